From an optimization exercise on the open Yosys and OpenROAD flow, aimed at a short achievable clock period and few clock cycles; shortcuts taken in it are not production practice. RTL that was checked went through simulation tests only; none was proved equivalent to the original. Runs are listed by start time; runs that overlapped did not see each other's results, and the first one shown may already differ from the original design. Some runs may be left out. An edit can pass the tests and still lose a function that they never use. The RTL of run 1 was laid out without a check of its function. Power is estimated from default activity; no workload was simulated.

--- config.mk ---
export PLATFORM = sky130hd
export DESIGN_NAME = y86_pipe
export DESIGN_NICKNAME = y86_pipe
export VERILOG_FILES = /design/flow/design.v
export SDC_FILE = /design/flow/constraint.sdc
export NUM_CORES = 4
export LEC_CHECK = 0
export CAP_MARGIN = 20
export CORE_MARGIN = 2
export CORE_UTILIZATION = 25
export GPL_ROUTABILITY_DRIVEN = 1
export PLACE_DENSITY = 0.35
export SLEW_MARGIN = 20
--- constraint.sdc ---
create_clock -name core_clock -period 33.0 [get_ports {clk}]
set_input_delay 6.6000 -clock core_clock [delete_from_list [all_inputs] [get_ports {clk}]]
set_output_delay 6.6000 -clock core_clock [all_outputs]
set_load 0.01 [all_outputs]
--- design.v ---
module mux (
    input S0, 
    input S1, 
    output D0, D1, D2, D3
);
    wire S0comp, S1comp;
    not n1(S0comp, S0);
    not n2(S1comp, S1);
    and a1(D0, S0comp, S1comp);
    and a2(D1, S0, S1comp);
    and a3(D2, S0comp, S1);
    and a4(D3, S0, S1);
endmodule
module adder (
    input [63:0] A, 
    input [63:0] B, 
    input M, 
    output [63:0] sum
);
    genvar i;
    wire [64:0] C;
    wire [63:0] AXORB, BXORM;
    wire [63:0] AND1, AND2;
    assign C[0] = M;
    generate
        for (i = 0; i <= 63; i = i + 1) 
        begin 
            xor x1(BXORM[i], C[0], B[i]);
            xor x2(AXORB[i], A[i], BXORM[i]);
            xor x3(sum[i], AXORB[i], C[i]);
            and a1(AND1[i], A[i], BXORM[i]);
            and a2(AND2[i], AXORB[i], C[i]);
            or o1(C[i+1], AND1[i], AND2[i]);
        end
    endgenerate
endmodule
module subtractor (
    input [63:0] A, 
    input [63:0] B, 
    input M, 
    output [63:0] diff
);
    genvar i;
    wire [64:0] C;
    wire [63:0] AXORB, BXORM;
    wire [63:0] AND1, AND2;
    assign C[0] = M;
    generate    
        for (i = 0; i <= 63; i = i + 1) 
        begin 
            xor x1(BXORM[i], C[0], B[i]);
            xor x2(AXORB[i], A[i], BXORM[i]);
            xor x3(diff[i], AXORB[i], C[i]);
            and a1(AND1[i], A[i], BXORM[i]);
            and a2(AND2[i], AXORB[i], C[i]);
            or o1(C[i+1], AND1[i], AND2[i]);
        end
    endgenerate
endmodule
module andder (
    input [63:0] A, 
    input [63:0] B, 
    output [63:0] and_out
);
    genvar i;
    generate
        for (i = 0; i <= 63; i = i + 1) 
        begin 
            and a1(and_out[i], A[i], B[i]);
        end
    endgenerate
endmodule
module xor_calc (
    input [63:0] A, 
    input [63:0] B, 
    output [63:0] xor_out
);
    genvar i;
    generate
        for (i = 0; i <= 63; i = i + 1) 
        begin 
            xor x1(xor_out[i], A[i], B[i]);
        end
    endgenerate
endmodule
module alu_final (
    input S0, 
    input S1, 
    input [63:0] A, 
    input [63:0] B, 
    output [63:0] sum, 
    output [63:0] diff, 
    output [63:0] and_out, 
    output [63:0] xor_out, 
    output reg overflow
);
    wire D0, D1, D2, D3;
    mux d1(S0, S1, D0, D1, D2, D3);
    wire [63:0] Aadd, Badd, Asub, Bsub, Aand, Band, Axor, Bxor;
    genvar i;
    generate
        for (i = 0; i <= 63; i = i + 1) 
        begin 
            and a1(Aadd[i], A[i], D0);
            and a2(Badd[i], B[i], D0);
            and a3(Asub[i], A[i], D1);
            and a4(Bsub[i], B[i], D1);
            and a5(Aand[i], A[i], D2);
            and a6(Band[i], B[i], D2);
            and a7(Axor[i], A[i], D3);
            and a8(Bxor[i], B[i], D3);
        end
    endgenerate
    adder add1(.A(Aadd), .B(Badd), .M(D1), .sum(sum));
    subtractor sub1(.A(Asub), .B(Bsub), .M(D1), .diff(diff));
    andder and1(.A(Aand), .B(Band), .and_out(and_out));  
    xor_calc xor1(.A(Axor), .B(Bxor), .xor_out(xor_out));
    always @* begin 
        if ((S0 == 0) && (S1 == 0))
            overflow = (A[63] == B[63]) && (sum[63] != A[63]);
        else if ((S0 == 1) && (S1 == 0))
            overflow = (A[63] != B[63]) && (diff[63] != A[63]);
        else
            overflow = 1'b0;
    end
endmodule
module select_PC(
    input [63:0] F_predPC,
    input [63:0] W_valM,
    input [63:0] M_valA,
    input [3:0] M_icode,
    input [3:0] W_icode,
    input M_cnd,
    output reg [63:0] PC_new
);
always @(*)
    begin
        if(M_icode == 4'd7 && M_cnd == 1'b0)
            PC_new = M_valA;
        else if(W_icode == 4'd9)
            PC_new = W_valM;
        else
            PC_new = F_predPC;
    end
endmodule
module f_reg(
    input clk,
    input rst,
    input F_stall,
    input [63:0] predPC,
    output reg [63:0] F_predPC
);
always @(posedge clk)
begin
    if(rst)
        F_predPC <= 64'd0;
    else if(F_stall == 1'b0)
        F_predPC <= predPC;
end
endmodule
module fetch(
    input clk,
    input rst,
    input [63:0] F_pc,
    input [79:0] instr_bytes,      
    input D_stall,
    input D_bubble,
    output reg [63:0] predPC,
    output reg [3:0] D_icode, D_ifun,
    output reg [1:0] D_stat,
    output reg [3:0] D_rA, D_rB,
    output reg [63:0] D_valC, D_valP
);
reg [63:0] f_valC, f_valP;
reg [3:0]  f_rA, f_rB, f_icode, f_ifun;
reg [1:0]  f_stat;
reg        instr_valid, need_regids, need_valC;
always @(*)
begin
    f_icode = instr_bytes[7:4];
    f_ifun  = instr_bytes[3:0];
    instr_valid = (f_icode <= 4'hB);
    if((f_icode == 4'd2 || f_icode == 4'd7) && (f_ifun > 4'd6))
        instr_valid = 1'b0;
    if((f_icode == 4'd6) && (f_ifun > 4'd3))
        instr_valid = 1'b0;
    if(!instr_valid)
        f_stat = 2'd2;             
    else if(f_icode == 4'd0)
        f_stat = 2'd1;             
    else
        f_stat = 2'd0;             
    need_regids = (f_icode == 4'd2) || (f_icode == 4'd3) || (f_icode == 4'd4) ||
                  (f_icode == 4'd5) || (f_icode == 4'd6) || (f_icode == 4'hA) ||
                  (f_icode == 4'hB);
    need_valC   = (f_icode == 4'd3) || (f_icode == 4'd4) || (f_icode == 4'd5) ||
                  (f_icode == 4'd7) || (f_icode == 4'd8);
    if(need_regids)
    begin
        f_rA = instr_bytes[15:12];
        f_rB = instr_bytes[11:8];
        f_valC = instr_bytes[79:16];
    end
    else
    begin
        f_rA = 4'hF;
        f_rB = 4'hF;
        f_valC = instr_bytes[71:8];
    end
    f_valP = F_pc + 64'd1 + {63'd0, need_regids} + {60'd0, need_valC, 3'd0};
    if(f_icode == 4'd7 || f_icode == 4'd8)
        predPC = f_valC;
    else
        predPC = f_valP;
end
always @(posedge clk)
begin
   if(rst || (D_stall == 1'b0 && D_bubble == 1'b1))
   begin
      D_icode <= 4'd1;
      D_ifun  <= 4'd0;
      D_stat  <= 2'd0;
      D_rA    <= 4'hF;
      D_rB    <= 4'hF;
   end
   else if(D_stall == 1'b0)
   begin
      D_rA    <= f_rA;
      D_rB    <= f_rB;
      D_icode <= f_icode;
      D_ifun  <= f_ifun;
      D_valC  <= f_valC;
      D_valP  <= f_valP;
      D_stat  <= f_stat;
   end
end
endmodule
module decoder(
    input [3:0] D_rA,
    input [3:0] D_rB,
    input [3:0] D_icode,
    input [63:0] D_valP,
    input [63:0] W_valM,
    input [63:0] m_valM,
    input [63:0] e_valE,
    input [63:0] M_valE,
    input [63:0] W_valE,
    input [3:0] W_destE, W_destM, M_destM, e_destE, M_destE,
    input [63:0] rdataA, rdataB,
    output reg [63:0] d_valA, d_valB,
    output reg [3:0] d_destE, d_destM, d_srcA, d_srcB
);
    always @(*)
    begin
        d_srcA = 4'hF;
        d_srcB = 4'hF;
        d_destE = 4'hF;
        d_destM = 4'hF;
        case (D_icode)
        4'd2: begin d_srcA = D_rA; d_destE = D_rB; end                    
        4'd3: begin d_destE = D_rB; end                                   
        4'd4: begin d_srcA = D_rA; d_srcB = D_rB; end                     
        4'd5: begin d_srcB = D_rB; d_destM = D_rA; end                    
        4'd6: begin d_srcA = D_rA; d_srcB = D_rB; d_destE = D_rB; end     
        4'd8: begin d_srcB = 4'd4; d_destE = 4'd4; end                    
        4'd9: begin d_srcA = 4'd4; d_srcB = 4'd4; d_destE = 4'd4; end     
        4'hA: begin d_srcA = D_rA; d_srcB = 4'd4; d_destE = 4'd4; end     
        4'hB: begin d_srcA = 4'd4; d_srcB = 4'd4; d_destE = 4'd4; d_destM = D_rA; end  
        default: ;
        endcase
    end
    always @(*)
    begin
        if (D_icode == 4'd7 || D_icode == 4'd8)
            d_valA = D_valP;
        else if(d_srcA != 4'hF && d_srcA == e_destE)
            d_valA = e_valE;
        else if(d_srcA != 4'hF && d_srcA == M_destM)
            d_valA = m_valM;
        else if(d_srcA != 4'hF && d_srcA == M_destE)
            d_valA = M_valE;
        else if(d_srcA != 4'hF && d_srcA == W_destM)
            d_valA = W_valM;
        else if(d_srcA != 4'hF && d_srcA == W_destE)
            d_valA = W_valE;
        else
            d_valA = rdataA;
    end
    always @(*)
    begin
        if(d_srcB != 4'hF && d_srcB == e_destE)
            d_valB = e_valE;
        else if(d_srcB != 4'hF && d_srcB == M_destM)
            d_valB = m_valM;
        else if(d_srcB != 4'hF && d_srcB == M_destE)
            d_valB = M_valE;
        else if(d_srcB != 4'hF && d_srcB == W_destM)
            d_valB = W_valM;
        else if(d_srcB != 4'hF && d_srcB == W_destE)
            d_valB = W_valE;
        else
            d_valB = rdataB;
    end
endmodule
module e_reg(
input clk,
input rst,
input E_bubble,
input [63:0] d_valA ,d_valB, d_valC,
input [3:0] d_destE ,d_destM, d_icode ,d_ifun,
input [1:0] d_stat,
output reg [63:0] E_valA, E_valB, E_valC,
output reg [3:0] E_destE, E_destM, E_icode, E_ifun,
output reg [1:0] E_stat
);
always @(posedge clk)
begin
   if(rst || E_bubble)
   begin
      E_icode <= 4'd1;
      E_ifun  <= 4'd0;
      E_destE <= 4'hF;
      E_destM <= 4'hF;
      E_stat  <= 2'd0;
   end
   else
   begin
      E_destE <= d_destE;
      E_destM <= d_destM;
      E_icode <= d_icode;
      E_ifun  <= d_ifun;
      E_stat  <= d_stat;
   end
   E_valA <= d_valA;
   E_valB <= d_valB;
   E_valC <= d_valC;
end
endmodule
module execute (
    input clk,
    input rst,
    input set_cc,
    input [63:0] E_valA, E_valB, E_valC,
    input [3:0] E_icode, E_ifun,
    input [3:0] E_destE,
    output reg [63:0] e_valE,
    output reg [3:0] e_destE,
    output reg e_cnd
);
    reg [63:0] aluA, aluB;
    reg [3:0]  alufun;
    wire [63:0] sum, diff, and_out, xor_out;
    wire overflow;
    reg ZF, SF, OF;
    reg cond;
    always @(*) begin
        case(E_icode)
            4'd2, 4'd6:             aluA = E_valA;       
            4'd3, 4'd4, 4'd5:       aluA = E_valC;       
            4'd8, 4'hA:             aluA = -64'd8;       
            4'd9, 4'hB:             aluA = 64'd8;        
            default:                aluA = 64'd0;
        endcase
        case(E_icode)
            4'd4, 4'd5, 4'd6, 4'd8, 4'd9, 4'hA, 4'hB: aluB = E_valB;
            default:                aluB = 64'd0;
        endcase
        alufun = (E_icode == 4'd6) ? E_ifun : 4'd0;
    end
    alu_final alu(alufun[0], alufun[1], aluB, aluA, sum, diff, and_out, xor_out, overflow);
    always @(*) begin
        case(alufun[1:0])
            2'd0: e_valE = sum;
            2'd1: e_valE = diff;
            2'd2: e_valE = and_out;
            default: e_valE = xor_out;
        endcase
    end
    always @(posedge clk) begin
        if(rst) begin
            ZF <= 1'b1;
            SF <= 1'b0;
            OF <= 1'b0;
        end
        else if(set_cc) begin
            ZF <= (e_valE == 64'd0);
            SF <= e_valE[63];
            OF <= overflow;
        end
    end
    always @(*) begin
        case(E_ifun)
            4'd0: cond = 1'b1;
            4'd1: cond = (SF ^ OF) | ZF;       
            4'd2: cond = SF ^ OF;              
            4'd3: cond = ZF;                   
            4'd4: cond = ~ZF;                  
            4'd5: cond = ~(SF ^ OF);           
            4'd6: cond = ~(SF ^ OF) & ~ZF;     
            default: cond = 1'b0;
        endcase
        e_cnd = (E_icode == 4'd2 || E_icode == 4'd7) ? cond : 1'b0;
        e_destE = (E_icode == 4'd2 && !e_cnd) ? 4'hF : E_destE;
    end
endmodule
module m_reg(
    input clk,
    input rst,
    input M_bubble,
    input e_cnd,
    input [1:0] e_stat,
    input [3:0] e_icode, e_destE, e_destM,
    input [63:0] e_valA, e_valE,
    output reg M_cnd,
    output reg [63:0] M_valA, M_valE,
    output reg [1:0] M_stat,
    output reg [3:0] M_icode, M_destE, M_destM
);
always@(posedge clk)
    begin
        if(rst || M_bubble)
        begin
            M_icode <= 4'd1;
            M_destE <= 4'hF;
            M_destM <= 4'hF;
            M_stat  <= 2'd0;
            M_cnd   <= 1'b1;
        end
        else
        begin
            M_icode <= e_icode;
            M_destE <= e_destE;
            M_destM <= e_destM;
            M_stat  <= e_stat;
            M_cnd   <= e_cnd;
        end
        M_valA <= e_valA;
        M_valE <= e_valE;
    end
endmodule
module memory(
    input [63:0] M_valA, M_valE,
    input [3:0] M_icode,
    output reg [63:0] mem_addr,
    output reg mem_write
);
always @(*)
    begin
        case(M_icode)
            4'd4, 4'd5, 4'd8, 4'hA: mem_addr = M_valE;    
            4'd9, 4'hB:             mem_addr = M_valA;    
            default:                mem_addr = M_valE;
        endcase
        mem_write = (M_icode == 4'd4) || (M_icode == 4'hA) || (M_icode == 4'd8);
    end
endmodule
module w_reg(
input clk, rst, W_stall,
input [1:0] m_stat,
input [3:0] m_icode, m_destE, m_destM,
input [63:0] m_valE, m_valM,
output reg [1:0] W_stat,
output reg [3:0] W_icode, W_destE, W_destM,
output reg [63:0] W_valE, W_valM
);
always @(posedge clk)
    begin
        if(rst)
        begin
            W_stat  <= 2'd0;
            W_icode <= 4'd1;
            W_destE <= 4'hF;
            W_destM <= 4'hF;
        end
        else if(W_stall == 1'b0)
        begin
            W_stat  <= m_stat;
            W_icode <= m_icode;
            W_valE  <= m_valE;
            W_valM  <= m_valM;
            W_destE <= m_destE;
            W_destM <= m_destM;
        end
    end
endmodule
module writeback(
    input clk,
    input rst,
    input [3:0] W_destE, W_destM,
    input [63:0] W_valM, W_valE,
    input [3:0] srcA, srcB,
    output [63:0] rdataA, rdataB
);
    reg  [64*15-1:0] registers;
    wire [64*16-1:0] rf = {64'd0, registers};    
    genvar i;
    generate
        for(i = 0; i <= 14; i = i + 1)
        begin : regs
            always @(posedge clk)
            begin
                if(rst)
                    registers[64*i +: 64] <= 64'd0;
                else if(W_destM == i)
                    registers[64*i +: 64] <= W_valM;
                else if(W_destE == i)
                    registers[64*i +: 64] <= W_valE;
            end
        end
    endgenerate
    assign rdataA = rf[64*srcA +: 64];
    assign rdataB = rf[64*srcB +: 64];
endmodule
module controllogic(
    input e_cnd,
    input [1:0] m_stat, W_stat,
    input [3:0] d_srcA, d_srcB, E_destM,
    input [3:0] D_icode, E_icode, M_icode,
    output reg set_cc,
    output reg D_bubble, E_bubble, M_bubble,
    output reg F_stall, D_stall, W_stall
);
reg load_use, ret_busy, mispred;
always @(*)
begin
    load_use = (E_icode == 4'd5 || E_icode == 4'd11) && (E_destM != 4'hF) &&
               (E_destM == d_srcA || E_destM == d_srcB);
    ret_busy = (D_icode == 4'd9 || E_icode == 4'd9 || M_icode == 4'd9);
    mispred  = (E_icode == 4'd7) && (!e_cnd);
    F_stall  = load_use || ret_busy;
    D_stall  = load_use;
    D_bubble = mispred || (!load_use && ret_busy);
    E_bubble = mispred || load_use;
    M_bubble = (m_stat != 2'd0) || (W_stat != 2'd0);
    W_stall  = (W_stat != 2'd0);
    set_cc   = (E_icode == 4'd6) && (m_stat == 2'd0) && (W_stat == 2'd0);
end
endmodule
module y86_pipe(
    input         clk,
    input         rst,             
    output [63:0] imem_addr,       
    input  [79:0] imem_data,       
    output [63:0] dmem_addr,
    output        dmem_we,
    output [63:0] dmem_wdata,
    input  [63:0] dmem_rdata,      
    output [1:0]  stat             
);
wire [63:0] F_predPC, predPC, PC_new;
wire F_stall, D_stall, D_bubble, E_bubble, M_bubble, W_stall, set_cc;
wire [3:0]  D_icode, D_ifun, D_rA, D_rB;
wire [1:0]  D_stat;
wire [63:0] D_valC, D_valP;
wire [63:0] d_valA, d_valB;
wire [3:0]  d_destE, d_destM, d_srcA, d_srcB;
wire [63:0] rdataA, rdataB;
wire [63:0] E_valA, E_valB, E_valC;
wire [3:0]  E_destE, E_destM, E_icode, E_ifun;
wire [1:0]  E_stat;
wire [63:0] e_valE;
wire [3:0]  e_destE;
wire        e_cnd;
wire        M_cnd;
wire [63:0] M_valA, M_valE;
wire [1:0]  M_stat;
wire [3:0]  M_icode, M_destE, M_destM;
wire [63:0] m_valM = dmem_rdata;
wire [1:0]  W_stat;
wire [3:0]  W_icode, W_destE, W_destM;
wire [63:0] W_valE, W_valM;
select_PC sel(F_predPC, W_valM, M_valA, M_icode, W_icode, M_cnd, PC_new);
assign imem_addr = PC_new;
f_reg freg(clk, rst, F_stall, predPC, F_predPC);
fetch fet(clk, rst, PC_new, imem_data, D_stall, D_bubble, predPC,
          D_icode, D_ifun, D_stat, D_rA, D_rB, D_valC, D_valP);
decoder dec(D_rA, D_rB, D_icode, D_valP, W_valM, m_valM, e_valE, M_valE, W_valE,
            W_destE, W_destM, M_destM, e_destE, M_destE, rdataA, rdataB,
            d_valA, d_valB, d_destE, d_destM, d_srcA, d_srcB);
e_reg ereg(clk, rst, E_bubble, d_valA, d_valB, D_valC, d_destE, d_destM, D_icode, D_ifun, D_stat,
           E_valA, E_valB, E_valC, E_destE, E_destM, E_icode, E_ifun, E_stat);
execute exe(clk, rst, set_cc, E_valA, E_valB, E_valC, E_icode, E_ifun, E_destE,
            e_valE, e_destE, e_cnd);
m_reg mreg(clk, rst, M_bubble, e_cnd, E_stat, E_icode, e_destE, E_destM, E_valA, e_valE,
           M_cnd, M_valA, M_valE, M_stat, M_icode, M_destE, M_destM);
memory mem(M_valA, M_valE, M_icode, dmem_addr, dmem_we);
assign dmem_wdata = M_valA;
w_reg wreg(clk, rst, W_stall, M_stat, M_icode, M_destE, M_destM, M_valE, m_valM,
           W_stat, W_icode, W_destE, W_destM, W_valE, W_valM);
writeback wb(clk, rst, W_destE, W_destM, W_valM, W_valE, d_srcA, d_srcB, rdataA, rdataB);
controllogic ctl(e_cnd, M_stat, W_stat, d_srcA, d_srcB, E_destM, D_icode, E_icode, M_icode,
                 set_cc, D_bubble, E_bubble, M_bubble, F_stall, D_stall, W_stall);
assign stat = W_stat;
endmodule
--- run.sh ---
#!/bin/bash
# synth_recipe.tcl (not shown) runs the flow's synth.tcl, then flattens the netlist and writes it again
# the make line also repeats each setting of config.mk as NAME=value (left out here)
make -C /OpenROAD-flow-scripts/flow DESIGN_CONFIG=/design/flow/config.mk WORK_HOME=/design/flow/orfs CLKGATE_MAP_FILE= SYNTH_SCRIPT=/design/flow/synth_recipe.tcl finish
==> flow_summary.json, run 1 <==
{
  "synth.distinct_cells": 96,
  "crit_required_ns": 33.79,
  "avgViaCountPerCell": 5.86,
  "drt-pass1-iter-count": 8,
  "async_flop_share_pct": 0,
  "syn_avg_cell_area_um2": 8.31,
  "fin_area_um2": 113000,
  "worst-r2r-cell-count": 73,
  "core_um2": 389000,
  "reg2reg_to": "exe.ZF",
  "cp_max_fo": 10,
  "r2r-start": "ereg.E_icode[2]",
  "final_nets": 11562,
  "yosysWarningCount": 12,
  "netlist_top_cells_count": "nand2_1, dfxtp_1, nor2_1, a211oi_1, mux2i_1",
  "setup_viol": 0,
  "p_leak_nw": 35.6,
  "period_share_pct": 97.4,
  "antenna_left": 0,
  "syn_nets": 12016,
  "dieHeight_um": 629,
  "track_usage_pct": 29.4,
  "num_io_pins": 341,
  "rows": 229,
  "place_area_um2": 106000,
  "cts_inserted_buffers": 213,
  "synth_edf_count": 256,
  "yosysMostFrequentCell": "nand2_1",
  "hold_depth": 0,
  "die-area_um2": 395000,
  "slew_headroom_pct": 12.2,
  "clkTransAtPathRegs_ns": 0.07,
  "layout-drive-gt1-share_pct": 9.36,
  "ys_ff_latch": 1668,
  "end_kind": "flip-flop",
  "slew_violations": 0,
  "antenna_found_initial": 58,
  "vdd_drop_max_uv": 41.3,
  "synth_cells": 11743,
  "ff2ff_setup_slack_ns": 0.85,
  "fmaxAchievable_mhz": 31.1,
  "start_util_pct": 25.1,
  "crit_type": "reg -> reg",
  "endpoint": "exe.ZF",
  "postCtsHoldBufs": 0,
  "wl_mm": 607,
  "port_buffers": 340,
  "cts-root-buf": "clkbuf_16",
  "drt_iter0_drc": 11964,
  "routabilityCongestion": 0.935,
  "cts.sinks": 1668,
  "route.detailed.drc": 0,
  "clockBufferDepth": 4,
  "min_period_ns": 32.15,
  "clk_latency_ns": 0.95,
  "status": "complete, no violations",
  "syn_area_um2": 97600,
  "finalPower_w": 0.00617,
  "synth_area_leader_cell": "dfxtp_1",
  "cts-htree-levels": 4,
  "grt_pass1_vias": 92333,
  "cp.arrival_ns": 32.95,
  "grt_start_max_net_pins": 147,
  "worst_pin_slew_ns": 1.30,
  "cp-startpoint": "ereg.E_icode[2]",
  "finalClockSkew_ns": 0.0503,
  "vias": 97753,
  "synth_top_area_share_pct": 29.0,
  "finalHoldViolations": 0,
  "crit_slowest_cell": "fa_1",
  "final_core_util_pct": 29.2,
  "cts_tree": "yes",
  "worst_path_most_repeated_cell": "fa_1",
  "seq_area_frac_synth_pct": 36.8,
  "power_density_nw_per_um2": 54.4,
  "hp-class": "reg -> reg",
  "critPathLaunchType": "flip-flop",
  "grt_first_pass_wirelength_mm": 821,
  "syn2layout_area_growth_pct": 16.2,
  "yosys-top-cells-area": "dfxtp_1, mux2i_1, a211oi_1, edfxtp_1, nand2_1",
  "grt.overflow.total": 0,
  "setup_ws_ns": 0.846,
  "synth-main-ff-cell": "dfxtp_1",
  "fin_hold_ws_ns": 0.318,
  "dpl.hpwl_mm": 390,
  "die_x_um": 629,
  "wl_per_cell_um": 36.4,
  "maxCapViolations": 0,
  "slowest_delay_ns": 0.55,
  "dp_worst_setup_slack_ns": 0.194
}
-- worst max-delay path, delay by kind of cell, from the launching register on --
kind,cells,cell delay [ns]
fa+ha+maj,62,29.50
compound gates,5,0.96
simple gates,4,0.79
flops,1,0.42
buf+inv,2,0.36
-- per-layer routing --
layer,vias up,part of all wire (%),GRT usage (%)
met5,-,0.014,0
met4,14,5.2,13.6
met3,1188,8.1,5.66
met2,5245,44,45.2
met1,49248,43,39.5
li1,42058,-,-
-- sequential cells by signal, indices dropped and copies added (netlist names), 64 cells and up --
name,cells
fet.D_valC,64
wreg.W_valM,64
wb.registers,960
freg.F_predPC,64
mreg.M_valA,64
wreg.W_valE,64
fet.D_valP,64
ereg.E_valB,64
mreg.M_valE,64
ereg.E_valA,64
ereg.E_valC,64
-- layout by cell type (no fill, tap or decap), types with 29 or more instances in the layout --
cell	count
a221oi_1	70
buf_4	340
o221ai_1	240
fa_1	118
clkbuf_1	55
a21oi_1	477
nand4_1	35
a221o_1	55
xnor2_1	62
xor2_1	29
mux2_2	174
a222oi_1	39
a31oi_1	243
clkbuf_16	220
edfxtp_1	256
inv_1	99
nand2b_1	38
o211ai_1	44
mux2i_1	1126
clkdlybuf4s50_1	339
a311oi_1	124
a22oi_1	42
nand3_1	239
a2111oi_0	67
a211oi_1	1145
clkinv_2	34
nand2_1	1606
or3_1	109
nor4_1	31
dfxtp_1	1407
nor2_1	1383
clkbuf_8	46
o21ai_1	64
o22ai_1	36
and2_1	30
nor3_1	156
buf_12	31
o21ai_0	282
and3_1	107
-- cell type report --
type,instances,area (µm²)
fillers,40933,275000
repair buffers,717,6650
multi-input cells,8587,56800
inverters,102,383
well taps,5197,6500
clock buffers,321,6340
flip-flops and latches,1668,36000
diodes,23,57.6
clock inverters,63,702
-- worst min path at each step --
stage                 endpoint  slack [ns]           start
2_1_floorplan   ereg.E_valC[0]        0.32   fet.D_valC[0]
3_3_place_gp   ereg.E_valC[35]        0.33  fet.D_valC[35]
3_5_place_dp   ereg.E_valC[35]        0.33  fet.D_valC[35]
4_1_cts         ereg.E_valC[4]        0.33   fet.D_valC[4]
5_1_grt        ereg.E_valC[46]        0.33  fet.D_valC[46]
6_report        ereg.E_valC[4]        0.32   fet.D_valC[4]
-- logic make-up (layout without fill, tap and decap cells) --
kind of cell	Yosys count	count (layout)	synth area share, %
muxes	1325	1325	14.1
other	0	23	0
xor gates and xnor gates	91	91	0.817
buffers and inverters	1488	1203	5.90
adders and majority gates	127	127	2.58
DFF	1668	1668	36.8
AOI/OAI and AO/OA	3142	3142	22.8
and+or+nand+nor	3902	3902	17.0
-- through the flow --
step	setup TNS (ns)	std cells
after floorplan	0	11743
after global placement	0	16257
after detailed placement	0	16258
after CTS	0	16642
after global routing	-0.0128	16663
final	0	16678
-- report_power, final --
part | internal (W) | switching, W
Combinational | 0.000390 | 0.000820
Clock | 0.00142 | 0.00104
Sequential | 0.00222 | 0.000279
Total | 0.00404 | 0.00214
-- repair_timing --
item                       CTS  global route
gates resized for setup      0            23
setup endpoints to repair    0            10
buffers inserted             0             8
==> inputs of run 2 (changes only) <==
==> design.v (replaced) <==
module y86_pipe(
    input         clk,
    input         rst,             
    output [63:0] imem_addr,       
    input  [79:0] imem_data,       
    output [63:0] dmem_addr,
    output        dmem_we,
    output [63:0] dmem_wdata,
    input  [63:0] dmem_rdata,      
    output [1:0]  stat             
);
localparam [3:0] RNONE = 4'hF, RSP = 4'd4;
reg  [63:0] pc;
reg         f_stop;                
reg         x_valid;
reg  [3:0]  x_icode, x_ifun;
reg  [3:0]  x_srcA, x_srcB, x_dstE, x_dstM;
reg  [63:0] x_valC, x_valP;
reg  [1:0]  x_stat;                
reg         m_we;
reg  [63:0] m_addr, m_wdata;
reg  [3:0]  m_dstM;
reg         m_isret;
reg  [63:0] w_valM;
reg  [3:0]  w_dstM;
reg  [1:0]  stat_r;
reg         zf, sf, of;
reg         rst_q;
reg  [63:0] rf [0:14];
assign imem_addr  = pc;
assign dmem_addr  = m_addr;
assign dmem_we    = m_we;
assign dmem_wdata = m_wdata;
assign stat       = stat_r;
wire x_rr  = x_icode == 4'h2;
wire x_ir  = x_icode == 4'h3;
wire x_rm  = x_icode == 4'h4;
wire x_mr  = x_icode == 4'h5;
wire x_op  = x_icode == 4'h6;
wire x_cl  = x_icode == 4'h8;
wire x_rt  = x_icode == 4'h9;
wire x_ps  = x_icode == 4'hA;
wire x_pp  = x_icode == 4'hB;
wire x_stall = x_valid && m_dstM != RNONE && (x_srcA == m_dstM || x_srcB == m_dstM);
wire x_go    = x_valid && !x_stall;
function [63:0] rdreg(input [3:0] s);
    rdreg = (s == RNONE) ? 64'd0 : rf[s];
endfunction
wire [63:0] valA = (x_srcA != RNONE && x_srcA == w_dstM) ? w_valM : rdreg(x_srcA);
wire [63:0] valB = (x_srcB != RNONE && x_srcB == w_dstM) ? w_valM : rdreg(x_srcB);
function cond_of(input [3:0] fn, input z, input s, input o);
    case (fn)
        4'd0: cond_of = 1'b1;
        4'd1: cond_of = (s ^ o) | z;
        4'd2: cond_of = s ^ o;
        4'd3: cond_of = z;
        4'd4: cond_of = ~z;
        4'd5: cond_of = ~(s ^ o);
        4'd6: cond_of = ~(s ^ o) & ~z;
        default: cond_of = 1'b0;
    endcase
endfunction
wire        x_sub = x_op && x_ifun[1:0] == 2'd1;
reg  [63:0] addA;
always @(*) begin
    if (x_op)              addA = x_sub ? ~valA : valA;
    else if (x_rm || x_mr) addA = x_valC;
    else if (x_cl || x_ps) addA = -64'd8;
    else                   addA = 64'd8;            
end
wire [64:0] sum65 = {1'b0, valB} + {1'b0, addA} + {64'd0, x_sub};
wire [63:0] sum   = sum65[63:0];
wire [63:0] andv  = valB & valA;
wire [63:0] xorv  = valB ^ valA;
reg  [63:0] opres;
reg         op_zf, op_of;
always @(*) begin
    case (x_ifun[1:0])
        2'd0: begin opres = sum;  op_zf = (valA ^ valB) == ((valA | valB) << 1);
                    op_of = (valA[63] == valB[63]) && (sum[63] != valB[63]); end
        2'd1: begin opres = sum;  op_zf = valA == valB;
                    op_of = (valA[63] != valB[63]) && (sum[63] != valB[63]); end
        2'd2: begin opres = andv; op_zf = andv == 64'd0; op_of = 1'b0; end
        default: begin opres = xorv; op_zf = valA == valB; op_of = 1'b0; end
    endcase
end
wire op_sf = opres[63];
wire x_cnd = cond_of(x_ifun, zf, sf, of);
reg  [63:0] valE;
always @(*) begin
    if (x_op)      valE = opres;
    else if (x_ir) valE = x_valC;
    else if (x_rr) valE = valA;
    else           valE = sum;
end
wire x_wrE = x_go && x_dstE != RNONE && !(x_rr && !x_cnd);
wire cc_upd = x_go && x_op;
wire zf_n = cc_upd ? op_zf : zf;
wire sf_n = cc_upd ? op_sf : sf;
wire of_n = cc_upd ? op_of : of;
wire [3:0] f_icode = imem_data[7:4];
wire [3:0] f_ifun  = imem_data[3:0];
wire [3:0] f_rA    = imem_data[15:12];
wire [3:0] f_rB    = imem_data[11:8];
wire f_bad  = (f_icode > 4'hB) ||
              ((f_icode == 4'h2 || f_icode == 4'h7) && f_ifun > 4'd6) ||
              (f_icode == 4'h6 && f_ifun > 4'd3);
wire f_halt = f_icode == 4'h0;
wire f_final = f_bad || f_halt;
wire f_take = (f_icode == 4'h8) || (f_icode == 4'h7 && cond_of(f_ifun, zf_n, sf_n, of_n));
wire [63:0] pc1 = pc + 64'd1;
wire [63:0] pc2 = pc + 64'd2;
wire [63:0] pc9 = pc + 64'd9;
wire [63:0] pc10 = pc + 64'd10;
reg [63:0] f_seq;
always @(*) begin
    case (f_icode)
        4'h2, 4'h6, 4'hA, 4'hB: f_seq = pc2;
        4'h3, 4'h4, 4'h5:       f_seq = pc10;
        4'h7, 4'h8:             f_seq = pc9;
        default:                f_seq = pc1;
    endcase
end
reg [3:0] f_srcA, f_srcB, f_dstE, f_dstM;
always @(*) begin
    f_srcA = RNONE; f_srcB = RNONE; f_dstE = RNONE; f_dstM = RNONE;
    if (!f_bad)
        case (f_icode)
            4'h2: begin f_srcA = f_rA; f_dstE = f_rB; end
            4'h3: begin f_dstE = f_rB; end
            4'h4: begin f_srcA = f_rA; f_srcB = f_rB; end
            4'h5: begin f_srcB = f_rB; f_dstM = f_rA; end
            4'h6: begin f_srcA = f_rA; f_srcB = f_rB; f_dstE = f_rB; end
            4'h8: begin f_srcB = RSP; f_dstE = RSP; end
            4'h9: begin f_srcA = RSP; f_srcB = RSP; f_dstE = RSP; end
            4'hA: begin f_srcA = f_rA; f_srcB = RSP; f_dstE = RSP; end
            4'hB: begin f_srcA = RSP; f_srcB = RSP; f_dstE = RSP; f_dstM = f_rA; end
            default: ;
        endcase
end
wire f_block = (x_valid && x_rt) || m_isret;       
wire f_go    = !f_stop && !f_block && !x_stall;
always @(posedge clk) begin
    if (rst)
        pc <= 64'd0;
    else if (m_isret)
        pc <= dmem_rdata;
    else if (f_go)
        pc <= f_take ? imem_data[71:8] : f_seq;
    if (rst)
        f_stop <= 1'b0;
    else if (f_go && f_final)
        f_stop <= 1'b1;
    if (rst)
        x_valid <= 1'b0;
    else if (!x_stall)
        x_valid <= f_go;
    if (f_go) begin
        x_icode <= f_bad ? 4'h1 : f_icode;
        x_ifun  <= f_ifun;
        x_srcA  <= f_srcA;
        x_srcB  <= f_srcB;
        x_dstE  <= f_dstE;
        x_dstM  <= f_dstM;
        x_valC  <= imem_data[79:16];
        x_valP  <= pc9;
        x_stat  <= f_bad ? 2'd2 : (f_halt ? 2'd1 : 2'd0);
    end
end
always @(posedge clk) begin
    if (rst) begin
        m_we    <= 1'b0;
        m_dstM  <= RNONE;
        m_isret <= 1'b0;
    end
    else begin
        m_we    <= x_go && (x_rm || x_ps || x_cl);
        m_dstM  <= x_go ? x_dstM : RNONE;
        m_isret <= x_go && x_rt;
    end
    m_addr  <= (x_rt || x_pp) ? valA : sum;
    m_wdata <= x_cl ? x_valP : valA;
    if (rst)
        w_dstM <= RNONE;
    else
        w_dstM <= (x_wrE && x_dstE == m_dstM) ? RNONE : m_dstM;
    w_valM <= dmem_rdata;
    if (rst) begin
        zf <= 1'b1; sf <= 1'b0; of <= 1'b0;
    end
    else if (cc_upd) begin
        zf <= op_zf; sf <= op_sf; of <= op_of;
    end
    if (rst)
        stat_r <= 2'd0;
    else if (x_valid && stat_r == 2'd0)
        stat_r <= x_stat;
    rst_q <= rst;
end
genvar i;
generate
    for (i = 0; i < 15; i = i + 1) begin : regs
        always @(posedge clk) begin
            if (rst_q)
                rf[i] <= 64'd0;
            else if (x_wrE && x_dstE == i)
                rf[i] <= valE;
            else if (w_dstM == i)
                rf[i] <= w_valM;
        end
    end
endgenerate
endmodule
==> run 2 against run 1 <==
  * Largest power group is now combinational cells
  * Largest cell class unchanged
  * Synthesized cell count decreased by 12%
  * First-iteration DRC count rose by 18%
  * Cell count decreased by 12%
  * Total power up 5.3%
==> flow_summary.json, run 2 <==
{
  "status": "complete, no violations",
  "vdd_drop_max_uv": 40.2,
  "min_period_ns": 10.28,
  "fin_tns_setup_ns": 0,
  "slew_violations": 0,
  "pwr-share-clk_pct": 32.3,
  "route.detailed.drc": 0,
  "use_met1_pct": 43.7,
  "synth_top_area_share_pct": 29.2,
  "cts_tree": "yes",
  "ff_latch_area_um2": 29300,
  "grt-busiest-layer": "met2",
  "async_flop_share_pct": 0,
  "largest_reg_flops": 960,
  "fmaxAchievable_mhz": 97.3,
  "p_sw_share_pct": 43.1,
  "die_x_um": 586,
  "regMostFlops": "rf",
  "yosys-top-cells-area": "dfxtp_1, a211oi_1, a22oi_1, edfxtp_1, mux2i_1",
  "multi_input_area_um2": 50800,
  "end_kind": "flip-flop",
  "maxCapViolations": 0,
  "drt_iter0_drc": 14142,
  "syn_nets": 10625,
  "nFillCells": 35713,
  "period_share_pct": 31.1,
  "cts-root-buf": "clkbuf_16",
  "globalRouteMet2Util_pct": 50.8,
  "avgViaCountPerCell": 6.29,
  "rows": 213,
  "crit_required_ns": 33.85,
  "critPathLaunchType": "primary input",
  "grt_start_max_net_pins": 153,
  "synth-main-ff-cell": "dfxtp_1",
  "track_usage_pct": 33.5,
  "wl_per_cell_um": 41.1,
  "yosysWarningCount": 2,
  "dp_worst_setup_slack_ns": 21.95,
  "final_nets": 10259,
  "post_cts_buffers": 0,
  "drt-pass1-iter-count": 10,
  "postCtsHoldBufs": 0,
  "cts-htree-levels": 4,
  "clkTransAtPathRegs_ns": 0.07,
  "final_common_cell": "a211oi_1",
  "port_buffers": 340,
  "yosysMostFrequentCell": "a211oi_1",
  "rsz0062_at_grt": "false",
  "die-area_um2": 343000,
  "cts_resized": 0,
  "wl_mm": 600,
  "cp.arrival_ns": 11.13,
  "syn_avg_cell_area_um2": 8.23,
  "cts_inserted_buffers": 184,
  "start_util_pct": 25.1,
  "cp_max_fo": 54,
  "grt_first_pass_wirelength_mm": 794,
  "hp-class": "reg -> reg",
  "internal_power_w": 0.00370,
  "num_io_pins": 341,
  "synth.distinct_cells": 103,
  "syn2layout_area_growth_pct": 16.3,
  "slew_headroom_pct": 14.3,
  "clk_latency_ns": 0.92,
  "finalClockSkew_ns": 0.0523,
  "core_um2": 337000,
  "synth_area_leader_cell": "dfxtp_1",
  "routabilityCongestion": 0.990,
  "dpl.hpwl_mm": 376,
  "final_cell_mix": "a211oi_1, dfxtp_1, nand2_1",
  "netSwitchingPower_w": 0.00280,
  "synth_edf_count": 154,
  "finalHoldViolations": 0,
  "cts.sinks": 1388,
  "syn_area_um2": 84700,
  "dieHeight_um": 586,
  "clockBufferDepth": 4,
  "power_density_nw_per_um2": 66.0,
  "vias": 91963,
  "ys_ff_latch": 1388,
  "setup_ws_ns": 22.72,
  "met3_usage_pct": 7.61,
  "antenna_left": 0,
  "antenna_found_initial": 62,
  "worst_pin_slew_ns": 1.27,
  "p_comb_share_pct": 37.0,
  "seq_area_frac_synth_pct": 34.6,
  "p_leak_nw": 33.2,
  "grt.overflow.total": 0,
  "grt_pass1_vias": 85710,
  "crit_type": "in -> reg",
  "layout-drive-gt1-share_pct": 9.00,
  "seq_power_share_pct": 30.8,
  "setup_viol": 0,
  "netlist_top_cells_count": "a211oi_1, dfxtp_1, nand2_1, clkbuf_1, a22oi_1",
  "synth_cells": 10285
}
run 2: cell count changes after synthesis, sizes merged, moves of 122 or more:
cell,delta
a22oi,+705
nand2,-597
nor2b,+458
a31oi,-219
fa,-122
dfxtp,-178
ha,+189
nor2,-801
nand4,+167
mux2i,-741
run 2: cell families (layout without fill, tap and decap cells):
family	after synthesis	after routing	synth area share [%]
AOI/OAI and AO/OA	3640	3640	30.9
xor gates and xnor gates	254	254	2.63
adders and majority gates	195	195	2.90
buffers and inverters	1372	1154	6.23
DFF	1388	1388	34.6
muxes	484	484	5.87
other	0	36	0
and+or+nand+nor	2952	2952	16.8
run 2: worst paths after layout:
| kind | start | to | slack [ns] | cells past startpoint |
|---|---|---|---|---|
| worst max-delay path | imem_data[7] | pc[47] | 22.72 | 13 |
| worst max register to register | x_srcA[3] | pc[2] | 22.81 | 29 |
| worst min register to register | x_dstM[3] | m_dstM[3] | 0.41 | 1 |
| worst min-delay path | x_dstM[3] | m_dstM[3] | 0.41 | 1 |
run 2: area by class of cell:
type                            instances  share of cell area (%)
Antenna cell                           36                  0.0914
Clock buffer                          281                    5.57
Clock inverter                         53                   0.547
Inverter                              196                   0.747
Multi-Input combinational cell       7525                    51.6
Sequential cell                      1388                    29.8
Tap cell                             4515                    5.73
Timing Repair Buffer                  624                    5.97
run 2: power groups by stage:
stage | logic (W) | clock network, W | registers, W
2_1_floorplan | 0.00109 | 0 | 0.00197
3_3_place_gp | 0.00233 | 0 | 0.00203
3_5_place_dp | 0.00232 | 0 | 0.00203
4_1_cts | 0.00233 | 0.00212 | 0.00199
5_1_grt | 0.00245 | 0.00218 | 0.00201
6_report | 0.00240 | 0.00210 | 0.00200
run 2: worst max-delay path: stages:
cell and delay, ns:
clkdlybuf4s50_1 0.85, nand2b_1 0.33, nor3_1 0.55, a21o_2 0.17, buf_4 0.63, nor2_1 0.37, a221o_1 0.56, nor2_1 0.25
nand2_1 0.13, nor2_1 0.15, xor2_1 0.21, mux2i_1 0.11, a21oi_1 0.17
run 2: layer usage:
layer | wire (µm) | vias to the layer above | share of wire [%]
met2 | 256000 | 6318 | 43
met3 | 56100 | 1550 | 9.3
li1 | - | 37905 | -
met5 | 267 | - | 0.044
met1 | 248000 | 46154 | 41
met4 | 39600 | 36 | 6.6
run 2: per-stage QoR:
step	util (%)	hold slack, ns	total power [W]	cells	cell area (µm²)
floorplan	-	0.405	0.00306	10285	84700
global placement	27.4	0.428	0.00436	14245	92300
detailed placement	27.4	0.418	0.00434	14247	92400
CTS	29.2	0.401	0.00644	14581	98400
global route	29.2	0.430	0.00663	14587	98500
finish	29.3	0.409	0.00650	14618	98500
Testbench counts for the RTL of run 2, summed over its fixed seeds: cycles 47,294.
==> inputs of run 3 (changes only) <==
==> design.v (replaced) <==
module y86_pipe(
    input         clk,
    input         rst,             
    output [63:0] imem_addr,       
    input  [79:0] imem_data,       
    output [63:0] dmem_addr,
    output        dmem_we,
    output [63:0] dmem_wdata,
    input  [63:0] dmem_rdata,      
    output [1:0]  stat             
);
localparam [3:0] RNONE = 4'hF, RSP = 4'd4;
reg  [63:0] pc;
reg         f_stop;                
reg         x_valid;
reg  [3:0]  x_icode, x_ifun;
reg  [3:0]  x_srcA, x_srcB, x_dstE, x_dstM;
reg  [63:0] x_valC, x_valP;
reg  [1:0]  x_stat;                
reg  [1:0]  x_ridx;
reg         x_pred;
reg         y_valid;
reg  [3:0]  y_icode, y_ifun;
reg  [3:0]  y_srcA, y_srcB, y_dstE, y_dstM;
reg         m_we;
reg  [63:0] m_addr, m_wdata;
reg  [3:0]  m_dstM;
reg         m_isret;               
reg         m_iscall;
reg  [1:0]  m_ridx;
reg  [63:0] w_valM;
reg  [3:0]  w_dstM;
reg  [1:0]  stat_r;
reg         zf, sf, of;
reg         rst_q;
reg  [63:0] rf [0:14];
reg  [63:0] ras_tgt [0:3];
reg  [11:0] ras_S   [0:3];
reg  [3:0]  ras_v;
reg  [1:0]  ras_ptr;
assign imem_addr  = pc;
assign dmem_addr  = m_addr;
assign dmem_we    = m_we;
assign dmem_wdata = m_wdata;
assign stat       = stat_r;
function [63:0] rdreg(input [3:0] s);
    rdreg = (s == RNONE) ? 64'd0 : rf[s];
endfunction
function cond_of(input [3:0] fn, input z, input s, input o);
    case (fn)
        4'd0: cond_of = 1'b1;
        4'd1: cond_of = (s ^ o) | z;
        4'd2: cond_of = s ^ o;
        4'd3: cond_of = z;
        4'd4: cond_of = ~z;
        4'd5: cond_of = ~(s ^ o);
        4'd6: cond_of = ~(s ^ o) & ~z;
        default: cond_of = 1'b0;
    endcase
endfunction
function overlap(input [11:0] a, input [11:0] sl);
    reg [11:0] d;
    begin
        d = a - sl;
        overlap = (d[11:3] == 9'd0) || (d[11:3] == 9'h1ff && d[2:0] != 3'd0);
    end
endfunction
function [66:0] opq(input [1:0] fn, input [63:0] a, input [63:0] b);
    reg [63:0] r;
    reg z, o;
    begin
        case (fn)
            2'd0: begin r = b + a; z = (a ^ b) == ((a | b) << 1);
                        o = (a[63] == b[63]) && (r[63] != b[63]); end
            2'd1: begin r = b - a; z = a == b;
                        o = (a[63] != b[63]) && (r[63] != b[63]); end
            2'd2: begin r = b & a; z = r == 64'd0; o = 1'b0; end
            default: begin r = b ^ a; z = a == b; o = 1'b0; end
        endcase
        opq = {z, r[63], o, r};
    end
endfunction
wire x_rr  = x_icode == 4'h2;
wire x_ir  = x_icode == 4'h3;
wire x_rm  = x_icode == 4'h4;
wire x_mr  = x_icode == 4'h5;
wire x_op  = x_icode == 4'h6;
wire x_cl  = x_icode == 4'h8;
wire x_rt  = x_icode == 4'h9;
wire x_ps  = x_icode == 4'hA;
wire x_pp  = x_icode == 4'hB;
wire y_rr  = y_icode == 4'h2;
wire y_op  = y_icode == 4'h6;
wire y_ps  = y_icode == 4'hA;
wire y_pp  = y_icode == 4'hB;
wire m_ld = m_dstM != RNONE;
wire x_stall = x_valid && m_ld &&
               (x_srcA == m_dstM || x_srcB == m_dstM ||
                (y_valid && (y_srcA == m_dstM || y_srcB == m_dstM)));
wire x_go    = x_valid && !x_stall;
function hits(input [3:0] s, input [3:0] d);
    hits = s != RNONE && s == d;
endfunction
wire y_dep = hits(y_srcA, x_dstE) || hits(y_srcB, x_dstE) ||
             hits(y_srcA, x_dstM) || hits(y_srcB, x_dstM);
wire y_go  = x_go && y_valid && !y_dep;
wire x_split = x_go && y_valid && y_dep;
wire [63:0] valA = (x_srcA != RNONE && x_srcA == w_dstM) ? w_valM : rdreg(x_srcA);
wire [63:0] valB = (x_srcB != RNONE && x_srcB == w_dstM) ? w_valM : rdreg(x_srcB);
wire [63:0] valA2 = (y_srcA != RNONE && y_srcA == w_dstM) ? w_valM : rdreg(y_srcA);
wire [63:0] valB2 = (y_srcB != RNONE && y_srcB == w_dstM) ? w_valM : rdreg(y_srcB);
wire [66:0] op1 = opq(x_ifun[1:0], valA, valB);
reg  [63:0] addA;
always @(*) begin
    if (x_rm || x_mr)      addA = x_valC;
    else if (x_cl || x_ps) addA = -64'd8;
    else                   addA = 64'd8;            
end
wire [63:0] sum = valB + addA;
wire x_cnd = cond_of(x_ifun, zf, sf, of);
reg  [63:0] valE;
always @(*) begin
    if (x_op)      valE = op1[63:0];
    else if (x_ir) valE = x_valC;
    else if (x_rr) valE = valA;
    else           valE = sum;
end
wire x_wrE = x_go && x_dstE != RNONE && !(x_rr && !x_cnd);
wire zf_1 = (x_go && x_op) ? op1[66] : zf;
wire sf_1 = (x_go && x_op) ? op1[65] : sf;
wire of_1 = (x_go && x_op) ? op1[64] : of;
wire [66:0] op2 = opq(y_ifun[1:0], valA2, valB2);
wire [63:0] sum2 = valB2 + (y_ps ? -64'd8 : 64'd8);
wire y_cnd = cond_of(y_ifun, zf_1, sf_1, of_1);
wire [63:0] valE2 = y_op ? op2[63:0] : (y_rr ? valA2 : sum2);
wire y_wrE = y_go && y_dstE != RNONE && !(y_rr && !y_cnd);
wire zf_n = (y_go && y_op) ? op2[66] : zf_1;
wire sf_n = (y_go && y_op) ? op2[65] : sf_1;
wire of_n = (y_go && y_op) ? op2[64] : of_1;
wire x_rt_ok = x_pred && valA[11:0] == ras_S[x_ridx];
wire [3:0] f_icode = imem_data[7:4];
wire [3:0] f_ifun  = imem_data[3:0];
wire [3:0] f_rA    = imem_data[15:12];
wire [3:0] f_rB    = imem_data[11:8];
wire [3:0] g_icode = imem_data[23:20];
wire [3:0] g_ifun  = imem_data[19:16];
wire [3:0] g_rA    = imem_data[31:28];
wire [3:0] g_rB    = imem_data[27:24];
wire f_bad  = (f_icode > 4'hB) ||
              ((f_icode == 4'h2 || f_icode == 4'h7) && f_ifun > 4'd6) ||
              (f_icode == 4'h6 && f_ifun > 4'd3);
wire f_halt = f_icode == 4'h0;
wire f_final = f_bad || f_halt;
wire [63:0] pc1, pc2, pc4, pc9, pc10;
pc_inc pcinc(.pc(pc), .pc1(pc1), .pc2(pc2), .pc4(pc4), .pc9(pc9), .pc10(pc10));
reg [3:0] f_srcA, f_srcB, f_dstE, f_dstM;
always @(*) begin
    f_srcA = RNONE; f_srcB = RNONE; f_dstE = RNONE; f_dstM = RNONE;
    if (!f_bad)
        case (f_icode)
            4'h2: begin f_srcA = f_rA; f_dstE = f_rB; end
            4'h3: begin f_dstE = f_rB; end
            4'h4: begin f_srcA = f_rA; f_srcB = f_rB; end
            4'h5: begin f_srcB = f_rB; f_dstM = f_rA; end
            4'h6: begin f_srcA = f_rA; f_srcB = f_rB; f_dstE = f_rB; end
            4'h8: begin f_srcB = RSP; f_dstE = RSP; end
            4'h9: begin f_srcA = RSP; f_srcB = RSP; f_dstE = RSP; end
            4'hA: begin f_srcA = f_rA; f_srcB = RSP; f_dstE = RSP; end
            4'hB: begin f_srcA = RSP; f_srcB = RSP; f_dstE = RSP; f_dstM = f_rA; end
            default: ;
        endcase
end
reg [3:0] g_srcA, g_srcB, g_dstE, g_dstM;
always @(*) begin
    g_srcA = RNONE; g_srcB = RNONE; g_dstE = RNONE; g_dstM = RNONE;
    case (g_icode)
        4'h2: begin g_srcA = g_rA; g_dstE = g_rB; end
        4'h6: begin g_srcA = g_rA; g_srcB = g_rB; g_dstE = g_rB; end
        4'hA: begin g_srcA = g_rA; g_srcB = RSP; g_dstE = RSP; end
        4'hB: begin g_srcA = RSP; g_srcB = RSP; g_dstE = RSP; g_dstM = g_rA; end
        default: ;
    endcase
end
wire f_ret = f_icode == 4'h9;
wire f_call = f_icode == 4'h8;
wire m_hits_top = m_we && overlap(m_addr[11:0], ras_S[ras_ptr]) && !(m_iscall && m_ridx == ras_ptr);
wire f_pred = ras_v[ras_ptr] && !(x_valid && (x_rm || x_ps || x_cl || (y_valid && y_ps))) && !m_hits_top;
wire f_block = (x_valid && x_rt && !x_rt_ok) || m_isret;    
wire f_go    = !f_stop && !f_block && !x_stall && !x_split;
wire [63:0] pc_next;
wire        f_pair;
pc_sel pcsel(.rst(rst), .redirect(m_isret), .go(f_go), .ins(imem_data), .zf(zf_n), .sf(sf_n), .of(of_n),
             .pc(pc), .pc1(pc1), .pc2(pc2), .pc4(pc4), .pc9(pc9), .pc10(pc10),
             .ras(ras_tgt[ras_ptr]), .rdata(dmem_rdata), .pair(f_pair), .pc_next(pc_next));
always @(posedge clk) begin
    pc <= pc_next;
    if (rst)
        f_stop <= 1'b0;
    else if (f_go && f_final)
        f_stop <= 1'b1;
    if (rst) begin
        ras_ptr <= 2'd0;
        x_pred  <= 1'b0;
    end
    else if (f_go) begin
        if (f_call) ras_ptr <= ras_ptr + 2'd1;
        if (f_ret)  ras_ptr <= ras_ptr - 2'd1;
        x_pred <= f_ret && f_pred;
    end
    if (f_go && f_call)
        ras_tgt[ras_ptr + 2'd1] <= pc9;
    if (f_go)
        x_ridx <= f_call ? ras_ptr + 2'd1 : ras_ptr;
    if (x_go && x_cl)
        ras_S[x_ridx] <= sum[11:0];
    if (rst) begin
        x_valid <= 1'b0;
        y_valid <= 1'b0;
    end
    else if (x_split) begin
        x_valid <= 1'b1;
        y_valid <= 1'b0;
    end
    else if (!x_stall) begin
        x_valid <= f_go;
        y_valid <= f_go && f_pair;
    end
    if (x_split) begin
        x_icode <= y_icode;
        x_ifun  <= y_ifun;
        x_srcA  <= y_srcA;
        x_srcB  <= y_srcB;
        x_dstE  <= y_dstE;
        x_dstM  <= y_dstM;
        x_stat  <= 2'd0;
    end
    else if (f_go) begin
        x_icode <= f_bad ? 4'h1 : f_icode;
        x_ifun  <= f_ifun;
        x_srcA  <= f_srcA;
        x_srcB  <= f_srcB;
        x_dstE  <= f_dstE;
        x_dstM  <= f_dstM;
        x_valC  <= imem_data[79:16];
        x_valP  <= pc9;
        x_stat  <= f_bad ? 2'd2 : (f_halt ? 2'd1 : 2'd0);
        y_icode <= g_icode;
        y_ifun  <= g_ifun;
        y_srcA  <= g_srcA;
        y_srcB  <= g_srcB;
        y_dstE  <= g_dstE;
        y_dstM  <= g_dstM;
    end
end
wire y_mem = y_go && (y_ps || y_pp);
always @(posedge clk) begin
    if (rst) begin
        m_we    <= 1'b0;
        m_dstM  <= RNONE;
        m_isret <= 1'b0;
    end
    else begin
        m_we    <= (x_go && (x_rm || x_ps || x_cl)) || (y_go && y_ps);
        m_dstM  <= y_go ? ((y_dstM != RNONE) ? y_dstM :
                           (y_wrE && y_dstE == x_dstM) ? RNONE : x_dstM) :
                   x_go ? x_dstM : RNONE;
        m_isret <= x_go && x_rt && !x_rt_ok;
    end
    m_iscall <= x_cl;
    m_ridx   <= x_ridx;
    if (y_mem) begin
        m_addr  <= y_pp ? valA2 : sum2;
        m_wdata <= valA2;
    end
    else begin
        m_addr  <= (x_rt || x_pp) ? valA : sum;
        m_wdata <= x_cl ? x_valP : valA;
    end
    if (rst)
        w_dstM <= RNONE;
    else
        w_dstM <= ((x_wrE && x_dstE == m_dstM) || (y_wrE && y_dstE == m_dstM)) ? RNONE : m_dstM;
    w_valM <= dmem_rdata;
    if (rst) begin
        zf <= 1'b1; sf <= 1'b0; of <= 1'b0;
    end
    else begin
        zf <= zf_n; sf <= sf_n; of <= of_n;
    end
    if (rst)
        stat_r <= 2'd0;
    else if (x_valid && stat_r == 2'd0)
        stat_r <= x_stat;
    rst_q <= rst;
end
genvar i;
generate
    for (i = 0; i < 4; i = i + 1) begin : rasv
        always @(posedge clk) begin
            if (rst)
                ras_v[i] <= 1'b0;
            else if (x_go && x_cl && x_ridx == i)
                ras_v[i] <= 1'b1;
            else if ((f_go && f_call && ras_ptr + 2'd1 == i) ||
                     (m_we && overlap(m_addr[11:0], ras_S[i]) && !(m_iscall && m_ridx == i)))
                ras_v[i] <= 1'b0;
        end
    end
    for (i = 0; i < 15; i = i + 1) begin : regs
        always @(posedge clk) begin
            if (rst_q)
                rf[i] <= 64'd0;
            else if (y_wrE && y_dstE == i)
                rf[i] <= valE2;
            else if (x_wrE && x_dstE == i)
                rf[i] <= valE;
            else if (w_dstM == i)
                rf[i] <= w_valM;
        end
    end
endgenerate
endmodule
module pc_inc(
    input  [63:0] pc,
    output [63:0] pc1, pc2, pc4, pc9, pc10
);
assign pc1  = pc + 64'd1;
assign pc2  = pc + 64'd2;
assign pc4  = pc + 64'd4;
assign pc9  = pc + 64'd9;
assign pc10 = pc + 64'd10;
endmodule
module pc_sel(
    input         rst,
    input         redirect,        
    input         go,              
    input  [79:0] ins,
    input         zf, sf, of,      
    input  [63:0] pc, pc1, pc2, pc4, pc9, pc10,
    input  [63:0] ras,
    input  [63:0] rdata,
    output        pair,
    output reg [63:0] pc_next
);
wire [3:0] ic = ins[7:4];
wire [3:0] fn = ins[3:0];
wire [3:0] ic2 = ins[23:20];
wire [3:0] fn2 = ins[19:16];
function pairable(input [3:0] c, input [3:0] f);
    pairable = (c == 4'h2 && f <= 4'd6) || (c == 4'h6 && f <= 4'd3) ||
               c == 4'hA || c == 4'hB;
endfunction
wire mem1 = ic == 4'hA || ic == 4'hB;
wire mem2 = ic2 == 4'hA || ic2 == 4'hB;
assign pair = pairable(ic, fn) && pairable(ic2, fn2) && !(mem1 && mem2);
reg cnd;
always @(*) begin
    case (fn)
        4'd0: cnd = 1'b1;
        4'd1: cnd = (sf ^ of) | zf;
        4'd2: cnd = sf ^ of;
        4'd3: cnd = zf;
        4'd4: cnd = ~zf;
        4'd5: cnd = ~(sf ^ of);
        4'd6: cnd = ~(sf ^ of) & ~zf;
        default: cnd = 1'b0;
    endcase
end
wire take = ic == 4'h8 || (ic == 4'h7 && cnd);
always @(*) begin
    if (rst)
        pc_next = 64'd0;
    else if (redirect)
        pc_next = rdata;
    else if (!go)
        pc_next = pc;
    else if (take)
        pc_next = ins[71:8];
    else
        case (ic)
            4'h2, 4'h6, 4'hA, 4'hB: pc_next = pair ? pc4 : pc2;
            4'h3, 4'h4, 4'h5:       pc_next = pc10;
            4'h7, 4'h8:             pc_next = pc9;
            4'h9:                   pc_next = ras;
            default:                pc_next = pc1;
        endcase
end
endmodule
==> flow/run.sh (new file) <==
#!/bin/bash
set -euo pipefail
bash standard.sh SETUP_SLACK_MARGIN=26 finish > standard_flow.log 2>&1
==> standard.sh (new file) <==
#!/bin/bash
# synth_recipe.tcl (not shown) runs the flow's synth.tcl, then flattens the netlist and writes it again
# the make line also repeats each setting of config.mk as NAME=value (left out here)
make -C /OpenROAD-flow-scripts/flow DESIGN_CONFIG=/design/flow/config.mk WORK_HOME=/design/flow/orfs CLKGATE_MAP_FILE= SYNTH_SCRIPT=/design/flow/synth_recipe.tcl "${@:-finish}"
--- a/config.mk
+++ b/config.mk
@@ -5,9 +5,12 @@
 export SDC_FILE = /design/flow/constraint.sdc
 export NUM_CORES = 4
 export LEC_CHECK = 0
+export ABC_CLOCK_PERIOD_IN_PS = 5000
 export CAP_MARGIN = 20
 export CORE_MARGIN = 2
-export CORE_UTILIZATION = 25
+export CORE_UTILIZATION = 40
 export GPL_ROUTABILITY_DRIVEN = 1
-export PLACE_DENSITY = 0.35
+export GPL_TIMING_DRIVEN = 1
+export PLACE_DENSITY = 0.5
 export SLEW_MARGIN = 20
+export SYNTH_HIERARCHICAL = 1
removed: run.sh
==> run 3 against run 2 <==
  * The flow now stops in global routing (5_1_grt)
  * Synthesized cell count rose by 100%
  * Synthesized area rose by 80%
==> flow_summary.json, run 3 <==
{
  "error_line": "[ERROR GRT-0116] Global routing finished with congestion. Check the congestion regions in the DRC Viewer.",
  "yosysMostFrequentCell": "nand2_1",
  "port_buffers": 340,
  "yosysWarningCount": 10,
  "ys_ff_latch": 1725,
  "grt.overflow.total": 43,
  "track_usage_pct": 76.1,
  "cts-htree-levels": 4,
  "routabilityCongestion": 1.12,
  "synth_edf_count": 474,
  "failed_stage": "global routing (5_1_grt)",
  "start_util_pct": 40.2,
  "syn_avg_cell_area_um2": 7.25,
  "synth_top_area_share_pct": 16.4,
  "synth.distinct_cells": 116,
  "status": "aborted with a tool error",
  "async_flop_share_pct": 0,
  "grt_first_pass_wirelength_mm": 2040,
  "cts.sinks": 1725,
  "syn_nets": 21780,
  "synth_cells": 21045,
  "cts-root-buf": "clkbuf_16",
  "synth-main-ff-cell": "dfxtp_1",
  "dieHeight_um": 622,
  "postCtsHoldBufs": 0,
  "synth_area_leader_cell": "dfxtp_1",
  "clockBufferDepth": 4,
  "num_io_pins": 341,
  "dpl.hpwl_mm": 853,
  "grt_pass1_vias": 209469,
  "yosys-top-cells-area": "dfxtp_1, edfxtp_1, nand2_1, a22oi_1, a21oi_1",
  "dp_worst_setup_slack_ns": 21.34,
  "syn_area_um2": 153000,
  "netlist_top_cells_count": "nand2_1, a21oi_1, clkbuf_1, nand3_1, nor2_1",
  "grt_start_max_net_pins": 147,
  "die_x_um": 622,
  "rows": 226,
  "cts_inserted_buffers": 216,
  "seq_area_frac_synth_pct": 25.7
}
## run 3: changes by cell type after synthesis, moves of 659 or more
| cell | previous run | this run |
|---|---|---|
| a211oi_1 | 1257 | 148 |
| nand2_1 | 1019 | 3555 |
| nor2_1 | 601 | 1260 |
| o21ai_0 | 290 | 1000 |
| clkbuf_1 | 1003 | 1670 |
| nand3_1 | 198 | 1387 |
| a21oi_1 | 499 | 1698 |
## run 3: kinds of logic after synthesis
logic type | Yosys count | synth area share, %
compound gates | 7074 | 31.7
xor+xnor | 757 | 4.35
fa+ha+maj | 589 | 4.88
buf+inv | 2769 | 7.11
flops | 1725 | 25.7
mux | 405 | 3.44
simple gates | 7726 | 22.8
## run 3: timing repair
| action | in CTS |
|---|---|
| setup buffers | 856 |
| setup endpoints to repair | 1637 |
| hold endpoints to repair | 0 |
| pin swaps | 480 |
| cloned | 272 |
| resized for setup | 3672 |
## run 3: worst max path at each step
stage,from,to,slack (ns)
floorplan,imem_data[7],ras_tgt[0][0],24.25
CTS,pc[34],imem_addr[34],24.76
global placement,y_srcB[3],pc[30],21.37
detailed placement,y_srcB[3],pc[48],21.34
## run 3: per-module statistics from Yosys (local to each module, per instance)
module    times used  cell area (µm²)
y86_pipe           1           140000
pc_inc             1             5700
pc_sel             1             7380
## run 3: power by group through the flow
stage | Sequential, W | Clock, W | Combinational [W]
2_1_floorplan | 0.00253 | 0 | 0.00297
3_5_place_dp | 0.00266 | 0 | 0.00579
4_1_cts | 0.00259 | 0.00258 | 0.00678
3_3_place_gp | 0.00266 | 0 | 0.00581
## run 3: metal layers
layer  GRT overflow  global-route usage, %
met1              0                   78.7
met2              3                   89.1
met3             25                   61.9
met4             15                   72.0
met5              0                   40.3
## run 3: through the flow
stage,area [µm²],cells
after CTS,197000,26591
after global placement,163000,25067
after floorplan,153000,21045
after detailed placement,163000,25072
Testbench counts for the RTL of run 3, summed over its fixed seeds: cycles 40,676.
==> inputs of run 4 (changes only) <==
--- a/design.v
+++ b/design.v
@@ -10,7 +10,8 @@
     output [1:0]  stat             
 );
 localparam [3:0] RNONE = 4'hF, RSP = 4'd4;
-reg  [63:0] pc;
+reg  [63:0] pc;                    
+reg  [63:0] pc_out;                
 reg         f_stop;                
 reg         x_valid;
 reg  [3:0]  x_icode, x_ifun;
@@ -19,17 +20,15 @@
 reg  [1:0]  x_stat;                
 reg  [1:0]  x_ridx;
 reg         x_pred;
-reg         y_valid;
+wire        y_valid = 1'b0;
 reg  [3:0]  y_icode, y_ifun;
 reg  [3:0]  y_srcA, y_srcB, y_dstE, y_dstM;
 reg         m_we;
 reg  [63:0] m_addr, m_wdata;
 reg  [3:0]  m_dstM;
 reg         m_isret;               
-reg         m_iscall;
-reg  [1:0]  m_ridx;
-reg  [63:0] w_valM;
-reg  [3:0]  w_dstM;
+reg  [3:0]  m_kill;                
+reg  [14:0] x_selA, x_selB, y_selA, y_selB;
 reg  [1:0]  stat_r;
 reg         zf, sf, of;
 reg         rst_q;
@@ -38,13 +37,21 @@
 reg  [11:0] ras_S   [0:3];
 reg  [3:0]  ras_v;
 reg  [1:0]  ras_ptr;
-assign imem_addr  = pc;
+assign imem_addr  = pc_out;
 assign dmem_addr  = m_addr;
 assign dmem_we    = m_we;
 assign dmem_wdata = m_wdata;
 assign stat       = stat_r;
-function [63:0] rdreg(input [3:0] s);
-    rdreg = (s == RNONE) ? 64'd0 : rf[s];
+function [63:0] rdreg(input [14:0] sel);
+    integer k;
+    begin
+        rdreg = 64'd0;
+        for (k = 0; k < 15; k = k + 1)
+            rdreg = rdreg | ({64{sel[k]}} & rf[k]);
+    end
+endfunction
+function [14:0] onehot(input [3:0] r);
+    onehot = (r == RNONE) ? 15'd0 : (15'd1 << r);
 endfunction
 function cond_of(input [3:0] fn, input z, input s, input o);
     case (fn)
@@ -105,10 +112,10 @@
              hits(y_srcA, x_dstM) || hits(y_srcB, x_dstM);
 wire y_go  = x_go && y_valid && !y_dep;
 wire x_split = x_go && y_valid && y_dep;
-wire [63:0] valA = (x_srcA != RNONE && x_srcA == w_dstM) ? w_valM : rdreg(x_srcA);
-wire [63:0] valB = (x_srcB != RNONE && x_srcB == w_dstM) ? w_valM : rdreg(x_srcB);
-wire [63:0] valA2 = (y_srcA != RNONE && y_srcA == w_dstM) ? w_valM : rdreg(y_srcA);
-wire [63:0] valB2 = (y_srcB != RNONE && y_srcB == w_dstM) ? w_valM : rdreg(y_srcB);
+wire [63:0] valA  = rdreg(x_selA);
+wire [63:0] valB  = rdreg(x_selB);
+wire [63:0] valA2 = rdreg(y_selA);
+wire [63:0] valB2 = rdreg(y_selB);
 wire [66:0] op1 = opq(x_ifun[1:0], valA, valB);
 reg  [63:0] addA;
 always @(*) begin
@@ -181,19 +188,34 @@
         default: ;
     endcase
 end
+function pairable(input [3:0] c, input [3:0] f);
+    pairable = (c == 4'h2 && f <= 4'd6) || (c == 4'h6 && f <= 4'd3) ||
+               c == 4'hA || c == 4'hB;
+endfunction
 wire f_ret = f_icode == 4'h9;
 wire f_call = f_icode == 4'h8;
-wire m_hits_top = m_we && overlap(m_addr[11:0], ras_S[ras_ptr]) && !(m_iscall && m_ridx == ras_ptr);
+wire m_hits_top = m_kill[ras_ptr];
 wire f_pred = ras_v[ras_ptr] && !(x_valid && (x_rm || x_ps || x_cl || (y_valid && y_ps))) && !m_hits_top;
 wire f_block = (x_valid && x_rt && !x_rt_ok) || m_isret;    
 wire f_go    = !f_stop && !f_block && !x_stall && !x_split;
-wire [63:0] pc_next;
-wire        f_pair;
-pc_sel pcsel(.rst(rst), .redirect(m_isret), .go(f_go), .ins(imem_data), .zf(zf_n), .sf(sf_n), .of(of_n),
-             .pc(pc), .pc1(pc1), .pc2(pc2), .pc4(pc4), .pc9(pc9), .pc10(pc10),
-             .ras(ras_tgt[ras_ptr]), .rdata(dmem_rdata), .pair(f_pair), .pc_next(pc_next));
+wire [63:0] pc_next, pco_next;
+wire [63:0] ras_top = ras_tgt[ras_ptr];
+genvar j;
+generate
+    for (j = 0; j < 4; j = j + 1) begin : nxt
+        pc_sel sl(.rst(rst), .redirect(m_isret), .go(f_go), .ins(imem_data), .zf(zf_n), .sf(sf_n), .of(of_n),
+                  .pc(pc[16*j +: 16]), .pc1(pc1[16*j +: 16]), .pc2(pc2[16*j +: 16]), .pc4(pc4[16*j +: 16]),
+                  .pc9(pc9[16*j +: 16]), .pc10(pc10[16*j +: 16]), .ras(ras_top[16*j +: 16]),
+                  .rdata(dmem_rdata[16*j +: 16]), .valC(imem_data[16*j+8 +: 16]), .pc_next(pc_next[16*j +: 16]));
+        pc_sel so(.rst(rst), .redirect(m_isret), .go(f_go), .ins(imem_data), .zf(zf_n), .sf(sf_n), .of(of_n),
+                  .pc(pc[16*j +: 16]), .pc1(pc1[16*j +: 16]), .pc2(pc2[16*j +: 16]), .pc4(pc4[16*j +: 16]),
+                  .pc9(pc9[16*j +: 16]), .pc10(pc10[16*j +: 16]), .ras(ras_top[16*j +: 16]),
+                  .rdata(dmem_rdata[16*j +: 16]), .valC(imem_data[16*j+8 +: 16]), .pc_next(pco_next[16*j +: 16]));
+    end
+endgenerate
 always @(posedge clk) begin
-    pc <= pc_next;
+    pc     <= pc_next;
+    pc_out <= pco_next;
     if (rst)
         f_stop <= 1'b0;
     else if (f_go && f_final)
@@ -215,15 +237,12 @@
         ras_S[x_ridx] <= sum[11:0];
     if (rst) begin
         x_valid <= 1'b0;
-        y_valid <= 1'b0;
     end
     else if (x_split) begin
         x_valid <= 1'b1;
-        y_valid <= 1'b0;
     end
     else if (!x_stall) begin
         x_valid <= f_go;
-        y_valid <= f_go && f_pair;
     end
     if (x_split) begin
         x_icode <= y_icode;
@@ -232,6 +251,8 @@
         x_srcB  <= y_srcB;
         x_dstE  <= y_dstE;
         x_dstM  <= y_dstM;
+        x_selA  <= y_selA;
+        x_selB  <= y_selB;
         x_stat  <= 2'd0;
     end
     else if (f_go) begin
@@ -241,6 +262,10 @@
         x_srcB  <= f_srcB;
         x_dstE  <= f_dstE;
         x_dstM  <= f_dstM;
+        x_selA  <= onehot(f_srcA);
+        x_selB  <= onehot(f_srcB);
+        y_selA  <= onehot(g_srcA);
+        y_selB  <= onehot(g_srcB);
         x_valC  <= imem_data[79:16];
         x_valP  <= pc9;
         x_stat  <= f_bad ? 2'd2 : (f_halt ? 2'd1 : 2'd0);
@@ -253,6 +278,9 @@
     end
 end
 wire y_mem = y_go && (y_ps || y_pp);
+wire st_go = (x_go && (x_rm || x_ps || x_cl)) || (y_go && y_ps);
+wire [63:0] st_addr = (y_go && y_ps) ? sum2 : sum;
+integer k;
 always @(posedge clk) begin
     if (rst) begin
         m_we    <= 1'b0;
@@ -266,8 +294,8 @@
                    x_go ? x_dstM : RNONE;
         m_isret <= x_go && x_rt && !x_rt_ok;
     end
-    m_iscall <= x_cl;
-    m_ridx   <= x_ridx;
+    for (k = 0; k < 4; k = k + 1)
+        m_kill[k] <= !rst && st_go && overlap(st_addr[11:0], ras_S[k]) && !(x_cl && x_ridx == k);
     if (y_mem) begin
         m_addr  <= y_pp ? valA2 : sum2;
         m_wdata <= valA2;
@@ -276,11 +304,6 @@
         m_addr  <= (x_rt || x_pp) ? valA : sum;
         m_wdata <= x_cl ? x_valP : valA;
     end
-    if (rst)
-        w_dstM <= RNONE;
-    else
-        w_dstM <= ((x_wrE && x_dstE == m_dstM) || (y_wrE && y_dstE == m_dstM)) ? RNONE : m_dstM;
-    w_valM <= dmem_rdata;
     if (rst) begin
         zf <= 1'b1; sf <= 1'b0; of <= 1'b0;
     end
@@ -302,7 +325,7 @@
             else if (x_go && x_cl && x_ridx == i)
                 ras_v[i] <= 1'b1;
             else if ((f_go && f_call && ras_ptr + 2'd1 == i) ||
-                     (m_we && overlap(m_addr[11:0], ras_S[i]) && !(m_iscall && m_ridx == i)))
+                     m_kill[i])
                 ras_v[i] <= 1'b0;
         end
     end
@@ -314,8 +337,8 @@
                 rf[i] <= valE2;
             else if (x_wrE && x_dstE == i)
                 rf[i] <= valE;
-            else if (w_dstM == i)
-                rf[i] <= w_valM;
+            else if (m_dstM == i)
+                rf[i] <= dmem_rdata;        
         end
     end
 endgenerate
@@ -336,11 +359,11 @@
     input         go,              
     input  [79:0] ins,
     input         zf, sf, of,      
-    input  [63:0] pc, pc1, pc2, pc4, pc9, pc10,
-    input  [63:0] ras,
-    input  [63:0] rdata,
-    output        pair,
-    output reg [63:0] pc_next
+    input  [15:0] pc, pc1, pc2, pc4, pc9, pc10,
+    input  [15:0] ras,
+    input  [15:0] rdata,
+    input  [15:0] valC,            
+    output reg [15:0] pc_next
 );
 wire [3:0] ic = ins[7:4];
 wire [3:0] fn = ins[3:0];
@@ -352,7 +375,7 @@
 endfunction
 wire mem1 = ic == 4'hA || ic == 4'hB;
 wire mem2 = ic2 == 4'hA || ic2 == 4'hB;
-assign pair = pairable(ic, fn) && pairable(ic2, fn2) && !(mem1 && mem2);
+wire pair = 1'b0;    
 reg cnd;
 always @(*) begin
     case (fn)
@@ -369,13 +392,13 @@
 wire take = ic == 4'h8 || (ic == 4'h7 && cnd);
 always @(*) begin
     if (rst)
-        pc_next = 64'd0;
+        pc_next = 16'd0;
     else if (redirect)
         pc_next = rdata;
     else if (!go)
         pc_next = pc;
     else if (take)
-        pc_next = ins[71:8];
+        pc_next = valC;
     else
         case (ic)
             4'h2, 4'h6, 4'hA, 4'hB: pc_next = pair ? pc4 : pc2;
--- a/config.mk
+++ b/config.mk
@@ -8,9 +8,9 @@
 export ABC_CLOCK_PERIOD_IN_PS = 5000
 export CAP_MARGIN = 20
 export CORE_MARGIN = 2
-export CORE_UTILIZATION = 40
+export CORE_UTILIZATION = 25
 export GPL_ROUTABILITY_DRIVEN = 1
 export GPL_TIMING_DRIVEN = 1
-export PLACE_DENSITY = 0.5
+export PLACE_DENSITY = 0.35
 export SLEW_MARGIN = 20
 export SYNTH_HIERARCHICAL = 1
==> run 4 against run 3 <==
  * The run now finishes clean
  * Synthesized cell count shrank 29%
  * Synthesized area shrank 24%
==> flow_summary.json, run 4 <==
{
  "status": "complete, no violations",
  "final_cell_mix": "nand2_1, dfxtp_1, a21oi_1",
  "rows": 250,
  "grt_start_max_net_pins": 96,
  "clockBufferDepth": 4,
  "drt-pass1-iter-count": 10,
  "postCtsHoldBufs": 0,
  "cts-htree-levels": 4,
  "clkTransAtPathRegs_ns": 0.06,
  "synth_cells": 14925,
  "die-area_um2": 470000,
  "clk_latency_ns": 1.04,
  "path_cells": "buf_6",
  "syn_avg_cell_area_um2": 7.78,
  "syn_nets": 15385,
  "cts-root-buf": "clkbuf_16",
  "wl_mm": 893,
  "grt_pass1_vias": 121455,
  "vias": 133227,
  "worst_pin_slew_ns": 1.47,
  "p_comb_share_pct": 40.5,
  "cts_tree": "yes",
  "layout-drive-gt1-share_pct": 20.8,
  "setup_viol": 0,
  "port_buffers": 340,
  "internal_power_w": 0.00480,
  "regMostFlops": "rf",
  "finalClockSkew_ns": 0.145,
  "slew_headroom_pct": 2.05,
  "yosysWarningCount": 9,
  "p_sw_share_pct": 44.9,
  "syn_area_um2": 116000,
  "fin_hold_ws_ns": 0.445,
  "slowest_delay_ns": 0.45,
  "critPathLaunchType": "flip-flop",
  "final_nets": 15430,
  "hp-class": "reg -> reg",
  "dp_worst_setup_slack_ns": 22.95,
  "route.detailed.drc": 0,
  "track_usage_pct": 36.0,
  "cts.sinks": 1735,
  "power_density_nw_per_um2": 59.5,
  "maxCapViolations": 0,
  "die_x_um": 686,
  "dieHeight_um": 686,
  "pwr-share-clk_pct": 29.7,
  "fmaxAchievable_mhz": 122,
  "rsz0062_at_grt": "true",
  "crit_type": "reg -> out",
  "critPathTopFamily": "flip-flops",
  "avgViaCountPerCell": 6.19,
  "syn2layout_area_growth_pct": 25.9,
  "core_um2": 463000,
  "seq_power_share_pct": 29.8,
  "p_leak_nw": 55.9,
  "routabilityCongestion": 1.00,
  "grt_first_pass_wirelength_mm": 1160,
  "slew_violations": 0,
  "grt.overflow.total": 0,
  "largest_reg_flops": 960,
  "setup_ws_ns": 24.82,
  "finalHoldViolations": 0,
  "cts_inserted_buffers": 225,
  "drt_iter0_drc": 20576,
  "period_share_pct": 24.8,
  "top_regs": "rf x960, ras_tgt x256",
  "antenna_found_initial": 115,
  "crit_required_ns": 26.40,
  "netSwitchingPower_w": 0.00390,
  "crit_slowest_cell": "dfxtp_4",
  "cp.arrival_ns": 1.58,
  "wl_per_cell_um": 41.5,
  "num_io_pins": 341,
  "cp_max_fo": 1,
  "final_common_cell": "nand2_1",
  "dpl.hpwl_mm": 578,
  "vdd_drop_max_uv": 49.7,
  "critPathBufInv": 1,
  "end_kind": "output pin",
  "fin_tns_setup_ns": 0,
  "start_util_pct": 25.1,
  "antenna_left": 0,
  "ff2ff_setup_slack_ns": 25.16,
  "min_period_ns": 8.18
}
[run 4: through the flow]
step / total power (W) / utilization [%] / instances / instance area (µm²)
floorplan: 0.00413 / - / 14925 / 121000
global placement: 0.00586 / 27.9 / 20536 / 129000
detailed placement: 0.00583 / 27.9 / 20536 / 129000
CTS: 0.00852 / 30.9 / 21238 / 143000
global route: 0.00884 / 31.5 / 21477 / 146000
finish: 0.00870 / 31.6 / 21520 / 146000
[run 4: path summary, 6_finish.rpt]
check | start | cells after the start | end
worst max register to register | x_selB[1] | 23 | pc[53]
worst max-delay path | pc_out[47] | 1 | imem_addr[47]
worst min register to register | x_dstM[1] | 1 | m_dstM[1]
worst min-delay path | x_dstM[1] | 1 | m_dstM[1]
[run 4: final cells by class]
type / count / area (µm²)
fillers: 48968 / 317000
multi-input cells: 11304 / 75100
flip-flops and latches: 1735 / 39900
repair buffers: 1222 / 13700
well taps: 6174 / 7720
clock buffers: 323 / 6520
inverters: 482 / 1840
clock inverters: 95 / 931
diodes: 185 / 463
[run 4: per-layer routing]
| layer | global-route usage, % | vias up | wire, µm |
|---|---|---|---|
| met2 | 53.3 | 8921 | 375000 |
| met3 | 7.86 | 2120 | 89100 |
| met4 | 23.9 | 24 | 71100 |
| met5 | 0 | - | 149 |
| li1 | - | 55008 | - |
| met1 | 46.8 | 67154 | 358000 |
[run 4: power groups by stage]
stage / Sequential, W / Clock, W / Combinational, W
6_report: 0.00259 / 0.00258 / 0.00353
3_5_place_dp: 0.00261 / 0 / 0.00322
4_1_cts: 0.00258 / 0.00261 / 0.00333
5_1_grt: 0.00260 / 0.00269 / 0.00355
2_1_floorplan: 0.00251 / 0 / 0.00162
3_3_place_gp: 0.00261 / 0 / 0.00324
[run 4: what timing repair did]
| action | in CTS | in global routing |
|---|---|---|
| endpoints found under the setup margin | 1082 | 1013 |
| buffers inserted | 219 | 76 |
| resized for setup | 1824 | 363 |
| cloned | 65 | 19 |
| pin swaps | 156 | 167 |
Testbench counts for the RTL of run 4, summed over its fixed seeds: cycles 45,702.
==> inputs of run 5 (changes only) <==
--- a/design.v
+++ b/design.v
@@ -20,7 +20,7 @@
 reg  [1:0]  x_stat;                
 reg  [1:0]  x_ridx;
 reg         x_pred;
-wire        y_valid = 1'b0;
+reg         y_valid;
 reg  [3:0]  y_icode, y_ifun;
 reg  [3:0]  y_srcA, y_srcB, y_dstE, y_dstM;
 reg         m_we;
@@ -213,6 +213,8 @@
                   .rdata(dmem_rdata[16*j +: 16]), .valC(imem_data[16*j+8 +: 16]), .pc_next(pco_next[16*j +: 16]));
     end
 endgenerate
+wire f_pair = pairable(f_icode, f_ifun) && pairable(g_icode, g_ifun) &&
+              !((f_icode == 4'hA || f_icode == 4'hB) && (g_icode == 4'hA || g_icode == 4'hB));
 always @(posedge clk) begin
     pc     <= pc_next;
     pc_out <= pco_next;
@@ -237,12 +239,15 @@
         ras_S[x_ridx] <= sum[11:0];
     if (rst) begin
         x_valid <= 1'b0;
+        y_valid <= 1'b0;
     end
     else if (x_split) begin
         x_valid <= 1'b1;
+        y_valid <= 1'b0;
     end
     else if (!x_stall) begin
         x_valid <= f_go;
+        y_valid <= f_go && f_pair;
     end
     if (x_split) begin
         x_icode <= y_icode;
@@ -375,7 +380,7 @@
 endfunction
 wire mem1 = ic == 4'hA || ic == 4'hB;
 wire mem2 = ic2 == 4'hA || ic2 == 4'hB;
-wire pair = 1'b0;    
+wire pair = pairable(ic, fn) && pairable(ic2, fn2) && !(mem1 && mem2);
 reg cnd;
 always @(*) begin
     case (fn)
--- a/config.mk
+++ b/config.mk
@@ -5,12 +5,12 @@
 export SDC_FILE = /design/flow/constraint.sdc
 export NUM_CORES = 4
 export LEC_CHECK = 0
-export ABC_CLOCK_PERIOD_IN_PS = 5000
 export CAP_MARGIN = 20
 export CORE_MARGIN = 2
 export CORE_UTILIZATION = 25
 export GPL_ROUTABILITY_DRIVEN = 1
 export GPL_TIMING_DRIVEN = 1
+export MIN_ROUTING_LAYER = met2
 export PLACE_DENSITY = 0.35
 export SLEW_MARGIN = 20
 export SYNTH_HIERARCHICAL = 1
==> run 5 against run 4 <==
  * The flow now stops in global routing (5_1_grt)
  * Synthesized cell count up 39%
  * Synthesized area up 34%
==> flow_summary.json, run 5 <==
{
  "grt_start_max_net_pins": 108,
  "cts-root-buf": "clkbuf_16",
  "rows": 290,
  "failed_stage": "global routing (5_1_grt)",
  "syn_area_um2": 156000,
  "synthSimpleGateAreaFrac_pct": 21.2,
  "die_x_um": 794,
  "netlist_top_cells_count": "nand2_1, clkbuf_1, a21oi_1, a22oi_1, o21ai_0",
  "syn_nets": 21537,
  "grt.overflow.total": 6968,
  "synthAdderAreaFrac_pct": 4.73,
  "synthXorXnorAreaFrac_pct": 3.97,
  "num_io_pins": 341,
  "yosysWarningCount": 9,
  "routabilityCongestion": 1.23,
  "yosysMostFrequentCell": "nand2_1",
  "clockBufferDepth": 4,
  "synth_top_family_by_area": "compound AO/OA/AOI/OAI gates",
  "track_usage_pct": 91.5,
  "ys_ff_latch": 1782,
  "synth_cells": 20815,
  "dp_worst_setup_slack_ns": 22.16,
  "cts_inserted_buffers": 244,
  "async_flop_share_pct": 0,
  "yosys-top-cells-area": "dfxtp_1, edfxtp_1, nand2_1, a22oi_1, a21oi_1",
  "synth_compound_gate_area_share_pct": 33.8,
  "dieHeight_um": 794,
  "grt_first_pass_wirelength_mm": 2690,
  "grt_pass1_vias": 327522,
  "cts-htree-levels": 4,
  "synth-main-ff-cell": "dfxtp_1",
  "synth_top_area_share_pct": 16.0,
  "synth_area_leader_cell": "dfxtp_1",
  "syn_avg_cell_area_um2": 7.49,
  "start_util_pct": 25.0,
  "synth.distinct_cells": 120,
  "error_line": "[ERROR GRT-0116] Global routing finished with congestion. Check the congestion regions in the DRC Viewer.",
  "cts.sinks": 1782,
  "dpl.hpwl_mm": 1170,
  "status": "aborted with a tool error",
  "synth_edf_count": 534,
  "seq_area_frac_synth_pct": 26.3,
  "synthMuxAreaShare_pct": 2.94,
  "postCtsHoldBufs": 0,
  "dp_cells": 28449,
  "port_buffers": 340
}
-- run 5: cell families after synthesis --
| family | Yosys count |
|---|---|
| and+or+nand+nor | 7101 |
| muxes | 344 |
| xor gates and xnor gates | 704 |
| AOI/OAI and AO/OA | 7572 |
| buffers and inverters | 2728 |
| DFF | 1782 |
| adders and majority gates | 584 |
-- run 5: stage by stage --
step	utilization (%)	cell area (µm²)	total power, W	hold slack, ns
4_1_cts	32.9	204000	0.0110	0.443
3_5_place_dp	28.7	179000	0.00740	0.436
3_3_place_gp	28.7	179000	0.00743	0.436
2_1_floorplan	-	165000	0.00462	0.423
-- run 5: per-module statistics from Yosys (local to each module, per instance) --
module    area [µm²]  flops+latches
y86_pipe      136000           1782
pc_inc          5700              0
pc_sel          1750              0
-- run 5: worst max path at each step --
stage               slack (ns)             to          from
CTS                      24.61  imem_addr[27]    pc_out[27]
detailed placement       22.16     pc_out[15]     y_selA[7]
global placement         22.13     pc_out[15]     y_selA[7]
floorplan                24.41  ras_tgt[3][0]  imem_data[6]
-- run 5: layer usage --
metal	overflow	GRT usage [%]
met1	-	-
met2	921	91.8
met3	4617	98.3
met4	742	79.9
met5	688	89.4
-- run 5: power by group through the flow --
stage / registers [W] / clock network [W] / logic (W)
after global placement: 0.00268 / 0 / 0.00475
after detailed placement: 0.00268 / 0 / 0.00473
after CTS: 0.00264 / 0.00308 / 0.00523
after floorplan: 0.00255 / 0 / 0.00206
-- run 5: repair_timing --
action,in CTS
gates resized for setup,2993
setup endpoints to repair,1795
setup buffers,551
gates cloned,131
pin swaps,510
Testbench counts for the RTL of run 5, summed over its fixed seeds: cycles 40,676.

[afterwards: timing with drivers on the ports]
How much do the figures lean on ideal ports? The routed layouts below were timed once more, with nothing changed but the port constraints. Step 1 assumes that a clkbuf_16 drives the clock port and a buf_2 every other input. Step 2, shift: input delay + t, output delay - t, t = (earliest + latest rising clock arrival at the registers) / 2. This alone moves slack from input paths to output paths. Slacks: ideal / step 1 / step 2; pairs: ideal / step 1.
| run | t, ns | setup slack, ns | worst setup path at the end | clock arrival spread, ns | worst slew at a driven data input, ns |
|---|---|---|---|---|---|
| run 1 | 1.043 | 0.846 / 0.846 / 0.846 | register to register | 0.050 / 0.050 | 0.13 |
| run 2 | 1.004 | 22.722 / 22.723 / 21.719 | input to register | 0.053 / 0.053 | 0.11 |
| run 4 | 1.101 | 24.820 / 24.689 / 24.087 | input to register | 0.145 / 0.145 | 0.40 |
After both steps setup and hold are still met in every run listed. The setup slack of run 2, which loses most, moves by +0.001 ns with the drivers and by -1.003 ns with both steps.
